Background: an optimization exercise with open tools, aiming at small area. Do not read the settings as production practice. At most, simulation tests tie the RTL to the original design; equivalence was not proved. The runs stand in the order in which they began. Some may have run side by side, so a run need not build on the results above it, and the first need not be the original design. The series may have gaps, and a smaller design here may also do less where the tests do not look. For runs 2 and 13, only the layout was checked, not whether the RTL still works. The flow treats the clock pin as an ideal source, which a real chip does not have.

===== flow/run.sh =====
#!/bin/bash
# synth_recipe.tcl (not shown) runs the flow's synth.tcl, then flattens the netlist and writes it again
# the make line also repeats each setting of config.mk as NAME=value (left out here)
make -C /OpenROAD-flow-scripts/flow DESIGN_CONFIG=/design/flow/config.mk WORK_HOME=/design/flow/orfs CLKGATE_MAP_FILE= SYNTH_SCRIPT=/design/flow/synth_recipe.tcl finish

===== flow/constraint.sdc =====
create_clock -name core_clock -period 11.0 [get_ports {clk}]
set_input_delay 2.2000 -clock core_clock [delete_from_list [all_inputs] [get_ports {clk}]]
set_output_delay 2.2000 -clock core_clock [all_outputs]
set_load 0.01 [all_outputs]

===== flow/design.v =====
`timescale 1ns/1ps
`default_nettype none
module power #(
    parameter DATA_WIDTH = 32
)(
    input  wire                     clk,
    input  wire                     reset_n,
    input  wire                     s_valid,
    input  wire  [DATA_WIDTH-1:0]   s_data,
    output wire                     s_ready,
    input wire                      m_ready, 
    output wire                     m_valid,
    output wire  [63:0]   m_data
);
    wire [63:0] power_of_2;
    wire        hs;
    reg [2:0] r_valid;
    reg [63:0] r_power_of_2;
    wire [63:0] power_of_4;
    reg [63:0] r_power_of_4;
    wire [63:0] power_of_8;
    reg [63:0] r_power_of_8;
    assign hs = m_valid & m_ready;
    assign power_of_2 = s_data * s_data;
    assign s_ready = !m_valid | m_ready;  
    assign power_of_4 = r_power_of_2 * r_power_of_2;
    assign power_of_8 = r_power_of_4 * r_power_of_4;
    always@(posedge clk or negedge reset_n)begin
        if(!reset_n)begin
            r_valid[0] <= 1'b0; 
        end 
        else if(s_ready)begin
            r_valid[0] <= s_valid;
        end
    end
    always@(posedge clk or negedge reset_n)begin
        if(!reset_n)begin
            r_power_of_2 <= 'b0;
        end
        else if(s_ready)begin
            r_power_of_2 <= power_of_2;
        end
    end
    always@(posedge clk or negedge reset_n)begin
        if(!reset_n)begin
            r_valid[1] <= 1'b0;
        end
        else if(s_ready)begin
            r_valid[1] <= r_valid[0];
        end
    end
    always@(posedge clk or negedge reset_n)begin
        if(!reset_n)begin
            r_power_of_4 <= 'b0;
        end
        else if(s_ready)begin
            r_power_of_4 <= power_of_4;
        end
    end
    always@(posedge clk or negedge reset_n)begin
        if(!reset_n)begin
            r_valid[2] <= 1'b0;
        end
        else if(s_ready)begin
            r_valid[2] <= r_valid[1];
        end
    end
    always@(posedge clk or negedge reset_n)begin
        if(!reset_n)begin
            r_power_of_8 <= 'b0;
        end
        else if(s_ready)begin
            r_power_of_8 <= power_of_8;
        end
    end
    assign m_valid = r_valid[2];
    assign m_data = r_power_of_8;
endmodule
`default_nettype wire

===== flow/config.mk =====
export PLATFORM = sky130hd
export DESIGN_NAME = power
export DESIGN_NICKNAME = power
export VERILOG_FILES = /design/flow/design.v
export SDC_FILE = /design/flow/constraint.sdc
export NUM_CORES = 4
export LEC_CHECK = 0
export CAP_MARGIN = 20
export CORE_MARGIN = 2
export CORE_UTILIZATION = 40
export SLEW_MARGIN = 20

==> metrics.yaml, run 1 <==
drtIter0Drc: 4838
multi_input_area_sq_mm: 0.114
path_clk_slew_ns: 0.10
pre_cts_ws_ns: 0.250
critPathArrivalTime_ns: 10.67
synth.top_cell.area_share: 0.578
grt_pass1_vias: 104000
clock_skew_ns: 0.0390
io_pins: 102
crit-reg2reg-launch: "r_power_of_4[26]"
antenna_found_initial: 14
layout.cells.non_filler: 19200
synth_top_area_cell: "fa_1"
post_cts_resized: 0
place_inst: 19100
setup_ws_ns: 0.782
avgSynthCellArea_sq_um: 9.57
status: "timing/DRC/antenna clean"
synth_edf_count: 0
holdPathEnd: "r_valid[0]"
syn_to_final_growth_pct: 6.05
slowest_delay_ns: 0.94
finalWorstPathRequiredPeriod_ns: 10.22
synthFlopType: "dfrtp_1"
crit_family: "adder cells"
rows: 216
synth-seq-area-share: 0.0341
yosys_warnings: 1
required_ns: 11.45
htreeDepth: 4
cts-buffers-inserted: 25
grt_max_degree: 173
routedWlPerCell_um: 19.9
ys_types: 83
hp-start: "r_valid[0]"
worst_pin_slew_ns: 1.09
maxCapViolCount: 0
n_fill_cell: 34000
via_count: 90600
dieArea_sq_mm: 0.354
cpMostUsedCell: "fa_1"
synth_most_common_cell: "inv_1"
clock-sinks: 190
dr_wl_met3_um: 20400
grt_usage: 0.226
cts_tree: "yes"
slew_viol_final: 0
ys_top_cells_by_area: "fa_1, inv_1, ha_1"
drive_above_1_share: 0.0299
final-setup-viol-count: 0
hold_path_class: "flip-flop to flip-flop"
cts_setup_buffers: 0
drt_first_pass_iters: 6
drtAntennaViolNets: 0
fin_crit_sh: 0.929
syn-cell-area_sq_mm: 0.140
hold_viol: 0
max_freq_ghz: 0.0979
crit_slowest_cell: "dfrtp_1"
dr.max_layer_used: "met5"
setup_tns_ns: 0
r2r_end: "r_power_of_8[63]"
initial_core_util: 0.402
clk_latency_ns: 0.62
worst-path-buf-inv: 10
die_w_um: 595
min_path_cells: 2
overflow: 0
fin_nets: 19700
critPathKind: "flip-flop to flip-flop"
routabilityCongestion: 0.909
synth_common_cells: "inv_1, fa_1, nand2_1"
synth-seq-cells: 190
root_buffer: "clkbuf_16"
final_util: 0.427
reg2reg_slack_ns: 0.78
cts_hold_buf: 0
core_sq_mm: 0.347
viasPerCell: 4.73
start_kind: "flip-flop"
async_flop_share: 1.00
dp_hpwl_um: 331000
slew-limit-headroom: 0.273
rsz0062_at_grt: "false"
worstRegToRegCells: 34
end_kind: "flip-flop"
drc: 0
seqCellArea_sq_mm: 0.00480
syn_inst: 14600
die_y_um: 595
grt_pass1_wl_um: 611000
drt-met1-wl_um: 161000
portBuffers: 100
wl_um: 381000
wl_met2_um: 187000
clock_path_buffers: 3
path_max_fanout: 24
==> layer usage <==
metal  up-vias  track usage
met5         -            0
met4         4       0.0624
met3       439       0.0303
met2      2235        0.392
met1     47500        0.297
li1      40400            -
==> registers in the layout (all words and copies together) (netlist names) <==
name          flops
r_power_of_2     62
r_power_of_8     63
r_valid           3
r_power_of_4     62
==> kinds of logic after synthesis <==
logic type	after synthesis	synth area share
buffers and inverters	5502	0.148
adders and majority gates	5087	0.673
and+or+nand+nor	2907	0.100
AOI/OAI and AO/OA	643	0.0284
xor gates and xnor gates	254	0.0159
DFF	190	0.0341
muxes	5	0.000377
other	2	0.0000538
==> through the flow <==
| stage | hold WS [ns] | area (sq um) |
|---|---|---|
| floorplan | 0.430 | 140000 |
| global placement | 0.458 | 147000 |
| detailed placement | 0.464 | 147000 |
| CTS | 0.487 | 148000 |
| global route | 0.513 | 148000 |
| finish | 0.484 | 148000 |
==> cells in the final DEF (no fill, tap or decap), drive strengths merged, types with 26 or more instances in the layout <==
cell and n:
a21o 98, a21oi 262, and2 1057, buf 315, clkbuf 26, clkdlybuf4s50 99
conb 40, dfrtp 190, fa 4028, ha 1059, inv 4985, nand2 1350
nand3 30, nor2 315, nor2b 35, nor3 26, o21ai 145, xnor2 154
xor2 100
==> worst max-delay path by stage <==
stage                          start          endpoint  depth (start not counted)
global placement           s_data[8]  r_power_of_2[59]                         33
floorplan                 s_data[16]  r_power_of_2[62]                         32
CTS                  r_power_of_4[5]  r_power_of_8[63]                         31
detailed placement         s_data[3]  r_power_of_2[62]                         29
finish              r_power_of_4[26]  r_power_of_8[63]                         34
global route         r_power_of_4[5]  r_power_of_8[63]                         31
==> worst min-delay path, stage by stage (launching register included) <==
cell	delay, ns
dfrtp_1	0.36
nand2_1	0.05
nand2_1	0.05
==> cell type report <==
class	count	share of cell area
Clock inverter	7	0.00113
Timing Repair Buffer	414	0.0245
Inverter	4994	0.127
Clock buffer	26	0.00432
Antenna cell	5	0.0000845
Multi-Input combinational cell	8936	0.772
Tap cell	4578	0.0387
Sequential cell	190	0.0324
Power of run 1 is not shown: default switching activity piles up to over one toggle a cycle in this logic, so the estimate is an artifact.
==> run 2: too many edits to list; what changed since run 1 <==
flow/design.v: 79 -> 7531 lines; modules unchanged: 0
  power: edited, 76 -> 7518 lines, shown in part
  power_fa: new, 10 lines
==> module power as of run 2, first 47 of 7518 lines <==
module power #(
    parameter DATA_WIDTH = 32
)(
    input  wire                     clk,
    input  wire                     reset_n,
    input  wire                     s_valid,
    input  wire  [DATA_WIDTH-1:0]   s_data,
    output wire                     s_ready,
    input  wire                     m_ready,
    output wire                     m_valid,
    output wire  [63:0]             m_data
);
  wire p1 = ~(s_data[0] & s_data[1]);
  wire p2 = ~(s_data[0] & s_data[2]);
  wire p3 = ~(s_data[0] & s_data[3]);
  wire p4 = ~(s_data[0] & s_data[4]);
  wire p5 = ~(s_data[0] & s_data[5]);
  wire p6 = ~(s_data[0] & s_data[6]);
  wire p7 = ~(s_data[0] & s_data[7]);
  wire p8 = ~(s_data[0] & s_data[8]);
  wire p9 = ~(s_data[0] & s_data[9]);
  wire p10 = ~(s_data[0] & s_data[10]);
  wire p11 = ~(s_data[0] & s_data[11]);
  wire p12 = ~(s_data[0] & s_data[12]);
  wire p13 = ~(s_data[0] & s_data[13]);
  wire p14 = ~(s_data[0] & s_data[14]);
  wire p15 = ~(s_data[0] & s_data[15]);
  wire p16 = ~(s_data[0] & s_data[16]);
  wire p17 = ~(s_data[0] & s_data[17]);
  wire p18 = ~(s_data[0] & s_data[18]);
  wire p19 = ~(s_data[0] & s_data[19]);
  wire p20 = ~(s_data[0] & s_data[20]);
  wire p21 = ~(s_data[0] & s_data[21]);
  wire p22 = ~(s_data[0] & s_data[22]);
  wire p23 = ~(s_data[0] & s_data[23]);
  wire p24 = ~(s_data[0] & s_data[24]);
  wire p25 = ~(s_data[0] & s_data[25]);
  wire p26 = ~(s_data[0] & s_data[26]);
  wire p27 = ~(s_data[0] & s_data[27]);
  wire p28 = ~(s_data[0] & s_data[28]);
  wire p29 = ~(s_data[0] & s_data[29]);
  wire p30 = ~(s_data[0] & s_data[30]);
  wire p31 = ~(s_data[0] & s_data[31]);
  wire p32 = ~(s_data[1] & s_data[2]);
  wire p33 = ~(s_data[1] & s_data[3]);
  wire p34 = ~(s_data[1] & s_data[4]);
  wire p35 = ~(s_data[1] & s_data[5]);
==> module power_fa as of run 2 <==
module power_fa (
    input  wire a,
    input  wire b,
    input  wire c,
    output wire s,
    output wire co
);
    assign s  = a ^ b ^ c;
    assign co = (a & b) | (a & c) | (b & c);
endmodule
--- a/flow/config.mk
+++ b/flow/config.mk
@@ -10,2 +10,3 @@
 export CORE_UTILIZATION = 40
 export SLEW_MARGIN = 20
+export SYNTH_HIERARCHICAL = 1
==> run 2 against run 1 <==
Sequential share of layout area rose by 2.3 points. First-iteration DRC count fell by 24%. Via count decreased by 50%. Critical endpoint is now m_data[63]. Largest cell class unchanged.
==> metrics.yaml, run 2 <==
core_sq_mm: 0.156  # -55%
crit_slowest_cell: "edfxtp_1"
worstPathCellList: "buf_4 -> nand2_1 -> fa_1 -> fa_1 -> fa_1 -> fa_1 -> fa_1 -> fa_1 -> inv_1 -> ha_1 -> o21a_1 -> a211o_1 -> or2_2 -> a31oi_1 -> nor2b_1 -> a21oi_1 -> buf_4 -> o211ai_1 -> a31oi_1 -> buf_4 -> a21oi_1 -> xnor2_1 -> clkdlybuf4s50_1"
synth_most_common_cell: "nand2_1"
crit_family: "adder cells"
antenna_found_initial: 1  # -13
max_freq_ghz: 0.0972  # -0.64%
slew-limit-headroom: 0.261  # -0.0119
end_kind: "primary output"
drt_first_pass_iters: 6  # unchanged
clock_path_buffers: 2  # -1
slowest_delay_ns: 0.85  # -0.09 ns
grt_pass1_wl_um: 300000  # -51%
path_max_fanout: 24  # unchanged
drive_above_1_share: 0.0366  # +0.00670
grt_pass1_vias: 51700  # -50%
antenna_cells: 0  # -5
worst-path-buf-inv: 5  # -5
final_cell_mix: "nand2_1, fa_1, inv_1"
die_w_um: 401  # -33%
routedWlPerCell_um: 23.3  # +17%
drtIter0Drc: 3674  # -24%
async_flop_share: 0.0163  # -0.984
finalWorstPathRequiredPeriod_ns: 10.28  # +0.0660 ns
cpMostUsedCell: "fa_1"
grt_usage: 0.243  # +0.0167
reg.largest.list: "r_x2 (61), r_x4 (60)"
largest_register: "r_x2"
start_kind: "flip-flop"
syn-cell-area_sq_mm: 0.0630  # -55%
viasPerCell: 5.50  # +16%
placed_area_sq_mm: 0.0657  # -55%
syn_to_final_growth_pct: 5.18
die_y_um: 401  # -33%
cts_hold_buf: 0  # unchanged
io_pins: 102  # unchanged
cts-buffers-inserted: 17  # -32%
hold_viol: 0  # unchanged
critPathArrivalTime_ns: 8.08  # -2.59 ns
overflow: 0  # unchanged
wl_um: 190000  # -50%
dp_hpwl_um: 138000  # -58%
post_cts_resized: 0  # unchanged
final_common_cell: "nand2_1"
fin_area_sq_mm: 0.0663  # -55%
synth-seq-area-share: 0.0585  # +0.0244
ys_top_cells_by_area: "fa_1, nand2_1, edfxtp_1"
syn_inst: 6352  # -56%
routabilityCongestion: 0.888  # -2.3%
portBuffers: 97  # -3.0%
synth_edf_count: 121  # +121
initial_core_util: 0.403  # about the same
synth_top_area_cell: "fa_1"
required_ns: 8.80  # -2.65 ns
maxCapViolCount: 0  # unchanged
synth_common_cells: "nand2_1, fa_1, inv_1"
status: "timing/DRC/antenna clean"
cts_tree: "yes"
avgSynthCellArea_sq_um: 9.92  # +3.7%
setup_tns_ns: 0  # unchanged
worst_pin_slew_ns: 1.11  # +0.0179 ns
cts_setup_buffers: 0  # unchanged
hold_path_class: "flip-flop to flip-flop"
clock_skew_ns: 0.0320  # -0.00693 ns
clock-sinks: 123  # -35%
drc: 0  # unchanged
ys_types: 61  # -27%
htreeDepth: 4  # unchanged
path_clk_slew_ns: 0.07  # -0.03 ns
grt_max_degree: 115  # -34%
slew_viol_final: 0  # unchanged
dieArea_sq_mm: 0.161  # -55%
clk_latency_ns: 0.50  # -0.12 ns
rows: 145  # -33%
fin_nets: 8312  # -58%
largest_reg_flops: 61  # -3.2%
synth.top_cell.area_share: 0.595  # +0.0175
synthFlopType: "edfxtp_1"
rsz0062_at_grt: "false"
via_count: 45000  # -50%
yosys_warnings: 7  # +6
critPathKind: "flip-flop to primary output"
root_buffer: "clkbuf_16"
fin_crit_sh: 0.935  # +0.00600
final-setup-viol-count: 0  # unchanged
drtAntennaViolNets: 0  # unchanged
synth-seq-cells: 123  # -35%
## run 2: changes by cell type after synthesis, sizes merged, moves of 51 or more
cell / previous run / this run
ha: 1059 / 289
xor2: 100 / 49
o21ai: 145 / 28
a21o: 98 / 30
nand2: 1350 / 2031
fa: 4028 / 1873
dfrtp: 190 / 2
a21oi: 262 / 70
nor2: 315 / 82
inv: 4983 / 645
buf: 9 / 112
edfxtp: 0 / 121
clkbuf: 499 / 406
and2: 1057 / 224
## run 2: final timing paths
kind,to,from,slack [ns],depth (start not counted)
setup / recovery,m_data[63],r_x4[2],0.72,23
hold / removal,r_valid,r_vpipe,0.48,1
setup reg to reg,r_x4[59],r_x2[17],3.35,21
hold reg to reg,r_valid,r_vpipe,0.48,1
max in group asynchronous,r_vpipe,reset_n,9.01,1
min in group asynchronous,r_valid,reset_n,1.87,1
## run 2: modules after synthesis (local to each module, per instance)
module	copies in the design	cells inside
power_fa	1855	1
power	1	4497
## run 2: cell type report
cell class                      instances  area (sq um)
Fill cell                           14900         90100
Timing Repair Buffer                  258          2260
Clock inverter                         12           139
Clock buffer                           20           457
Tap cell                             2058          2570
Inverter                              645          2420
Multi-Input combinational cell       5069         54700
Sequential cell                       123          3680
## run 2: routing by layer
metal  GRT usage  share of wire  vias up
li1            -              -    18300
met1       0.305           0.38    23800
met2       0.421           0.50     2384
met3      0.0395          0.082      523
met4      0.0912          0.038        2
met5           0       0.000068        -
## run 2: metrics by stage
step           worst slack, ns  utilization  cells  hold WS, ns
2_1_floorplan             2.53            -   6355        0.430
3_3_place_gp              1.21        0.420   8153        0.440
3_5_place_dp              1.26        0.420   8153        0.459
4_1_cts                  0.717        0.424   8185        0.479
5_1_grt                  0.331        0.424   8185        0.511
6_report                 0.716        0.424   8185        0.476
## run 2: cell families (layout without fill, tap and decap cells)
kind of cell | Yosys count | count (layout) | share of synthesized area
muxes | 3 | 3 | 0.000497
AOI/OAI and AO/OA | 230 | 230 | 0.0253
xor gates and xnor gates | 226 | 226 | 0.0314
other | 1 | 4 | 0.0000595
buffers and inverters | 1163 | 935 | 0.0731
DFF | 123 | 123 | 0.0585
adders and majority gates | 2162 | 2162 | 0.653
and+or+nand+nor | 2444 | 2444 | 0.158
Power of run 2 is left out for the same reason.
--- run 3: outline of the changes from run 2 ---
flow/design.v: 7531 -> 9040 lines; modules unchanged: 0
  power: edited, 7518 -> 9037 lines, shown in part
  removed: power_fa
==> module power as of run 3, first 50 of 9037 lines <==
module power #(
    parameter DATA_WIDTH = 32
)(
    input  wire                     clk,
    input  wire                     reset_n,
    input  wire                     s_valid,
    input  wire  [DATA_WIDTH-1:0]   s_data,
    output wire                     s_ready,
    input  wire                     m_ready,
    output wire                     m_valid,
    output wire  [63:0]             m_data
);
  wire p1 = s_data[0] & s_data[1];
  wire p2 = s_data[0] & s_data[2];
  wire p3 = s_data[0] & s_data[3];
  wire p4 = s_data[0] & s_data[4];
  wire p5 = s_data[0] & s_data[5];
  wire p6 = s_data[0] & s_data[6];
  wire p7 = s_data[0] & s_data[7];
  wire p8 = s_data[0] & s_data[8];
  wire p9 = s_data[0] & s_data[9];
  wire p10 = s_data[0] & s_data[10];
  wire p11 = s_data[0] & s_data[11];
  wire p12 = s_data[0] & s_data[12];
  wire p13 = s_data[0] & s_data[13];
  wire p14 = s_data[0] & s_data[14];
  wire p15 = s_data[0] & s_data[15];
  wire p16 = s_data[0] & s_data[16];
  wire p17 = s_data[0] & s_data[17];
  wire p18 = s_data[0] & s_data[18];
  wire p19 = s_data[0] & s_data[19];
  wire p20 = s_data[0] & s_data[20];
  wire p21 = s_data[0] & s_data[21];
  wire p22 = s_data[0] & s_data[22];
  wire p23 = s_data[0] & s_data[23];
  wire p24 = s_data[0] & s_data[24];
  wire p25 = s_data[0] & s_data[25];
  wire p26 = s_data[0] & s_data[26];
  wire p27 = s_data[0] & s_data[27];
  wire p28 = s_data[0] & s_data[28];
  wire p29 = s_data[0] & s_data[29];
  wire p30 = s_data[0] & s_data[30];
  wire p31 = s_data[0] & s_data[31];
  wire p32 = s_data[1] & s_data[2];
  wire p33 = s_data[1] & s_data[3];
  wire p34 = s_data[1] & s_data[4];
  wire p35 = s_data[1] & s_data[5];
  wire p36 = s_data[1] & s_data[6];
  wire p37 = s_data[1] & s_data[7];
  wire p38 = s_data[1] & s_data[8];
--- a/flow/config.mk
+++ b/flow/config.mk
@@ -10,3 +10,2 @@
 export CORE_UTILIZATION = 40
 export SLEW_MARGIN = 20
-export SYNTH_HIERARCHICAL = 1
==> run 3 against run 2 <==
Synthesized cell count is 15% higher. Critical path type unchanged. Largest cell class unchanged. Non-clock buffer count is 37 higher. Still clean on timing, DRC and antenna. Design area is 15% higher. Utilization is 0.22 points higher. Wire length is 8.4% higher.
==> metrics.yaml, run 3 <==
status: "timing/DRC/antenna clean"
critPathKind: "flip-flop to primary output"
fin_nets: 9425  # +13%
grt_pass1_vias: 54700  # +5.8%
fin_crit_sh: 0.947  # +0.0123
synth.top_cell.area_share: 0.541  # -0.0543
ys_top_cells_by_area: "fa_1, and2_1, inv_1"
grt_pass1_wl_um: 326000  # +8.5%
grt_max_degree: 62  # -46%
clock-sinks: 123  # unchanged
largest_register: "r_x2"
dp_hpwl_um: 150000  # +8.5%
final_common_cell: "and2_1"
grt_usage: 0.236  # -0.00661
required_ns: 8.80  # about the same
worst_pin_slew_ns: 1.11  # -0.00282 ns
path_max_fanout: 2  # -92%
rsz0062_at_grt: "false"
clock_path_buffers: 2  # unchanged
die_y_um: 427  # +6.6%
path_clk_slew_ns: 0.07  # about the same
dieArea_sq_mm: 0.183  # +14%
initial_core_util: 0.402  # -0.000775
core_sq_mm: 0.178  # +14%
final_cell_mix: "and2_1, fa_1, inv_1"
maxCapViolCount: 0  # unchanged
end_kind: "primary output"
synth_edf_count: 121  # unchanged
viasPerCell: 4.99  # -9.3%
overflow: 0  # unchanged
start_kind: "flip-flop"
antenna_found_initial: 10  # +9
yosys_warnings: 1  # -6
slew-limit-headroom: 0.261  # -0.000432
critPathArrivalTime_ns: 8.22  # +0.14 ns
finalWorstPathRequiredPeriod_ns: 10.42  # +0.135 ns
largest_reg_flops: 61  # unchanged
root_buffer: "clkbuf_16"
syn_inst: 7323  # +15%
clk_latency_ns: 0.52  # +0.02 ns
cts-buffers-inserted: 17  # unchanged
final-setup-viol-count: 0  # unchanged
io_pins: 102  # unchanged
synth-seq-area-share: 0.0514  # -0.00707
hold_path_class: "flip-flop to flip-flop"
synth_common_cells: "and2_1, fa_1, inv_1"
crit_slowest_cell: "edfxtp_1"
slew_viol_final: 0  # unchanged
routabilityCongestion: 0.882  # -0.69%
max_freq_ghz: 0.0960  # -1.3%
clock_skew_ns: 0.0244  # -0.00764 ns
routedWlPerCell_um: 21.6  # -7.1%
ys_types: 46  # -25%
synthFlopType: "edfxtp_1"
cts_tree: "yes"
die_w_um: 427  # +6.6%
synth_top_area_cell: "fa_1"
synth-seq-cells: 123  # unchanged
drive_above_1_share: 0.0377  # +0.00115
cpMostUsedCell: "fa_2"
slowest_delay_ns: 0.40  # -0.45 ns
synth_most_common_cell: "and2_1"
wl_um: 206000  # +8.4%
rows: 155  # +6.9%
drc: 0  # unchanged
reg.largest.list: "r_x2 (61), r_x4 (60)"
hold_viol: 0  # unchanged
drtAntennaViolNets: 0  # unchanged
via_count: 47700  # +5.8%
syn_to_final_growth_pct: 5.93
async_flop_share: 0.0163  # unchanged
final_util: 0.426  # +0.00218
cts_hold_buf: 0  # unchanged
drt_first_pass_iters: 5  # -1
htreeDepth: 4  # unchanged
setup_tns_ns: 0  # unchanged
avgSynthCellArea_sq_um: 9.78  # -1.3%
syn-cell-area_sq_mm: 0.0716  # +14%
drtIter0Drc: 2945  # -20%
portBuffers: 97  # unchanged
holdWs_ns: 0.472  # -0.00366 ns
## run 3: repair_timing
| action | in CTS | in global routing |
|---|---|---|
| pin swaps | 5 | 7 |
| buffers inserted | 1 | 4 |
| endpoints found under the setup margin | 2 | 1 |
| resized for setup | 17 | 11 |
## run 3: area by class of cell
class	count	area, sq um
Antenna cell	7	17.5
Clock buffer	18	429
Clock inverter	14	138
Fill cell	17300	102000
Inverter	1802	6760
Multi-Input combinational cell	4935	59300
Sequential cell	123	3680
Tap cell	2355	2950
Timing Repair Buffer	295	2620
## run 3: final timing paths
path	startpoint	end	slack [ns]	cells past startpoint
setup / recovery	r_x4[4]	m_data[63]	0.58	33
hold / removal	r_vpipe	r_valid	0.47	1
setup reg to reg	r_x2[0]	r_x4[58]	1.96	25
hold reg to reg	r_vpipe	r_valid	0.47	1
max in group asynchronous	reset_n	r_vpipe	9.05	1
min in group asynchronous	reset_n	r_valid	1.84	1
## run 3: metal layers
metal,vias up,track usage,wire length [um]
li1,20200,-,-
met1,25500,0.307,84200
met2,1550,0.411,102000
met3,394,0.0264,12300
met4,8,0.0793,7480
met5,-,0,58
## run 3: cell families (layout without fill, tap and decap cells)
logic type,count (synthesis),in the layout,share of synthesized area
and+or+nand+nor,2345,2345,0.197
other,1,11,0.0000523
xor gates and xnor gates,182,182,0.0222
buffers and inverters,2268,2129,0.122
muxes,1,1,0.000157
DFF,123,123,0.0514
adders and majority gates,2215,2215,0.590
AOI/OAI and AO/OA,188,188,0.0172
## run 3: critical path: cells and delay by family, from the launching register on
family | cells | cell delay, ns
AOI/OAI and AO/OA | 8 | 1.23
adders and majority gates | 13 | 4.21
buffers and inverters | 5 | 0.69
xor gates and xnor gates | 5 | 0.93
and+or+nand+nor | 2 | 0.24
DFF | 1 | 0.40
## run 3: stage by stage
stage / instance area [sq um] / cells / setup WS (ns)
4_1_cts: 75800 / 9538 / 0.0102
5_1_grt: 75900 / 9543 / 0.245
3_5_place_dp: 75200 / 9506 / -0.374
2_1_floorplan: 71700 / 7326 / 1.20
3_3_place_gp: 75200 / 9506 / -0.305
6_report: 75900 / 9549 / 0.581
Power of run 3 is left out for the same reason.
## Run 4: large edit since run 3, in outline
flow/design.v: 9040 -> 7502 lines; modules unchanged: 0
  power: edited, 9037 -> 7483 lines, shown in part
  power_fa: new, 10 lines
  power_inv: new, 6 lines
==> module power as of run 4, first 44 of 7483 lines <==
module power #(
    parameter DATA_WIDTH = 32
)(
    input  wire                     clk,
    input  wire                     reset_n,
    input  wire                     s_valid,
    input  wire  [DATA_WIDTH-1:0]   s_data,
    output wire                     s_ready,
    input  wire                     m_ready,
    output wire                     m_valid,
    output wire  [63:0]             m_data
);
  wire [31:0] s_data_n;
  power_inv u_inv (.a(s_data), .y(s_data_n));
  wire p1 = ~(s_data_n[0] | s_data_n[1]);
  wire p2 = ~(s_data_n[0] | s_data_n[2]);
  wire p3 = ~(s_data_n[0] | s_data_n[3]);
  wire p4 = ~(s_data_n[0] | s_data_n[4]);
  wire p5 = ~(s_data_n[0] | s_data_n[5]);
  wire p6 = ~(s_data_n[0] | s_data_n[6]);
  wire p7 = ~(s_data_n[0] | s_data_n[7]);
  wire p8 = ~(s_data_n[0] | s_data_n[8]);
  wire p9 = ~(s_data_n[0] | s_data_n[9]);
  wire p10 = ~(s_data_n[0] | s_data_n[10]);
  wire p11 = ~(s_data_n[0] | s_data_n[11]);
  wire p12 = ~(s_data_n[0] | s_data_n[12]);
  wire p13 = ~(s_data_n[0] | s_data_n[13]);
  wire p14 = ~(s_data_n[0] | s_data_n[14]);
  wire p15 = ~(s_data_n[0] | s_data_n[15]);
  wire p16 = ~(s_data_n[0] | s_data_n[16]);
  wire p17 = ~(s_data_n[0] | s_data_n[17]);
  wire p18 = ~(s_data_n[0] | s_data_n[18]);
  wire p19 = ~(s_data_n[0] | s_data_n[19]);
  wire p20 = ~(s_data_n[0] | s_data_n[20]);
  wire p21 = ~(s_data_n[0] | s_data_n[21]);
  wire p22 = ~(s_data_n[0] | s_data_n[22]);
  wire p23 = ~(s_data_n[0] | s_data_n[23]);
  wire p24 = ~(s_data_n[0] | s_data_n[24]);
  wire p25 = ~(s_data_n[0] | s_data_n[25]);
  wire p26 = ~(s_data_n[0] | s_data_n[26]);
  wire p27 = ~(s_data_n[0] | s_data_n[27]);
  wire p28 = ~(s_data_n[0] | s_data_n[28]);
  wire p29 = ~(s_data_n[0] | s_data_n[29]);
  wire p30 = ~(s_data_n[0] | s_data_n[30]);
==> module power_fa as of run 4 <==
module power_fa (
    input  wire a,
    input  wire b,
    input  wire c,
    output wire s,
    output wire co
);
    assign s  = a ^ b ^ c;
    assign co = (a & b) | (a & c) | (b & c);
endmodule
==> module power_inv as of run 4 <==
module power_inv (
    input  wire [31:0] a,
    output wire [31:0] y
);
    assign y = ~a;
endmodule
--- a/flow/config.mk
+++ b/flow/config.mk
@@ -10,2 +10,3 @@
 export CORE_UTILIZATION = 40
 export SLEW_MARGIN = 20
+export SYNTH_HIERARCHICAL = 1
==> run 4 against run 3 <==
Critical endpoint is now m_data[48]. Count of clock-buffer cells in the layout fell by 1. Critical path type unchanged. Hold slack worse by 0.011 ns. Via count shrank 8.0%.
==> metrics.yaml, run 4 <==
setup_ws_ns: 0.758  # +0.177 ns
io_pins: 102  # unchanged
async_flop_share: 0.0163  # unchanged
antenna_cells: 0  # -7
cts_tree: "yes"
synth_top_area_cell: "fa_1"
synth-seq-area-share: 0.0606  # +0.00917
synth_most_common_cell: "nor2_1"
initial_core_util: 0.402  # about the same
path_clk_slew_ns: 0.08  # about the same
clock-sinks: 123  # unchanged
final_common_cell: "nor2_1"
ys_top_cells_by_area: "fa_1, nor2_1, edfxtp_1"
finalWorstPathRequiredPeriod_ns: 10.24  # -0.177 ns
routabilityCongestion: 0.941  # +6.7%
setup_tns_ns: 0  # unchanged
yosys_warnings: 7  # +6
via_count: 43900  # -8.0%
seqCellArea_sq_mm: 0.00368  # unchanged
synth_edf_count: 121  # unchanged
critPathArrivalTime_ns: 8.04  # -0.18 ns
die_y_um: 394  # -7.8%
clk_latency_ns: 0.51  # about the same
drc: 0  # unchanged
dr_wl_met3_um: 17000  # +39%
cts_hold_buf: 0  # unchanged
drt_first_pass_iters: 7  # +2
multi_input_area_sq_mm: 0.0542  # -8.5%
cts_setup_buffers: 0  # -1
viasPerCell: 5.70  # +14%
critPathKind: "flip-flop to primary output"
final-setup-viol-count: 0  # unchanged
syn_inst: 5890  # -20%
root_buffer: "clkbuf_16"
rsz0062_at_grt: "false"
synth-seq-cells: 123  # unchanged
slew-limit-headroom: 0.186  # -0.0751
fin_nets: 7853  # -17%
wl_met2_um: 92700  # -9.4%
end_kind: "primary output"
fin_crit_sh: 0.931  # -0.0161
reg.largest.list: "r_x2 (61), r_x4 (60)"
grt_max_degree: 66  # +6.5%
dr.max_layer_used: "met5"
core_sq_mm: 0.151  # -15%
dieArea_sq_mm: 0.155  # -15%
grt_pass1_wl_um: 297000  # -8.9%
pre_cts_ws_ns: 1.20  # +1.58 ns
start_kind: "flip-flop"
grt_pass1_vias: 50100  # -8.5%
ys_types: 71  # +54%
largest_register: "r_x2"
status: "timing/DRC/antenna clean"
maxCapViolCount: 0  # unchanged
drtAntennaViolNets: 0  # unchanged
routedWlPerCell_um: 24.7  # +14%
synth_common_cells: "nor2_1, fa_1, clkbuf_1"
die_w_um: 394  # -7.8%
drt-met1-wl_um: 71200  # -15%
hold_path_class: "flip-flop to flip-flop"
cts-buffers-inserted: 17  # unchanged
drtIter0Drc: 3969  # +35%
synth.top_cell.area_share: 0.617  # +0.0758
clock_path_buffers: 2  # unchanged
worst_pin_slew_ns: 1.22  # +0.116 ns
final_cell_mix: "nor2_1, fa_1, ha_1"
avgSynthCellArea_sq_um: 10.3  # +5.5%
antenna_found_initial: 1  # -9
post_cts_resized: 0  # -17
dp_hpwl_um: 136000  # -9.3%
syn-cell-area_sq_mm: 0.0608  # -15%
required_ns: 8.80  # about the same
max_freq_ghz: 0.0976  # +1.7%
hold_viol: 0  # unchanged
grt_usage: 0.250  # +0.0138
slew_viol_final: 0  # unchanged
overflow: 0  # unchanged
synthFlopType: "edfxtp_1"
portBuffers: 97  # unchanged
path_max_fanout: 42  # +40
drive_above_1_share: 0.0418  # +0.00411
wl_um: 190000  # -7.8%
largest_reg_flops: 61  # unchanged
clock_skew_ns: 0.0244  # -0.0000160 ns
n_fill_cell: 14500  # -16%
htreeDepth: 4  # unchanged
rows: 143  # -7.7%
syn_to_final_growth_pct: 5.34
run 4: cell count changes after synthesis, moves of 57 or more:
| cell | previous run | this run |
|---|---|---|
| nor2_1 | 25 | 2261 |
| and2_1 | 2057 | 5 |
| inv_1 | 1802 | 177 |
| fa_1 | 1936 | 1873 |
| buf_1 | 0 | 95 |
| xnor2_1 | 116 | 173 |
| nand2_1 | 190 | 36 |
run 4: metrics by stage:
stage	hold WS [ns]	utilization	cells	instance area (sq um)
finish	0.461	0.423	7698	64000
global route	0.506	0.423	7698	64000
CTS	0.467	0.423	7697	64000
detailed placement	0.453	0.419	7665	63500
global placement	0.442	0.419	7665	63500
floorplan	0.424	-	5893	60800
run 4: worst paths after layout:
kind,start,to,slack [ns],cells after the start
hold / removal,r_vpipe,r_valid,0.46,1
setup / recovery,r_x4[1],m_data[48],0.76,21
hold reg to reg,r_vpipe,r_valid,0.46,1
setup reg to reg,r_x2[6],r_x4[59],3.32,20
max in group asynchronous,reset_n,r_valid,9.01,1
min in group asynchronous,reset_n,r_vpipe,1.87,1
run 4: layout make-up:
class	instances	area share
Sequential cell	123	0.0575
Multi-Input combinational cell	5063	0.847
Inverter	177	0.0104
Tap cell	2030	0.0397
Clock inverter	15	0.00242
Clock buffer	17	0.00664
Timing Repair Buffer	273	0.0365
run 4: kinds of logic (layout without fill, tap and decap cells):
group                    count (synthesis)  after routing  share of synthesized area
AND/OR/NAND/NOR                       2414           2414                      0.154
adder cells (fa/ha/maj)               2162           2162                      0.676
buffers and inverters                  707            482                     0.0476
AO/OA/AOI/OAI                          246            246                     0.0278
XOR/XNOR                               235            235                     0.0339
flip-flops                             123            123                     0.0606
multiplexers                             2              2                   0.000350
other                                    1              4                  0.0000617
run 4: worst max-delay path, cell delays in order, from the launching register on:
cell,delay (ns)
edfxtp_1,0.71
buf_12,0.31
nor2_1,0.12
fa_1,0.48
fa_1,0.57
fa_1,0.44
fa_1,0.41
fa_1,0.52
fa_1,0.43
ha_1,0.38
nand4_1,0.12
or3_1,0.40
a2111oi_4,0.38
o21ai_1,0.15
o21ai_0,0.39
a21oi_1,0.22
nor2b_1,0.18
o21a_1,0.15
nor2_1,0.06
fa_1,0.37
xnor2_1,0.14
clkdlybuf4s50_1,0.56
run 4: modules after synthesis, one instance, submodules excluded:
module	flip-flops and latches	copies in the design	cell area (sq um)
power_inv	0	1	120
power_fa	0	1855	20.0
power	123	1	23500
run 4: layer usage:
| layer | up-vias | global-route usage |
|---|---|---|
| met2 | 2582 | 0.423 |
| met5 | - | 0 |
| met4 | 2 | 0.112 |
| met3 | 623 | 0.0472 |
| li1 | 17400 | - |
| met1 | 23300 | 0.312 |
Power of run 4 is left out for the same reason.
==> run 5, diff against run 4 <==
--- a/flow/config.mk
+++ b/flow/config.mk
@@ -8,5 +8,6 @@
 export CAP_MARGIN = 20
 export CORE_MARGIN = 2
-export CORE_UTILIZATION = 40
+export CORE_UTILIZATION = 65
+export PLACE_DENSITY = 0.75
 export SLEW_MARGIN = 20
 export SYNTH_HIERARCHICAL = 1
==> run 5 against run 4 <==
Synthesized cell count is the same. Count of clock-buffer cells in the layout unchanged. Via count up 2.0%. Die area fell by 38%. Hold slack hardly changed. Global-route usage is 14 points higher. Clock skew down 0.011 ns. Sequential share of layout area up 0.092 points. Design area down 1.6%. Flip-flop and latch count did not move. Final cell count decreased by 10%. Worst setup slack improved by 0.0098 ns. Largest cell class unchanged.
==> metrics.yaml, run 5 <==
status: "timing/DRC/antenna clean"
clock-sinks: 123  # unchanged
required_ns: 8.80  # about the same
post_cts_resized: 0  # unchanged
crit_slowest_cell: "edfxtp_1"
avgSynthCellArea_sq_um: 10.3  # unchanged
syn_inst: 5890  # unchanged
final_common_cell: "nor2_1"
path_clk_slew_ns: 0.07  # about the same
largest_register: "r_x2"
hold_viol: 0  # unchanged
cts_tree: "yes"
setup_ws_ns: 0.768  # +0.00975 ns
grt_usage: 0.395  # +0.145
path_max_fanout: 16  # -62%
ys_top_cells_by_area: "fa_1, nor2_1, edfxtp_1"
worst_pin_slew_ns: 1.24  # +0.0227 ns
viasPerCell: 6.46  # +13%
drt_first_pass_iters: 9  # +2
critPathKind: "flip-flop to primary output"
max_freq_ghz: 0.0977  # about the same
grt_pass1_wl_um: 284000  # -4.2%
wl_um: 178000  # -6.5%
die_w_um: 310  # -21%
routabilityCongestion: 0.992  # +5.5%
clk_latency_ns: 0.48  # -0.03 ns
portBuffers: 97  # unchanged
hold_path_class: "flip-flop to flip-flop"
antenna_cells: 0  # unchanged
fin_nets: 7850  # -0.038%
syn-cell-area_sq_mm: 0.0608  # unchanged
layout.cells.non_filler: 6919  # -10%
place_inst: 6887  # -10%
finalWorstPathRequiredPeriod_ns: 10.23  # -0.00975 ns
cpMostUsedCell: "fa_1"
reg.largest.list: "r_x2 (61), r_x4 (60)"
critPathArrivalTime_ns: 8.03  # about the same
drive_above_1_share: 0.0411  # -0.000684
fin_area_sq_mm: 0.0630  # -1.6%
placed_area_sq_mm: 0.0625  # -1.6%
dr.max_layer_used: "met5"
root_buffer: "clkbuf_16"
dr_wl_met3_um: 20600  # +21%
drc: 0  # unchanged
htreeDepth: 4  # unchanged
io_pins: 102  # unchanged
async_flop_share: 0.0163  # unchanged
synthFlopType: "edfxtp_1"
rows: 112  # -22%
initial_core_util: 0.653  # +0.252
slew-limit-headroom: 0.170  # -0.0151
dp_hpwl_um: 131000  # -3.9%
slew_viol_final: 0  # unchanged
synth_top_area_cell: "fa_1"
reg2reg_slack_ns: 2.93  # -0.39 ns
overflow: 0  # unchanged
yosys_warnings: 7  # unchanged
largest_reg_flops: 61  # unchanged
wl_met2_um: 85400  # -7.9%
ys_types: 71  # unchanged
die_y_um: 310  # -21%
setup_tns_ns: 0  # unchanged
syn_to_final_growth_pct: 3.69
synth.top_cell.area_share: 0.617  # unchanged
synth_most_common_cell: "nor2_1"
grt_max_degree: 64  # -3.0%
drtAntennaViolNets: 0  # unchanged
start_kind: "flip-flop"
final_cell_mix: "nor2_1, fa_1, ha_1"
synth-seq-cells: 123  # unchanged
worstPathCellList: "nor2_1 -> fa_1 -> fa_1 -> fa_1 -> fa_1 -> fa_1 -> fa_1 -> ha_1 -> nand4_1 -> or3_1 -> a2111oi_4 -> o21ai_1 -> o21ai_0 -> a21oi_1 -> nor2b_1 -> o21a_1 -> nor2_1 -> fa_1 -> xnor2_1 -> clkdlybuf4s50_1"
pre_cts_ws_ns: 1.29  # +0.0866 ns
grt_pass1_vias: 51200  # +2.3%
core_sq_mm: 0.0930  # -39%
routedWlPerCell_um: 25.7  # +4.0%
synth-seq-area-share: 0.0606  # unchanged
fin_crit_sh: 0.930  # about the same
drtIter0Drc: 4420  # +11%
cts_hold_buf: 0  # unchanged
end_kind: "primary output"
rsz0062_at_grt: "false"
drt-met1-wl_um: 59300  # -17%
dieArea_sq_mm: 0.0960  # -38%
synth_edf_count: 121  # unchanged
clock_path_buffers: 2  # unchanged
cts-buffers-inserted: 17  # unchanged
antenna_found_initial: 3  # +2
cts_setup_buffers: 0  # unchanged
via_count: 44700  # +2.0%
clock_skew_ns: 0.0131  # -0.0113 ns
final-setup-viol-count: 0  # unchanged
maxCapViolCount: 0  # unchanged
slowest_delay_ns: 1.09  # +0.38 ns
synth_common_cells: "nor2_1, fa_1, clkbuf_1"
## run 5: final cells by class
type                    instances  area, sq um
repair buffers                270         2310
flip-flops and latches        123         3680
inverters                     177          664
clock buffers                  17          425
multi-input cells            5063        54200
fillers                      7035        30000
clock inverters                15          150
well taps                    1254         1570
## run 5: logic make-up (layout without fill, tap and decap cells)
kind of cell	after synthesis	count (layout)	synth area share
compound gates	246	246	0.0278
xor+xnor	235	235	0.0339
fa+ha+maj	2162	2162	0.676
buf+inv	707	479	0.0476
flops	123	123	0.0606
mux	2	2	0.000350
other cells	1	4	0.0000617
simple gates	2414	2414	0.154
## run 5: critical path, delay by kind of cell (launching register included)
family          cells  cell delay (ns)
buf+inv             1             0.54
xor+xnor            1             0.14
fa+ha+maj           8             3.52
simple gates        5             0.94
flops               1             1.09
compound gates      5             1.31
## run 5: metrics by stage
step / utilization / hold slack [ns]
after floorplan: - / 0.424
after global placement: 0.671 / 0.441
after detailed placement: 0.671 / 0.449
after CTS: 0.678 / 0.464
after global routing: 0.678 / 0.491
final: 0.678 / 0.462
## run 5: metal layers
| layer | global-route usage | vias up |
|---|---|---|
| met5 | 0 | - |
| met4 | 0.235 | 4 |
| met3 | 0.0981 | 997 |
| met2 | 0.646 | 3355 |
| met1 | 0.479 | 23000 |
| li1 | - | 17400 |
## run 5: modules after synthesis (local to each module, per instance)
module,flip-flops and latches,times used
power,123,1
power_fa,0,1855
power_inv,0,1
## run 5: path summary, 6_finish.rpt
path | startpoint | end | depth (start not counted)
max in group asynchronous | reset_n | r_vpipe | 1
worst max-delay path | r_x4[8] | m_data[48] | 20
worst min register to register | r_vpipe | r_valid | 1
worst max register to register | r_x2[4] | r_x4[57] | 20
worst min-delay path | r_vpipe | r_valid | 1
min in group asynchronous | reset_n | r_valid | 1
Power of run 5 is left out for the same reason.
==> run 6, diff against run 5 <==
--- a/flow/config.mk
+++ b/flow/config.mk
@@ -6,8 +6,8 @@
 export NUM_CORES = 4
 export LEC_CHECK = 0
-export CAP_MARGIN = 20
+export CAP_MARGIN = 5
 export CORE_MARGIN = 2
 export CORE_UTILIZATION = 65
 export PLACE_DENSITY = 0.75
-export SLEW_MARGIN = 20
+export SLEW_MARGIN = 5
 export SYNTH_HIERARCHICAL = 1
==> run 6 against run 5 <==
Flip-flop and latch count did not move. Design area did not move. Die area stayed put. Register-to-register slack hardly changed. Count of clock-buffer cells in the layout did not move. Critical endpoint unchanged.
==> metrics.yaml, run 6 <==
status: "timing/DRC/antenna clean"
syn_to_final_growth_pct: 3.69  # unchanged
grt_max_degree: 64  # unchanged
syn-cell-area_sq_mm: 0.0608  # unchanged
path_max_fanout: 16  # unchanged
synth_top_area_cell: "fa_1"
cts-buffers-inserted: 17  # unchanged
critPathKind: "flip-flop to primary output"
core_sq_mm: 0.0930  # unchanged
antenna_found_initial: 3  # unchanged
drt_first_pass_iters: 9  # unchanged
hold_viol: 0  # unchanged
rsz0062_at_grt: "false"
syn_inst: 5890  # unchanged
synth_most_common_cell: "nor2_1"
drtIter0Drc: 4420  # unchanged
drc: 0  # unchanged
slowest_delay_ns: 1.09  # about the same
viasPerCell: 6.46  # unchanged
hold_path_class: "flip-flop to flip-flop"
crit_slowest_cell: "edfxtp_1"
synth-seq-area-share: 0.0606  # unchanged
worstPathCellList: "nor2_1 -> fa_1 -> fa_1 -> fa_1 -> fa_1 -> fa_1 -> fa_1 -> ha_1 -> nand4_1 -> or3_1 -> a2111oi_4 -> o21ai_1 -> o21ai_0 -> a21oi_1 -> nor2b_1 -> o21a_1 -> nor2_1 -> fa_1 -> xnor2_1 -> clkdlybuf4s50_1"
synthFlopType: "edfxtp_1"
io_pins: 102  # unchanged
fin_nets: 7850  # unchanged
antenna_cells: 0  # unchanged
worst_pin_slew_ns: 1.24  # unchanged
ys_types: 71  # unchanged
htreeDepth: 4  # unchanged
final-setup-viol-count: 0  # unchanged
synth_common_cells: "nor2_1, fa_1, clkbuf_1"
grt_usage: 0.395  # unchanged
synth.top_cell.area_share: 0.617  # unchanged
yosys_warnings: 7  # unchanged
largest_register: "r_x2"
die_w_um: 310  # unchanged
finalWorstPathRequiredPeriod_ns: 10.23  # unchanged
root_buffer: "clkbuf_16"
final_cell_mix: "nor2_1, fa_1, ha_1"
largest_reg_flops: 61  # unchanged
maxCapViolCount: 0  # unchanged
grt_pass1_vias: 51200  # unchanged
slew-limit-headroom: 0.170  # unchanged
routedWlPerCell_um: 25.7  # unchanged
drive_above_1_share: 0.0411  # unchanged
routabilityCongestion: 0.992  # unchanged
grt_pass1_wl_um: 284000  # unchanged
dp_hpwl_um: 131000  # unchanged
dieArea_sq_mm: 0.0960  # unchanged
portBuffers: 97  # unchanged
die_y_um: 310  # unchanged
avgSynthCellArea_sq_um: 10.3  # unchanged
final_util: 0.678  # unchanged
clock-sinks: 123  # unchanged
cpMostUsedCell: "fa_1"
ys_top_cells_by_area: "fa_1, nor2_1, edfxtp_1"
clock_path_buffers: 2  # unchanged
async_flop_share: 0.0163  # unchanged
fin_crit_sh: 0.930  # unchanged
critPathArrivalTime_ns: 8.03  # about the same
end_kind: "primary output"
overflow: 0  # unchanged
fin_area_sq_mm: 0.0630  # unchanged
cts_tree: "yes"
start_kind: "flip-flop"
synth-seq-cells: 123  # unchanged
post_cts_resized: 0  # unchanged
max_freq_ghz: 0.0977  # unchanged
placed_area_sq_mm: 0.0625  # unchanged
reg.largest.list: "r_x2 (61), r_x4 (60)"
n_fill_cell: 7035  # unchanged
clock_skew_ns: 0.0131  # unchanged
setup_tns_ns: 0  # unchanged
via_count: 44700  # unchanged
initial_core_util: 0.653  # unchanged
synth_edf_count: 121  # unchanged
holdWs_ns: 0.462  # unchanged
drtAntennaViolNets: 0  # unchanged
rows: 112  # unchanged
wl_um: 178000  # unchanged
cts_setup_buffers: 0  # unchanged
clk_latency_ns: 0.48  # about the same
slew_viol_final: 0  # unchanged
path_clk_slew_ns: 0.07  # about the same
cts_hold_buf: 0  # unchanged
required_ns: 8.80  # about the same
final_common_cell: "nor2_1"
==> run 6: cell counts in the layout (fill, tap and decap cells not counted) <==
No cell type changed its count.
==> run 6: kinds of logic (layout without fill, tap and decap cells) <==
logic type | Yosys count | in the layout | synth area share
compound gates | 246 | 246 | 0.0278
other cells | 1 | 4 | 0.0000617
fa+ha+maj | 2162 | 2162 | 0.676
mux | 2 | 2 | 0.000350
simple gates | 2414 | 2414 | 0.154
xor+xnor | 235 | 235 | 0.0339
buf+inv | 707 | 479 | 0.0476
flops | 123 | 123 | 0.0606
==> run 6: per-layer routing <==
| metal | vias to the layer above | share of wire | track usage |
|---|---|---|---|
| met3 | 997 | 0.12 | 0.0981 |
| met5 | - | 0.00017 | 0 |
| met2 | 3355 | 0.48 | 0.646 |
| li1 | 17400 | - | - |
| met1 | 23000 | 0.33 | 0.479 |
| met4 | 4 | 0.071 | 0.235 |
==> run 6: final cells by class <==
class	instances	area, sq um	area share
clock buffer	17	425	0.00675
clock inverter	15	150	0.00238
inverter	177	664	0.0105
multi-input combinational	5063	54200	0.860
sequential	123	3680	0.0584
tap	1254	1570	0.0249
timing repair buffer	270	2310	0.0366
==> run 6: metrics by stage <==
stage	instances	worst slack, ns
4_1_cts	6919	0.761
6_report	6919	0.768
5_1_grt	6919	0.353
3_3_place_gp	6887	1.33
3_5_place_dp	6887	1.29
2_1_floorplan	5893	2.48
==> run 6: Yosys stat by module, one instance, submodules excluded <==
module     flip-flops and latches  times used  area [sq um]
power                         123           1         23500
power_inv                       0           1           120
power_fa                        0        1855          20.0
==> run 6: final timing paths <==
kind / to / cells after the start / slack, ns / from
min: r_valid / 1 / 0.46 / r_vpipe
max in group asynchronous: r_vpipe / 1 / 8.99 / reset_n
min in group asynchronous: r_valid / 1 / 1.89 / reset_n
max reg2reg: r_x4[57] / 20 / 2.93 / r_x2[4]
min reg2reg: r_valid / 1 / 0.46 / r_vpipe
max: m_data[48] / 20 / 0.77 / r_x4[8]
==> run 6: critical path, delay by kind of cell, from the launching register on <==
kind,cells,cell delay [ns]
and+or+nand+nor,5,0.94
DFF,1,1.09
xor gates and xnor gates,1,0.14
buffers and inverters,1,0.54
AOI/OAI and AO/OA,5,1.31
adders and majority gates,8,3.52
Power of run 6 is left out for the same reason.
--- run 7: outline of the changes from run 6 ---
flow/design.v: 7502 -> 7266 lines; modules unchanged: 2
  power: edited, 7483 -> 7247 lines, shown in part
==> module power, changes in run 7, first 41 of 12060 lines <==
@@ -508,102 +508,102 @@
   wire p494 = ~(s_data_n[29] | s_data_n[30]);
   wire p495 = ~(s_data_n[29] | s_data_n[31]);
-  wire s496 = ~s_data_n[2] ^ p3;
-  wire c497 = ~s_data_n[2] & p3;
-  wire s498 = p4 ^ p33;
-  wire c499 = p4 & p33;
-  wire s500 = ~s_data_n[3] ^ p5;
-  wire c501 = ~s_data_n[3] & p5;
+  wire s496, c497;
+  power_fa u_s496 (.a(s_data[2]), .b(p3), .c(p32), .s(s496), .co(c497));
+  wire s498, c499;
+  power_fa u_s498 (.a(p4), .b(p33), .c(c497), .s(s498), .co(c499));
+  wire s500, c501;
+  power_fa u_s500 (.a(s_data[3]), .b(p5), .c(p34), .s(s500), .co(c501));
   wire s502, c503;
-  power_fa u_s502 (.a(p34), .b(p62), .c(c499), .s(s502), .co(c503));
-  wire s504 = p6 ^ p35;
-  wire c505 = p6 & p35;
+  power_fa u_s502 (.a(p62), .b(s500), .c(c499), .s(s502), .co(c503));
+  wire s504, c505;
+  power_fa u_s504 (.a(p6), .b(p35), .c(p63), .s(s504), .co(c505));
   wire s506, c507;
-  power_fa u_s506 (.a(p63), .b(c501), .c(s504), .s(s506), .co(c507));
-  wire s508 = ~s_data_n[4] ^ p7;
-  wire c509 = ~s_data_n[4] & p7;
+  power_fa u_s506 (.a(c501), .b(s504), .c(c503), .s(s506), .co(c507));
+  wire s508, c509;
+  power_fa u_s508 (.a(s_data[4]), .b(p7), .c(p36), .s(s508), .co(c509));
   wire s510, c511;
-  power_fa u_s510 (.a(p36), .b(p64), .c(p91), .s(s510), .co(c511));
+  power_fa u_s510 (.a(p64), .b(p91), .c(c505), .s(s510), .co(c511));
   wire s512, c513;
-  power_fa u_s512 (.a(c505), .b(s508), .c(s510), .s(s512), .co(c513));
-  wire s514 = p8 ^ p37;
-  wire c515 = p8 & p37;
+  power_fa u_s512 (.a(s508), .b(s510), .c(c507), .s(s512), .co(c513));
+  wire s514, c515;
+  power_fa u_s514 (.a(p8), .b(p37), .c(p65), .s(s514), .co(c515));
   wire s516, c517;
-  power_fa u_s516 (.a(p65), .b(p92), .c(c509), .s(s516), .co(c517));
--- a/flow/config.mk
+++ b/flow/config.mk
@@ -6,8 +6,7 @@
 export NUM_CORES = 4
 export LEC_CHECK = 0
-export CAP_MARGIN = 5
+export CAP_MARGIN = 20
 export CORE_MARGIN = 2
-export CORE_UTILIZATION = 65
-export PLACE_DENSITY = 0.75
-export SLEW_MARGIN = 5
+export CORE_UTILIZATION = 40
+export SLEW_MARGIN = 20
 export SYNTH_HIERARCHICAL = 1
==> run 7 against run 6 <==
Worst setup slack worse by 0.32 ns. Hold slack worse by 0.0031 ns. Highest routed layer unchanged. Design area is 0.81% lower.
==> metrics.yaml, run 7 <==
worstPathCellList: "buf_4 -> nor2_1 -> fa_1 -> fa_1 -> fa_1 -> fa_1 -> fa_1 -> fa_1 -> ha_1 -> a31o_2 -> a21oi_1 -> o21ai_0 -> a21o_1 -> a31oi_1 -> o41ai_2 -> buf_4 -> a21oi_1 -> a21oi_1 -> buf_4 -> a21oi_1 -> xnor2_1 -> clkdlybuf4s50_1"
final_cell_mix: "nor2_1, fa_1, buf_4"
drc: 0  # unchanged
final_common_cell: "nor2_1"
htreeDepth: 4  # unchanged
grt_pass1_wl_um: 290000  # +2.0%
setup_tns_ns: 0  # unchanged
antenna_found_initial: 2  # -1
cpMostUsedCell: "fa_1"
maxCapViolCount: 0  # unchanged
syn_inst: 5675  # -3.7%
holdPathEnd: "r_valid"
post_cts_resized: 0  # unchanged
critPathKind: "flip-flop to primary output"
final_util: 0.424  # -0.253
clock-sinks: 123  # unchanged
hold_viol: 0  # unchanged
synth_common_cells: "nor2_1, fa_1, clkbuf_1"
crit_family: "adder cells"
die_y_um: 389  # +25%
finalWorstPathRequiredPeriod_ns: 10.55  # +0.320 ns
slew_viol_final: 0  # unchanged
clk_latency_ns: 0.48  # about the same
routedWlPerCell_um: 25.1  # -2.4%
cts_hold_buf: 0  # unchanged
worst_pin_slew_ns: 0.997  # -0.247 ns
path_clk_slew_ns: 0.06  # about the same
portBuffers: 97  # unchanged
drive_above_1_share: 0.0483  # +0.00717
slew-limit-headroom: 0.335  # +0.165
synth_top_area_cell: "fa_1"
io_pins: 102  # unchanged
overflow: 0  # unchanged
avgSynthCellArea_sq_um: 10.4  # +1.0%
hp-start: "r_vpipe"
required_ns: 8.80  # about the same
cts_tree: "yes"
via_count: 42200  # -5.7%
grt_usage: 0.253  # -0.142
drtAntennaViolNets: 0  # unchanged
reg2reg_slack_ns: 2.80  # -0.13 ns
end_kind: "primary output"
fin_crit_sh: 0.959  # +0.0291
cp_num_cells: 22  # +10%
initial_core_util: 0.402  # -0.252
drt_first_pass_iters: 5  # -4
cts-buffers-inserted: 17  # unchanged
viasPerCell: 5.69  # -12%
worstRegToRegCells: 21  # +5.0%
start_kind: "flip-flop"
clock_skew_ns: 0.0195  # +0.00639 ns
ys_types: 61  # -14%
drtIter0Drc: 3755  # -15%
crit_slowest_cell: "edfxtp_1"
max_freq_ghz: 0.0948  # -3.0%
routabilityCongestion: 0.925  # -6.8%
syn_to_final_growth_pct: 5.65
crit_start: "r_x4[6]"
slowest_delay_ns: 0.86  # -0.23 ns
rows: 141  # +26%
hold_path_class: "flip-flop to flip-flop"
root_buffer: "clkbuf_16"
grt_pass1_vias: 48500  # -5.3%
synth-seq-area-share: 0.0622  # +0.00165
synth_most_common_cell: "nor2_1"
core_sq_mm: 0.147  # +58%
status: "timing/DRC/antenna clean"
synth-seq-cells: 123  # unchanged
setup_ws_ns: 0.448  # -0.320 ns
path_max_fanout: 26  # +10
fin_nets: 7586  # -3.4%
ys_top_cells_by_area: "fa_1, nor2_1, edfxtp_1"
antenna_cells: 0  # unchanged
critPathArrivalTime_ns: 8.35  # +0.32 ns
largest_reg_flops: 61  # unchanged
async_flop_share: 0.0163  # unchanged
synth_edf_count: 121  # unchanged
dieArea_sq_mm: 0.151  # +57%
r2r_end: "r_x4[58]"
die_w_um: 389  # +25%
worst-path-buf-inv: 4  # +3
synthFlopType: "edfxtp_1"
syn-cell-area_sq_mm: 0.0592  # -2.7%
synth.top_cell.area_share: 0.642  # +0.0256
final-setup-viol-count: 0  # unchanged
wl_um: 186000  # +4.6%
yosys_warnings: 7  # unchanged
min_path_cells: 1  # unchanged
pre_cts_ws_ns: 0.797  # -0.494 ns
holdWs_ns: 0.459  # -0.00307 ns
crit-reg2reg-launch: "r_x2[0]"
reg.largest.list: "r_x2 (61), r_x4 (60)"
clock_path_buffers: 2  # unchanged
largest_register: "r_x2"
grt_max_degree: 61  # -4.7%
dp_hpwl_um: 136000  # +4.3%
rsz0062_at_grt: "false"
-- run 7: cell types whose count changed after synthesis, moves of 7 or more --
| cell | before | now |
|---|---|---|
| nor2_1 | 2261 | 2245 |
| o21ai_0 | 41 | 21 |
| a21oi_1 | 72 | 56 |
| ha_1 | 289 | 177 |
| a21o_1 | 43 | 24 |
| a31oi_1 | 4 | 11 |
| a211oi_1 | 8 | 1 |
| inv_1 | 177 | 156 |
| fa_1 | 1873 | 1899 |
-- run 7: cells by family (layout without fill, tap and decap cells) --
logic type	Yosys count	after routing	synth area share
buffers and inverters	685	494	0.0474
and+or+nand+nor	2376	2376	0.154
xor gates and xnor gates	235	235	0.0348
DFF	123	123	0.0622
other	1	4	0.0000634
adders and majority gates	2076	2076	0.680
AOI/OAI and AO/OA	178	178	0.0214
muxes	1	1	0.000190
-- run 7: layout make-up --
class	instances	area, sq um
fill	13900	84800
multi-input combinational	4870	52700
sequential	123	3680
timing repair buffer	306	2580
tap	1930	2410
inverter	156	586
clock buffer	18	429
clock inverter	14	123
-- run 7: per-stage QoR --
step,cells,area (sq um)
final,7417,62500
after floorplan,5678,59200
after detailed placement,7384,62000
after global routing,7417,62500
after global placement,7384,62000
after CTS,7416,62500
-- run 7: metal layers --
| layer | global-route usage | vias to the layer above | share of wire | routed length (um) |
|---|---|---|---|---|
| li1 | - | 16600 | - | - |
| met1 | 0.320 | 22400 | 0.37 | 69300 |
| met2 | 0.432 | 2577 | 0.50 | 92200 |
| met3 | 0.0436 | 561 | 0.089 | 16600 |
| met4 | 0.101 | 4 | 0.042 | 7820 |
| met5 | 0 | - | 0.00013 | 24 |
-- run 7: what timing repair did --
| item | 4_1_cts | 5_1_grt |
|---|---|---|
| setup endpoints to repair | 0 | 1 |
| setup buffers | 0 | 1 |
| hold endpoints to repair | 0 | 0 |
-- run 7: worst reg2reg max path, delay by kind of cell (launching register included) --
kind	cells	cell delay (ns)
xor+xnor	1	0.54
flops	1	0.67
simple gates	3	0.47
compound gates	7	2.49
fa+ha+maj	9	3.29
buf+inv	1	0.44
-- run 7: worst max path at each step --
stage                 endpoint  slack (ns)
finish              m_data[63]        0.45
global route        m_data[63]        0.01
CTS                 m_data[63]        0.25
detailed placement  m_data[63]        0.80
global placement    m_data[63]        0.87
floorplan           m_data[53]        2.46
-- run 7: per-module statistics from Yosys, one instance, submodules excluded --
module     copies in the design  area [sq um]  cells inside  flip-flops and latches
power_inv                     1           120            32                       0
power_fa                   1890          20.0             1                       0
power                         1         21200          3753                     123
Power of run 7 is left out for the same reason.
==> run 8, diff against run 7 <==
==> flow/flow/run.sh (new file) <==
#!/bin/bash
# The standard layout, with one change: the port buffers that global
# placement inserts are buf_1 cells (buffer_ports picks clkdlybuf4s50_1 on
# its own).  Everything else, synthesis included, is standard.sh's.
set -euo pipefail
bash standard.sh 'BUFFER_PORTS_ARGS=-buffer_cell sky130_fd_sc_hd__buf_1' finish > standard_flow.log 2>&1
==> flow/standard.sh (new file) <==
#!/bin/bash
# synth_recipe.tcl (not shown) runs the flow's synth.tcl, then flattens the netlist and writes it again
# the make line also repeats each setting of config.mk as NAME=value (left out here)
make -C /OpenROAD-flow-scripts/flow DESIGN_CONFIG=/design/flow/config.mk WORK_HOME=/design/flow/orfs CLKGATE_MAP_FILE= SYNTH_SCRIPT=/design/flow/synth_recipe.tcl "${@:-finish}"
removed: flow/run.sh
==> run 8 against run 7 <==
Global-route usage shrank 0.058 points. Count of clock-buffer cells in the layout shrank 1. Still clean on timing, DRC and antenna. Die area is the same. Hold slack gained 0.0059 ns. Synthesized cell count is the same. Final cell count shrank 0.40%. Utilization shrank 0.56 points. Largest cell class unchanged.
==> metrics.yaml, run 8 <==
ys_types: 61  # unchanged
n_fill_cell: 14000  # +0.83%
cts_tree: "yes"
path_max_fanout: 16  # -38%
wl_um: 186000  # about the same
end_kind: "primary output"
clock-sinks: 123  # unchanged
rows: 141  # unchanged
syn-cell-area_sq_mm: 0.0592  # unchanged
drive_above_1_share: 0.0434  # -0.00487
initial_core_util: 0.402  # unchanged
hold_viol: 0  # unchanged
overflow: 0  # unchanged
routedWlPerCell_um: 25.2  # +0.44%
drtIter0Drc: 3571  # -4.9%
clock_path_buffers: 2  # unchanged
fin_crit_sh: 0.954  # -0.00525
synth_edf_count: 121  # unchanged
routabilityCongestion: 0.939  # +1.5%
slew-limit-headroom: 0.303  # -0.0323
largest_reg_flops: 61  # unchanged
fin_nets: 7556  # -0.40%
synth-seq-cells: 123  # unchanged
worstRegToRegCells: 22  # +4.8%
clock_skew_ns: 0.0158  # -0.00366 ns
status: "timing/DRC/antenna clean"
slew_viol_final: 0  # unchanged
synth.top_cell.area_share: 0.642  # unchanged
grt_usage: 0.252  # -0.000584
reg2reg_slack_ns: 2.68  # -0.12 ns
drc: 0  # unchanged
synth_top_area_cell: "fa_1"
dp_hpwl_um: 135000  # -0.97%
setup_tns_ns: 0  # unchanged
die_y_um: 389  # unchanged
synth-seq-area-share: 0.0622  # unchanged
critPathKind: "flip-flop to primary output"
final-setup-viol-count: 0  # unchanged
core_sq_mm: 0.147  # unchanged
portBuffers: 97  # unchanged
via_count: 42100  # -0.064%
start_kind: "flip-flop"
largest_register: "r_x2"
antenna_cells: 0  # unchanged
finalWorstPathRequiredPeriod_ns: 10.49  # -0.0577 ns
clk_latency_ns: 0.49  # about the same
syn_to_final_growth_pct: 4.26
root_buffer: "clkbuf_16"
cts_hold_buf: 0  # unchanged
crit_end: "m_data[63]"
reg.largest.list: "r_x2 (61), r_x4 (60)"
worst_pin_slew_ns: 1.05  # +0.0484 ns
async_flop_share: 0.0163  # unchanged
max_freq_ghz: 0.0953  # +0.55%
path_clk_slew_ns: 0.06  # about the same
hold_path_class: "flip-flop to flip-flop"
antenna_found_initial: 0  # -2
avgSynthCellArea_sq_um: 10.4  # unchanged
syn_inst: 5675  # unchanged
grt_pass1_wl_um: 289000  # -0.22%
maxCapViolCount: 0  # unchanged
rsz0062_at_grt: "false"
grt_max_degree: 61  # unchanged
die_w_um: 389  # unchanged
critPathArrivalTime_ns: 8.29  # -0.06 ns
grt_pass1_vias: 48400  # -0.29%
dieArea_sq_mm: 0.151  # unchanged
required_ns: 8.80  # about the same
final_cell_mix: "nor2_1, fa_1, ha_1, buf_4, xnor2_1"
htreeDepth: 4  # unchanged
viasPerCell: 5.71  # +0.34%
final_common_cell: "nor2_1"
yosys_warnings: 7  # unchanged
synthFlopType: "edfxtp_1"
crit-reg2reg-launch: "r_x2[0]"
synth_most_common_cell: "nor2_1"
synth_common_cells: "nor2_1, fa_1, clkbuf_1"
cts-buffers-inserted: 17  # unchanged
io_pins: 102  # unchanged
crit_start: "r_x4[2]"
drtAntennaViolNets: 0  # unchanged
r2r_end: "r_x4[58]"
drt_first_pass_iters: 6  # +1
ys_top_cells_by_area: "fa_1, nor2_1, edfxtp_1"
## run 8: cell types whose count changed in the layout (fill, tap and decap cells not counted), moves of 2 or more
cell,change
inv_8,+5
inv_6,+2
buf_4,-28
clkinvlp_4,-3
clkdlybuf4s50_1,-97
buf_1,+97
clkinv_2,-4
## run 8: cell families (layout without fill, tap and decap cells)
family,after synthesis,after routing,share of synthesized area
AOI/OAI and AO/OA,178,178,0.0214
xor gates and xnor gates,235,235,0.0348
adders and majority gates,2076,2076,0.680
buffers and inverters,685,464,0.0474
DFF,123,123,0.0622
muxes,1,1,0.000190
other,1,4,0.0000634
and+or+nand+nor,2376,2376,0.154
## run 8: per-stage QoR
step	hold WS [ns]	worst slack [ns]	instances	util	instance area, sq um
detailed placement	0.448	0.545	7348	0.415	61100
global route	0.504	0.158	7387	0.419	61700
finish	0.464	0.505	7387	0.419	61700
CTS	0.463	0.0151	7380	0.419	61700
global placement	0.439	0.695	7348	0.415	61100
floorplan	0.424	2.46	5678	-	59200
## run 8: final cells by class
type	count	area, sq um	area share
multi-input cells	4870	52700	0.854
flip-flops and latches	123	3680	0.0597
clock inverters	15	149	0.00241
well taps	1930	2410	0.0391
clock buffers	17	425	0.00689
inverters	156	586	0.00949
repair buffers	276	1730	0.0281
## run 8: routing by layer
metal	part of all wire	up-vias	global-route usage
met5	0	-	0
met4	0.042	0	0.102
met3	0.095	522	0.0476
met2	0.49	2659	0.428
met1	0.37	22400	0.318
li1	-	16500	-
## run 8: Yosys stat by module, one instance, submodules excluded
module	cell area, sq um	times used	cells
power	21200	1	3753
power_inv	120	1	32
power_fa	20.0	1890	1
## run 8: repair_timing
| action | 4_1_cts | 5_1_grt |
|---|---|---|
| setup buffers | 0 | 7 |
| resized for setup | 0 | 1 |
| endpoints found under the hold margin | 0 | 0 |
| setup endpoints to repair | 0 | 2 |
## run 8: worst max-delay path: stages (launching register included)
cell and delay [ns]:
edfxtp_1 0.70, buf_4 0.36, nor2_1 0.11, fa_1 0.43
fa_1 0.58, fa_1 0.45, fa_1 0.47, fa_1 0.44
fa_1 0.42, fa_1 0.39, ha_1 0.35, nand4_1 0.17
nor3_1 0.27, o2111a_1 0.27, o21a_1 0.20, a31oi_1 0.33
o41ai_2 0.43, buf_4 0.20, a21oi_1 0.10, a21oi_2 0.40
a21oi_1 0.17, xnor2_1 0.37, buf_1 0.20
## run 8: worst min path at each step
stage          startpoint      end  slack, ns  cells after the start
2_1_floorplan     r_x2[0]  r_x4[0]       0.42                      0
3_3_place_gp      r_vpipe  r_valid       0.44                      1
3_5_place_dp      r_vpipe  r_valid       0.45                      1
4_1_cts           r_vpipe  r_valid       0.46                      1
5_1_grt           r_vpipe  r_valid       0.50                      1
6_report          r_vpipe  r_valid       0.46                      1
Power of run 8 is left out for the same reason.
==> run 9, diff against run 8 <==
==> flow/flow/run.sh (replaced) <==
#!/bin/bash
# The standard layout (standard.sh, its synthesis unchanged), with two
# changes after synthesis:
#  - the port buffers that global placement inserts are buf_1 cells
#    (buffer_ports picks clkdlybuf4s50_1 on its own);
#  - the resizer may not use buffers larger than buf_2 (flow/dontuse.tcl,
#    sourced at the start of each layout step).
set -euo pipefail
bash standard.sh synth > standard_synth.log 2>&1
H="$PWD/flow/dontuse.tcl"
bash standard.sh 'BUFFER_PORTS_ARGS=-buffer_cell sky130_fd_sc_hd__buf_1' \
  PRE_FLOORPLAN_TCL="$H" PRE_GLOBAL_PLACE_TCL="$H" PRE_RESIZE_TCL="$H" \
  PRE_DETAIL_PLACE_TCL="$H" PRE_CTS_TCL="$H" PRE_GLOBAL_ROUTE_TCL="$H" \
  PRE_REPAIR_TIMING_POST_PLACE_TCL="$H" PRE_DETAIL_ROUTE_TCL="$H" \
  finish > standard_flow.log 2>&1
==> flow/flow/dontuse.tcl (new file) <==
# Keep the resizer to small buffers: it otherwise splits the fanout of the
# registers with buf_4 cells, where buf_1/buf_2 do.
set_dont_use {sky130_fd_sc_hd__buf_4 sky130_fd_sc_hd__buf_6 sky130_fd_sc_hd__buf_8 sky130_fd_sc_hd__buf_12 sky130_fd_sc_hd__buf_16}
--- a/flow/config.mk
+++ b/flow/config.mk
@@ -9,4 +9,5 @@
 export CORE_MARGIN = 2
 export CORE_UTILIZATION = 40
+export CTS_BUF_LIST = sky130_fd_sc_hd__clkbuf_8
 export SLEW_MARGIN = 20
 export SYNTH_HIERARCHICAL = 1
==> run 9 against run 8 <==
Still clean. Critical path depth unchanged. Die area unchanged. Maximum frequency shrank 1.4%. Design area increased by 0.97%. Register-to-register slack better by 0.42 ns. Final cell count grew 0.22%. Hold slack gained 0.00084 ns. Flip-flop and latch count unchanged. Critical path type unchanged. Critical endpoint unchanged.
==> metrics.yaml, run 9 <==
die_y_um: 389  # unchanged
worst_pin_slew_ns: 1.23  # +0.183 ns
wl_um: 186000  # -0.18%
syn_to_final_growth_pct: 5.27
worstRegToRegCells: 19  # -14%
crit_slowest_cell: "edfxtp_1"
finalWorstPathRequiredPeriod_ns: 10.65  # +0.154 ns
dieArea_sq_mm: 0.151  # unchanged
synth_most_common_cell: "nor2_1"
syn-cell-area_sq_mm: 0.0592  # unchanged
grt_usage: 0.253  # +0.00106
initial_core_util: 0.402  # unchanged
grt_pass1_wl_um: 291000  # +0.73%
met3_usage: 0.0478  # +0.000213
avgSynthCellArea_sq_um: 10.4  # unchanged
r2r_end: "r_x4[58]"
fin_crit_sh: 0.968  # +0.0140
critPathKind: "flip-flop to primary output"
via_count: 42200  # +0.16%
hold_path_class: "flip-flop to flip-flop"
async_flop_share: 0.0163  # unchanged
overflow: 0  # unchanged
path_max_fanout: 26  # +10
synth_top_area_cell: "fa_1"
synth-seq-area-share: 0.0622  # unchanged
path_clk_slew_ns: 0.09  # +0.03 ns
ys_types: 61  # unchanged
post_cts_resized: 0  # unchanged
min_path_cells: 1  # unchanged
drtIter0Drc: 4197  # +18%
status: "timing/DRC/antenna clean"
routedWlPerCell_um: 25.1  # -0.40%
largest_register: "r_x2"
critPathArrivalTime_ns: 8.45  # +0.16 ns
cts_hold_buf: 0  # unchanged
reg.largest.list: "r_x2 (61), r_x4 (60)"
dp_hpwl_um: 139000  # +3.1%
io_pins: 102  # unchanged
largest_reg_flops: 61  # unchanged
final_util: 0.423  # +0.00405
core_sq_mm: 0.147  # unchanged
grt_pass1_vias: 48700  # +0.61%
drt_first_pass_iters: 5  # -1
max_freq_ghz: 0.0939  # -1.4%
reg2reg_slack_ns: 3.10  # +0.42 ns
start_kind: "flip-flop"
drc: 0  # unchanged
use_met2: 0.429  # +0.00101
slew-limit-headroom: 0.180  # -0.122
clk_latency_ns: 0.55  # +0.06 ns
n_fill_cell: 14000  # -0.0071%
cpMostUsedCell: "fa_1"
worstPathCellList: "nor2_1 -> fa_1 -> fa_1 -> fa_1 -> fa_1 -> fa_1 -> fa_1 -> fa_1 -> ha_1 -> nand4_1 -> nor4b_1 -> dlygate4sd1_1 -> o2111a_1 -> o21a_1 -> a31oi_1 -> o41ai_2 -> a21oi_1 -> a21oi_1 -> dlygate4sd1_1 -> a21oi_1 -> xnor2_1 -> buf_1"
fin_nets: 7571  # +0.20%
antenna_found_initial: 3  # +3
portBuffers: 97  # unchanged
cts_setup_buffers: 0  # unchanged
slew_viol_final: 0  # unchanged
synth_edf_count: 121  # unchanged
holdPathEnd: "r_valid"
die_w_um: 389  # unchanged
drtAntennaViolNets: 0  # unchanged
final-setup-viol-count: 0  # unchanged
clock_skew_ns: 0.0237  # +0.00782 ns
setup_tns_ns: 0  # unchanged
routabilityCongestion: 0.925  # -1.5%
rsz0062_at_grt: "false"
grt_max_degree: 67  # +9.8%
clock-sinks: 123  # unchanged
hold_viol: 0  # unchanged
top_usage_layer: "met2"
synthFlopType: "edfxtp_1"
final_common_cell: "nor2_1"
final_cell_mix: "nor2_1, fa_1, ha_1"
cts-buffers-inserted: 17  # unchanged
synth-seq-cells: 123  # unchanged
synth.top_cell.area_share: 0.642  # unchanged
synth_common_cells: "nor2_1, fa_1, clkbuf_1"
maxCapViolCount: 0  # unchanged
ys_top_cells_by_area: "fa_1, nor2_1, edfxtp_1"
met1_usage: 0.322  # +0.00374
required_ns: 8.80  # about the same
slowest_delay_ns: 1.10  # +0.40 ns
end_kind: "primary output"
syn_inst: 5675  # unchanged
cts_tree: "yes"
rows: 141  # unchanged
hp-start: "r_vpipe"
crit-reg2reg-launch: "r_x2[0]"
viasPerCell: 5.70  # about the same
drive_above_1_share: 0.0289  # -0.0146
yosys_warnings: 7  # unchanged
## run 9: cell counts after synthesis
Identical to the previous run, type by type.
## run 9: per-layer routing
| metal | wire [um] | share of wire | vias to the layer above |
|---|---|---|---|
| met2 | 91500 | 0.49 | 2575 |
| met3 | 17200 | 0.093 | 532 |
| met5 | 0 | 0 | - |
| met4 | 7600 | 0.041 | 0 |
| met1 | 69400 | 0.37 | 22500 |
| li1 | - | - | 16600 |
## run 9: logic make-up (layout without fill, tap and decap cells)
logic type | Yosys count | count (layout) | share of synthesized area
buf+inv | 685 | 479 | 0.0474
other cells | 1 | 5 | 0.0000634
compound gates | 178 | 178 | 0.0214
fa+ha+maj | 2076 | 2076 | 0.680
simple gates | 2376 | 2376 | 0.154
xor+xnor | 235 | 235 | 0.0348
flops | 123 | 123 | 0.0622
mux | 1 | 1 | 0.000190
## run 9: how the worst max path moves through the flow
stage             from         end  slack (ns)  cells past startpoint
6_report       r_x4[1]  m_data[63]        0.35                     22
5_1_grt        r_x4[1]  m_data[53]        0.07                     23
2_1_floorplan  r_x4[0]  m_data[53]        2.46                     24
3_5_place_dp   r_x4[0]  m_data[63]        0.89                     22
4_1_cts        r_x4[0]  m_data[63]        0.25                     22
3_3_place_gp   r_x4[0]  m_data[53]        0.92                     23
## run 9: metrics by stage
stage	instance area [sq um]	cells	setup WS (ns)	hold WS [ns]
global route	62300	7403	0.0731	0.508
global placement	61800	7364	0.922	0.438
floorplan	59200	5678	2.46	0.424
detailed placement	61900	7368	0.893	0.447
CTS	62300	7400	0.252	0.469
finish	62300	7403	0.351	0.465
## run 9: per-module statistics from Yosys, one instance, submodules excluded
| module | copies in the design | flip-flops and latches | cell area, sq um |
|---|---|---|---|
| power | 1 | 123 | 21200 |
| power_fa | 1890 | 0 | 20.0 |
| power_inv | 1 | 0 | 120 |
## run 9: worst max-delay path, delay by kind of cell (launching register included)
family / cells / cell delay [ns]
adder cells (fa/ha/maj): 8 / 3.31
buffers and inverters: 3 / 0.88
XOR/XNOR: 1 / 0.17
AO/OA/AOI/OAI: 7 / 1.62
AND/OR/NAND/NOR: 3 / 0.80
flip-flops: 1 / 1.10
## run 9: cell type report
type	instances	area, sq um	share of cell area
flip-flops and latches	123	3680	0.0591
clock buffers	17	234	0.00376
repair buffers	291	2520	0.0405
inverters	156	586	0.00940
diodes	1	2.50	0.0000402
multi-input cells	4870	52700	0.846
well taps	1930	2410	0.0388
clock inverters	15	149	0.00239
Power of run 9 is left out for the same reason.
==> run 10, diff against run 9 <==
==> flow/flow/run.sh (replaced) <==
#!/bin/bash
# The standard layout, with one change: the port buffers that global
# placement inserts are buf_1 cells (buffer_ports picks clkdlybuf4s50_1 on
# its own).  Everything else, synthesis included, is standard.sh's.
set -euo pipefail
bash standard.sh 'BUFFER_PORTS_ARGS=-buffer_cell sky130_fd_sc_hd__buf_1' finish > standard_flow.log 2>&1
--- a/flow/config.mk
+++ b/flow/config.mk
@@ -10,4 +10,6 @@
 export CORE_UTILIZATION = 40
 export CTS_BUF_LIST = sky130_fd_sc_hd__clkbuf_8
+export CTS_CLUSTER_DIAMETER = 150
+export CTS_CLUSTER_SIZE = 40
 export SLEW_MARGIN = 20
 export SYNTH_HIERARCHICAL = 1
removed: flow/flow/dontuse.tcl
==> run 10 against run 9 <==
Synthesized cell count unchanged. Sequential share of layout area rose by 0.079 points. Die area stayed put. Utilization is 0.56 points lower. Maximum frequency up 0.83%. Global-route usage down 0.11 points.
==> metrics.yaml, run 10 <==
status: "timing/DRC/antenna clean"
dp_hpwl_um: 135000  # -3.0%
routabilityCongestion: 0.939  # +1.5%
synth_top_area_cell: "fa_1"
wl_um: 186000  # -0.11%
avgSynthCellArea_sq_um: 10.4  # unchanged
drt_first_pass_iters: 6  # +1
drtIter0Drc: 3568  # -15%
slew_viol_final: 0  # unchanged
drtAntennaViolNets: 0  # unchanged
synth-seq-area-share: 0.0622  # unchanged
fin_crit_sh: 0.960  # -0.00801
largest_reg_flops: 61  # unchanged
antenna_found_initial: 2  # -1
worst-path-buf-inv: 3  # unchanged
final_common_cell: "nor2_1"
n_fill_cell: 14000  # +0.23%
crit_slowest_cell: "edfxtp_1"
worstPathCellList: "buf_4 -> nor2_1 -> fa_1 -> fa_1 -> fa_1 -> fa_1 -> fa_1 -> fa_1 -> fa_1 -> ha_1 -> nand4_1 -> nor3_1 -> o2111a_1 -> o21a_1 -> a31oi_1 -> o41ai_2 -> buf_4 -> a21oi_1 -> a21oi_2 -> a21oi_1 -> xnor2_1 -> buf_1"
slowest_delay_ns: 0.70  # -0.40 ns
async_flop_share: 0.0163  # unchanged
final-setup-viol-count: 0  # unchanged
cts_hold_buf: 0  # unchanged
fin_nets: 7551  # -0.26%
dieArea_sq_mm: 0.151  # unchanged
critPathArrivalTime_ns: 8.36  # -0.09 ns
synth.top_cell.area_share: 0.642  # unchanged
ys_top_cells_by_area: "fa_1, nor2_1, edfxtp_1"
core_sq_mm: 0.147  # unchanged
hold_path_class: "flip-flop to flip-flop"
overflow: 0  # unchanged
drc: 0  # unchanged
rsz0062_at_grt: "false"
routedWlPerCell_um: 25.1  # +0.16%
grt_pass1_vias: 48400  # -0.55%
initial_core_util: 0.402  # unchanged
yosys_warnings: 7  # unchanged
syn_to_final_growth_pct: 3.88
grt_max_degree: 61  # -9.0%
viasPerCell: 5.69  # -0.22%
ys_types: 61  # unchanged
die_y_um: 389  # unchanged
min_path_cells: 1  # unchanged
finalWorstPathRequiredPeriod_ns: 10.56  # -0.0881 ns
hold_viol: 0  # unchanged
path_max_fanout: 16  # -38%
cts-buffers-inserted: 17  # unchanged
path_clk_slew_ns: 0.08  # about the same
syn_inst: 5675  # unchanged
cp_num_cells: 22  # unchanged
die_w_um: 389  # unchanged
htreeDepth: 4
clock_skew_ns: 0.0257  # +0.00200 ns
synth_common_cells: "nor2_1, fa_1, clkbuf_1"
max_freq_ghz: 0.0947  # +0.83%
clock_path_buffers: 2
worstRegToRegCells: 22  # +3
start_kind: "flip-flop"
cpMostUsedCell: "fa_1"
final_cell_mix: "nor2_1, fa_1, ha_1"
grt_usage: 0.252  # -0.00108
cts_tree: "yes"
portBuffers: 97  # unchanged
grt_pass1_wl_um: 289000  # -0.73%
synth-seq-cells: 123  # unchanged
root_buffer: "clkbuf_8"
crit_family: "adder cells"
clk_latency_ns: 0.55  # about the same
multi_input_area_sq_mm: 0.0527  # about the same
synth_edf_count: 121  # unchanged
largest_register: "r_x2"
slew-limit-headroom: 0.312  # +0.132
io_pins: 102  # unchanged
clock-sinks: 123  # unchanged
drive_above_1_share: 0.0426  # +0.0137
synthFlopType: "edfxtp_1"
synth_most_common_cell: "nor2_1"
critPathKind: "flip-flop to primary output"
end_kind: "primary output"
reg.largest.list: "r_x2 (61), r_x4 (60)"
rows: 141  # unchanged
required_ns: 8.80  # about the same
worst_pin_slew_ns: 1.03  # -0.198 ns
maxCapViolCount: 0  # unchanged
seqCellArea_sq_mm: 0.00368  # unchanged
syn-cell-area_sq_mm: 0.0592  # unchanged
setup_tns_ns: 0  # unchanged
via_count: 42000  # -0.49%
## run 10: cell counts after synthesis
Identical to the previous run, type by type.
## run 10: final timing paths
check / from / to / slack [ns]
max: r_x4[2] / m_data[63] / 0.44
min: r_vpipe / r_valid / 0.47
max reg2reg: r_x2[0] / r_x4[58] / 2.64
min reg2reg: r_vpipe / r_valid / 0.47
max in group asynchronous: reset_n / r_vpipe / 9.44
min in group asynchronous: reset_n / r_valid / 1.44
## run 10: per-module statistics from Yosys (local to each module, per instance)
| module | flops+latches | area (sq um) | copies in the design |
|---|---|---|---|
| power_inv | 0 | 120 | 1 |
| power_fa | 0 | 20.0 | 1890 |
| power | 123 | 21200 | 1 |
## run 10: routing by layer
| layer | up-vias | GRT usage | part of all wire |
|---|---|---|---|
| met5 | - | 0 | 0.000070 |
| met4 | 2 | 0.101 | 0.042 |
| met3 | 519 | 0.0481 | 0.093 |
| met2 | 2573 | 0.428 | 0.49 |
| met1 | 22400 | 0.319 | 0.37 |
| li1 | 16500 | - | - |
## run 10: logic make-up after synthesis
family / synth area share
compound gates: 0.0214
xor+xnor: 0.0348
fa+ha+maj: 0.680
buf+inv: 0.0474
flops: 0.0622
mux: 0.000190
other cells: 0.0000634
simple gates: 0.154
## run 10: stage by stage
step	hold slack, ns	utilization	instance area (sq um)	cells	setup WS (ns)
after floorplan	0.424	-	59200	5678	2.46
after global placement	0.439	0.415	61100	7348	0.695
after detailed placement	0.448	0.415	61100	7348	0.545
after CTS	0.469	0.417	61500	7382	0.0859
after global routing	0.510	0.417	61500	7383	0.0730
final	0.470	0.417	61500	7383	0.439
## run 10: cell type report
cell class | count | share of cell area
clock inverter | 15 | 0.00242
tap | 1930 | 0.0393
clock buffer | 17 | 0.00381
multi-input combinational | 4870 | 0.857
antenna | 1 | 0.0000407
inverter | 156 | 0.00952
timing repair buffer | 271 | 0.0276
sequential | 123 | 0.0599
## run 10: repair_timing
item,CTS,global route
gates resized for setup,0,1
setup endpoints to repair,1,1
endpoints found under the hold margin,0,0
setup buffers,2,0
cloned,0,0
Power of run 10 is left out for the same reason.
==> run 11, diff against run 10 <==
--- a/flow/config.mk
+++ b/flow/config.mk
@@ -10,6 +10,4 @@
 export CORE_UTILIZATION = 40
 export CTS_BUF_LIST = sky130_fd_sc_hd__clkbuf_8
-export CTS_CLUSTER_DIAMETER = 150
-export CTS_CLUSTER_SIZE = 40
 export SLEW_MARGIN = 20
 export SYNTH_HIERARCHICAL = 1
==> run 11 against run 10 <==
First-iteration DRC count stayed put. Global-route usage stayed put. Utilization stayed put. Final cell count stayed put. Critical path type unchanged. Critical endpoint unchanged.
==> metrics.yaml, run 11 <==
status: "timing/DRC/antenna clean"
max_freq_ghz: 0.0947  # unchanged
fin_nets: 7551  # unchanged
path_max_fanout: 16  # unchanged
synth-seq-area-share: 0.0622  # unchanged
grt_usage: 0.252  # unchanged
fin_area_sq_mm: 0.0615  # unchanged
async_flop_share: 0.0163  # unchanged
crit_start: "r_x4[2]"
grt_pass1_vias: 48400  # unchanged
grt_max_degree: 61  # unchanged
drtIter0Drc: 3568  # unchanged
hold_viol: 0  # unchanged
clock-sinks: 123  # unchanged
fin_crit_sh: 0.960  # unchanged
rows: 141  # unchanged
hold_path_class: "flip-flop to flip-flop"
synth_top_area_cell: "fa_1"
drtAntennaViolNets: 0  # unchanged
viasPerCell: 5.69  # unchanged
setup_tns_ns: 0  # unchanged
reg2reg_slack_ns: 2.64  # about the same
placed_area_sq_mm: 0.0611  # unchanged
slew_viol_final: 0  # unchanged
synth_edf_count: 121  # unchanged
final_util: 0.417  # unchanged
synth.top_cell.area_share: 0.642  # unchanged
portBuffers: 97  # unchanged
synth_most_common_cell: "nor2_1"
worstPathCellList: "buf_4 -> nor2_1 -> fa_1 -> fa_1 -> fa_1 -> fa_1 -> fa_1 -> fa_1 -> fa_1 -> ha_1 -> nand4_1 -> nor3_1 -> o2111a_1 -> o21a_1 -> a31oi_1 -> o41ai_2 -> buf_4 -> a21oi_1 -> a21oi_2 -> a21oi_1 -> xnor2_1 -> buf_1"
finalWorstPathRequiredPeriod_ns: 10.56  # unchanged
initial_core_util: 0.402  # unchanged
antenna_found_initial: 2  # unchanged
clk_latency_ns: 0.55  # about the same
drt_first_pass_iters: 6  # unchanged
core_sq_mm: 0.147  # unchanged
slew-limit-headroom: 0.312  # unchanged
rsz0062_at_grt: "false"
crit_slowest_cell: "edfxtp_1"
hp-start: "r_vpipe"
cts-buffers-inserted: 17  # unchanged
htreeDepth: 4  # unchanged
grt_pass1_wl_um: 289000  # unchanged
io_pins: 102  # unchanged
largest_reg_flops: 61  # unchanged
ys_types: 61  # unchanged
cts_hold_buf: 0  # unchanged
clock_path_buffers: 2  # unchanged
final_cell_mix: "nor2_1, fa_1, ha_1"
die_w_um: 389  # unchanged
syn_inst: 5675  # unchanged
ys_top_cells_by_area: "fa_1, nor2_1, edfxtp_1"
via_count: 42000  # unchanged
worst_pin_slew_ns: 1.03  # unchanged
synthFlopType: "edfxtp_1"
syn_to_final_growth_pct: 3.88  # unchanged
crit_end: "m_data[63]"
r2r_end: "r_x4[58]"
crit-reg2reg-launch: "r_x2[0]"
required_ns: 8.80  # about the same
drc: 0  # unchanged
dieArea_sq_mm: 0.151  # unchanged
drive_above_1_share: 0.0426  # unchanged
reg.largest.list: "r_x2 (61), r_x4 (60)"
wl_um: 186000  # unchanged
die_y_um: 389  # unchanged
overflow: 0  # unchanged
path_clk_slew_ns: 0.08  # about the same
critPathArrivalTime_ns: 8.36  # about the same
critPathKind: "flip-flop to primary output"
maxCapViolCount: 0  # unchanged
dp_hpwl_um: 135000  # unchanged
cts_tree: "yes"
synth-seq-cells: 123  # unchanged
final_common_cell: "nor2_1"
synth_common_cells: "nor2_1, fa_1, clkbuf_1"
routedWlPerCell_um: 25.1  # unchanged
avgSynthCellArea_sq_um: 10.4  # unchanged
cpMostUsedCell: "fa_1"
end_kind: "primary output"
syn-cell-area_sq_mm: 0.0592  # unchanged
slowest_delay_ns: 0.70  # about the same
start_kind: "flip-flop"
worstRegToRegCells: 22  # unchanged
routabilityCongestion: 0.939  # unchanged
clock_skew_ns: 0.0257  # unchanged
holdWs_ns: 0.470  # unchanged
root_buffer: "clkbuf_8"
final-setup-viol-count: 0  # unchanged
largest_register: "r_x2"
yosys_warnings: 7  # unchanged
run 11: cell counts in the layout (fill, tap and decap cells not counted):
No cell type changed its count.
run 11: area by class of cell:
cell class,count,area (sq um)
fillers,14000,85800
flip-flops and latches,123,3680
multi-input cells,4870,52700
clock inverters,15,149
well taps,1930,2410
clock buffers,17,234
inverters,156,586
diodes,1,2.50
repair buffers,271,1700
run 11: cells by family (layout without fill, tap and decap cells):
group / after synthesis / after routing / share of synthesized area
AND/OR/NAND/NOR: 2376 / 2376 / 0.154
adder cells (fa/ha/maj): 2076 / 2076 / 0.680
buffers and inverters: 685 / 459 / 0.0474
XOR/XNOR: 235 / 235 / 0.0348
AO/OA/AOI/OAI: 178 / 178 / 0.0214
flip-flops: 123 / 123 / 0.0622
other: 1 / 5 / 0.0000634
multiplexers: 1 / 1 / 0.000190
run 11: per-stage QoR:
| stage | setup slack [ns] | cells |
|---|---|---|
| global route | 0.0730 | 7383 |
| global placement | 0.695 | 7348 |
| CTS | 0.0859 | 7382 |
| detailed placement | 0.545 | 7348 |
| finish | 0.439 | 7383 |
| floorplan | 2.46 | 5678 |
run 11: repair_timing:
item	CTS	global route
buffers inserted	2	0
hold endpoints to repair	0	0
resized for setup	0	1
setup endpoints to repair	1	1
run 11: worst min-delay path by stage:
stage	endpoint	slack [ns]	depth (start not counted)
floorplan	r_x4[0]	0.42	0
global placement	r_valid	0.44	1
detailed placement	r_valid	0.45	1
CTS	r_valid	0.47	1
global route	r_valid	0.51	1
finish	r_valid	0.47	1
run 11: per-module statistics from Yosys (local to each module, per instance):
module,cells inside,times used,area (sq um)
power,3753,1,21200
power_fa,1,1890,20.0
power_inv,32,1,120
run 11: layer usage:
metal	global-route usage	part of all wire	vias up
met5	0	0.000070	-
met4	0.101	0.042	2
met3	0.0481	0.093	519
met2	0.428	0.49	2573
met1	0.319	0.37	22400
li1	-	-	16500
run 11: critical path, delay by kind of cell (launching register included):
family | cells | cell delay (ns)
xor gates and xnor gates | 1 | 0.37
and+or+nand+nor | 3 | 0.55
AOI/OAI and AO/OA | 7 | 1.88
DFF | 1 | 0.70
buffers and inverters | 3 | 0.76
adders and majority gates | 8 | 3.56
Power of run 11 is left out for the same reason.
==> run 12, diff against run 11 <==
==> flow/flow/run.sh (replaced) <==
#!/bin/bash
# The standard layout (standard.sh, its synthesis unchanged), with two
# changes after synthesis:
#  - the port buffers that global placement inserts are buf_1 cells
#    (buffer_ports picks clkdlybuf4s50_1 on its own);
#  - clock tree synthesis inserts no dummy loads (its arguments are ORFS's
#    own, with the buffer list of config.mk, plus -dont_use_dummy_load).
set -euo pipefail
bash standard.sh 'BUFFER_PORTS_ARGS=-buffer_cell sky130_fd_sc_hd__buf_1' \
  'CTS_ARGS=-sink_clustering_enable -repair_clock_nets -buf_list sky130_fd_sc_hd__clkbuf_8 -dont_use_dummy_load' \
  finish > standard_flow.log 2>&1
==> run 12 against run 11 <==
Final cell count shrank 0.19%. Worst setup slack better by 0.034 ns. Hold slack worse by 0.011 ns. Wire length is 0.16% higher. Clock skew is 0.015 ns higher. Critical path type unchanged.
==> metrics.yaml, run 12 <==
status: "timing/DRC/antenna clean"
required_ns: 8.80  # about the same
root_buffer: "clkbuf_8"
htreeDepth: 4  # unchanged
final_cell_mix: "nor2_1, fa_1, ha_1"
yosys.area_share.adder: 0.680  # unchanged
clock-sinks: 123  # unchanged
avgSynthCellArea_sq_um: 10.4  # unchanged
synth-seq-cells: 123  # unchanged
synth_xor_area_frac: 0.0348  # unchanged
routedWlPerCell_um: 25.2  # +0.35%
initial_core_util: 0.402  # unchanged
drtIter0Drc: 3604  # +1.0%
setup_ws_ns: 0.474  # +0.0341 ns
synth_top_area_cell: "fa_1"
via_count: 42000  # +0.079%
clock_skew_ns: 0.0409  # +0.0153 ns
hold_viol: 0  # unchanged
ys_top_cells_by_area: "fa_1, nor2_1, edfxtp_1"
syn-cell-area_sq_mm: 0.0592  # unchanged
die_y_um: 389  # unchanged
largest_register: "r_x2"
synth_common_cells: "nor2_1, fa_1, clkbuf_1"
synth_edf_count: 121  # unchanged
synth-compound-area-share: 0.0214  # unchanged
finalWorstPathRequiredPeriod_ns: 10.53  # -0.0341 ns
antenna_found_initial: 2  # unchanged
maxCapViolCount: 0  # unchanged
syn_inst: 5675  # unchanged
drtAntennaViolNets: 0  # unchanged
wl_um: 186000  # +0.16%
rsz0062_at_grt: "false"
die_w_um: 389  # unchanged
cts-buffers-inserted: 17  # unchanged
synthMuxAreaShare: 0.000190  # unchanged
slew_viol_final: 0  # unchanged
syn_to_final_growth_pct: 3.63
grt_max_degree: 61  # unchanged
reg.largest.list: "r_x2 (61), r_x4 (60)"
worst_pin_slew_ns: 1.04  # +0.00969 ns
synthFlopType: "edfxtp_1"
yosys_warnings: 7  # unchanged
final_common_cell: "nor2_1"
layout.cells.non_filler: 7369  # -0.19%
cts_tree: "yes"
clk_latency_ns: 0.54  # about the same
fin_crit_sh: 0.957  # -0.00310
slew-limit-headroom: 0.306  # -0.00646
async_flop_share: 0.0163  # unchanged
dp_hpwl_um: 135000  # unchanged
synth_top_family_by_area: "adder cells"
max_freq_ghz: 0.0950  # +0.32%
grt_pass1_wl_um: 289000  # about the same
core_sq_mm: 0.147  # unchanged
portBuffers: 97  # unchanged
path_max_fanout: 15  # -1
cts_hold_buf: 0  # unchanged
drc: 0  # unchanged
setup_tns_ns: 0  # unchanged
place_inst: 7348  # unchanged
synth-seq-area-share: 0.0622  # unchanged
final-setup-viol-count: 0  # unchanged
synth.top_cell.area_share: 0.642  # unchanged
hold_path_class: "flip-flop to flip-flop"
end_kind: "primary output"
drt_first_pass_iters: 8  # +2
routabilityCongestion: 0.939  # unchanged
critPathArrivalTime_ns: 8.33  # -0.03 ns
ys_types: 61  # unchanged
clock_path_buffers: 2  # unchanged
pre_cts_ws_ns: 0.545  # unchanged
fin_nets: 7551  # unchanged
yosys.area_share.simple: 0.154  # unchanged
start_kind: "flip-flop"
dieArea_sq_mm: 0.151  # unchanged
reg2reg_slack_ns: 2.55  # -0.09 ns
grt_usage: 0.252  # about the same
grt_pass1_vias: 48400  # -0.054%
viasPerCell: 5.70  # +0.27%
drive_above_1_share: 0.0399  # -0.00264
holdWs_ns: 0.459  # -0.0107 ns
largest_reg_flops: 61  # unchanged
io_pins: 102  # unchanged
synth_most_common_cell: "nor2_1"
rows: 141  # unchanged
path_clk_slew_ns: 0.09  # about the same
critPathKind: "flip-flop to primary output"
overflow: 0  # unchanged
-- run 12: cells by family (layout without fill, tap and decap cells) --
| logic type | Yosys count | after routing |
|---|---|---|
| AO/OA/AOI/OAI | 178 | 178 |
| XOR/XNOR | 235 | 235 |
| adder cells (fa/ha/maj) | 2076 | 2076 |
| buffers and inverters | 685 | 444 |
| flip-flops | 123 | 123 |
| multiplexers | 1 | 1 |
| other | 1 | 6 |
| AND/OR/NAND/NOR | 2376 | 2376 |
-- run 12: critical path: stages, from the launching register on --
cell and delay [ns]:
edfxtp_1 0.74, buf_4 0.33, nor2_1 0.09, fa_1 0.47
fa_1 0.47, fa_1 0.53, fa_1 0.45, fa_1 0.44
fa_1 0.42, fa_1 0.39, ha_1 0.35, nand4_1 0.17
nor3_1 0.25, o2111a_1 0.26, o21a_1 0.19, a31oi_1 0.32
o41ai_2 0.43, buf_4 0.20, a21oi_1 0.10, a21oi_2 0.42
a21oi_1 0.18, xnor2_1 0.36, buf_1 0.20
-- run 12: area by class of cell --
type / count / area [sq um]
Multi-Input combinational cell: 4870 / 52700
Inverter: 156 / 586
Antenna cell: 2 / 5.00
Sequential cell: 123 / 3680
Clock buffer: 17 / 234
Tap cell: 1930 / 2410
Fill cell: 14000 / 86000
Timing Repair Buffer: 271 / 1700
-- run 12: final timing paths --
kind	startpoint	end	cells past startpoint
max in group asynchronous	reset_n	r_valid	1
worst max register to register	r_x2[0]	r_x4[59]	19
worst min-delay path	r_vpipe	r_valid	1
min in group asynchronous	reset_n	r_valid	1
worst min register to register	r_vpipe	r_valid	1
worst max-delay path	r_x4[7]	m_data[63]	22
-- run 12: per-module statistics from Yosys (local to each module, per instance) --
module | area (sq um) | copies in the design | cells
power | 21200 | 1 | 3753
power_inv | 120 | 1 | 32
power_fa | 20.0 | 1890 | 1
-- run 12: what timing repair did --
action | 4_1_cts | 5_1_grt
resized for setup | 0 | 1
pin swaps | 0 | 0
buffers inserted | 2 | 0
endpoints found under the setup margin | 1 | 1
-- run 12: through the flow --
step / area [sq um] / utilization
global route: 61300 / 0.416
CTS: 61300 / 0.416
global placement: 61100 / 0.415
floorplan: 59200 / -
detailed placement: 61100 / 0.415
finish: 61300 / 0.416
-- run 12: routing by layer --
| metal | up-vias | routed length, um | track usage |
|---|---|---|---|
| li1 | 16500 | - | - |
| met1 | 22400 | 69200 | 0.319 |
| met2 | 2583 | 91500 | 0.427 |
| met3 | 513 | 17200 | 0.0476 |
| met4 | 0 | 7830 | 0.102 |
| met5 | - | 0 | 0 |
Power of run 12 is left out for the same reason.
--- run 13: outline of the changes from run 12 ---
flow/design.v: 7266 -> 7216 lines; modules unchanged: 2
  power: edited, 7247 -> 7197 lines, shown in part
==> module power, changes in run 13, first 38 of 10485 lines <==
@@ -548,14 +548,14 @@
   wire s534, c535;
   power_fa u_s534 (.a(s530), .b(s532), .c(c527), .s(s534), .co(c535));
-  wire s536 = s_data[6] ^ p11;
-  wire c537 = s_data[6] & p11;
+  wire s536, c537;
+  power_fa u_s536 (.a(s_data[6]), .b(p11), .c(p40), .s(s536), .co(c537));
   wire s538, c539;
-  power_fa u_s538 (.a(p40), .b(p68), .c(p95), .s(s538), .co(c539));
+  power_fa u_s538 (.a(p68), .b(p95), .c(p121), .s(s538), .co(c539));
   wire s540, c541;
-  power_fa u_s540 (.a(p121), .b(p146), .c(s536), .s(s540), .co(c541));
+  power_fa u_s540 (.a(p146), .b(c529), .c(s536), .s(s540), .co(c541));
   wire s542, c543;
-  power_fa u_s542 (.a(c529), .b(s538), .c(s540), .s(s542), .co(c543));
+  power_fa u_s542 (.a(s538), .b(c531), .c(s540), .s(s542), .co(c543));
   wire s544, c545;
-  power_fa u_s544 (.a(c531), .b(s542), .c(c533), .s(s544), .co(c545));
+  power_fa u_s544 (.a(c533), .b(s542), .c(c535), .s(s544), .co(c545));
   wire s546, c547;
   power_fa u_s546 (.a(p12), .b(p41), .c(p69), .s(s546), .co(c547));
@@ -592,32 +592,32 @@
   wire s578, c579;
   power_fa u_s578 (.a(c565), .b(s576), .c(c567), .s(s578), .co(c579));
-  wire s580, c581;
-  power_fa u_s580 (.a(s_data[8]), .b(p15), .c(p44), .s(s580), .co(c581));
+  wire s580 = s_data[8] ^ p15;
+  wire c581 = s_data[8] & p15;
   wire s582, c583;
-  power_fa u_s582 (.a(p72), .b(p99), .c(p125), .s(s582), .co(c583));
+  power_fa u_s582 (.a(p44), .b(p72), .c(p99), .s(s582), .co(c583));
   wire s584, c585;
-  power_fa u_s584 (.a(p150), .b(p174), .c(p197), .s(s584), .co(c585));
+  power_fa u_s584 (.a(p125), .b(p150), .c(p174), .s(s584), .co(c585));
   wire s586, c587;
-  power_fa u_s586 (.a(c569), .b(c571), .c(s580), .s(s586), .co(c587));
+  power_fa u_s586 (.a(p197), .b(s580), .c(c569), .s(s586), .co(c587));
   wire s588, c589;
==> run 13 against run 12 <==
Still clean on timing, DRC and antenna. Final cell count barely moved. Sequential share of layout area barely moved. Maximum frequency fell by 0.81%. Worst setup slack got worse by 0.086 ns. Critical path depth rose by 2. Hold slack improved by 0.0052 ns. Critical endpoint is now m_data[62].
==> metrics.yaml, run 13 <==
synth-seq-cells: 123  # unchanged
cts_tree: "yes"
dr.max_layer_used: "met4"
die_y_um: 388  # -0.16%
r2r_end: "r_x4[56]"
synthFlopType: "edfxtp_1"
clock_skew_ns: 0.0303  # -0.0106 ns
worst-path-buf-inv: 4  # +1
final_cell_mix: "nor2_1, fa_1, buf_4"
wl_um: 186000  # +0.32%
status: "timing/DRC/antenna clean"
finalWorstPathRequiredPeriod_ns: 10.61  # +0.0863 ns
synthMuxAreaShare: 0.000191  # +0.000000630
setup_tns_ns: 0  # unchanged
syn_inst: 5644  # -0.55%
synth-compound-area-share: 0.0184  # -0.00307
core_sq_mm: 0.146  # -0.83%
holdWs_ns: 0.464  # +0.00515 ns
drt-met1-wl_um: 69300  # +0.11%
worstPathCellList: "buf_4 -> nor2_1 -> fa_1 -> fa_1 -> fa_1 -> fa_1 -> fa_1 -> fa_1 -> fa_1 -> ha_1 -> nand2_1 -> nor3_1 -> o211ai_1 -> a211oi_2 -> o211a_1 -> a31oi_1 -> o31ai_2 -> nand4_1 -> nand4b_1 -> buf_4 -> buf_4 -> nand2_1 -> xnor2_1 -> buf_1"
critPathArrivalTime_ns: 8.41  # +0.08 ns
slew-limit-headroom: 0.267  # -0.0385
final_common_cell: "nor2_1"
synth_top_area_cell: "fa_1"
largest_reg_flops: 61  # unchanged
fin_crit_sh: 0.965  # +0.00785
die_w_um: 388  # -0.16%
grt_max_degree: 61  # unchanged
start_kind: "flip-flop"
grt_pass1_vias: 48200  # -0.41%
drive_above_1_share: 0.0496  # +0.00967
holdPathEnd: "r_valid"
syn-cell-area_sq_mm: 0.0590  # -0.33%
routedWlPerCell_um: 25.3  # +0.37%
clock-sinks: 123  # unchanged
worst_pin_slew_ns: 1.10  # +0.0578 ns
min_path_cells: 1  # unchanged
hp-start: "r_vpipe"
async_flop_share: 0.0163  # unchanged
dieArea_sq_mm: 0.151  # -0.33%
cpMostUsedCell: "fa_1"
routabilityCongestion: 0.948  # +0.92%
reg2reg_slack_ns: 3.19  # +0.64 ns
yosys.area_share.adder: 0.682  # +0.00221
clk_latency_ns: 0.54  # about the same
required_ns: 8.80  # about the same
cts-buffers-inserted: 17  # unchanged
max_freq_ghz: 0.0942  # -0.81%
hold_path_class: "flip-flop to flip-flop"
yosys.area_share.simple: 0.157  # +0.00252
critPathKind: "flip-flop to primary output"
synth.top_cell.area_share: 0.649  # +0.00654
dp_hpwl_um: 138000  # +2.1%
slowest_delay_ns: 0.71  # -0.03 ns
synth_common_cells: "nor2_1, fa_1, clkbuf_1"
crit-reg2reg-launch: "r_x2[12]"
path_max_fanout: 35  # +20
ys_types: 63  # +3.3%
cp_num_cells: 24  # +9.1%
overflow: 0  # unchanged
fin_nets: 7552  # +0.013%
synth_most_common_cell: "nor2_1"
crit_slowest_cell: "edfxtp_1"
rsz0062_at_grt: "false"
n_fill_cell: 14000  # +0.021%
worstRegToRegCells: 20  # +1
initial_core_util: 0.404  # +0.00202
crit_start: "r_x4[10]"
multi_input_area_sq_mm: 0.0525  # -0.36%
ys_top_cells_by_area: "fa_1, nor2_1, edfxtp_1"
final-setup-viol-count: 0  # unchanged
yosys_warnings: 7  # unchanged
drtAntennaViolNets: 0  # unchanged
io_pins: 102  # unchanged
htreeDepth: 4  # unchanged
maxCapViolCount: 0  # unchanged
grt_usage: 0.254  # +0.00210
clock_path_buffers: 2  # unchanged
synth-seq-area-share: 0.0624  # +0.000206
path_clk_slew_ns: 0.08  # about the same
drt_first_pass_iters: 6  # -2
root_buffer: "clkbuf_8"
largest_register: "r_x2"
end_kind: "primary output"
synth_edf_count: 121  # unchanged
synth_xor_area_frac: 0.0328  # -0.00196
synth_top_family_by_area: "adder cells"
grt_pass1_wl_um: 290000  # +0.27%
hold_viol: 0  # unchanged
wl_met2_um: 92500  # +1.0%
via_count: 41600  # -0.97%
dr_wl_met3_um: 15800  # -8.3%
slew_viol_final: 0  # unchanged
viasPerCell: 5.65  # -0.92%
reg.largest.list: "r_x2 (61), r_x4 (60)"
layout.cells.non_filler: 7365  # -0.054%
seqCellArea_sq_mm: 0.00368  # unchanged
syn_to_final_growth_pct: 4.15
antenna_found_initial: 3  # +1
portBuffers: 97  # unchanged
avgSynthCellArea_sq_um: 10.5  # +0.22%
rows: 140  # -0.71%
crit_family: "adder cells"
place_inst: 7342  # -0.082%
drc: 0  # unchanged
drtIter0Drc: 3769  # +4.6%
[run 13: changes by cell type in the layout (fill, tap and decap cells not counted), sizes merged, moves of 5 or more]
cell    before   now
a31oi       11     6
a21oi       56    40
nor2b       12     6
o21bai      15     8
o21ai       23    29
fa        1899  1912
or3          2     7
buf        271   311
a211oi       1     6
nand2       41    50
xnor2      174   157
ha         177   156
[run 13: per-module statistics from Yosys (local to each module, per instance)]
module     area [sq um]  flip-flops and latches  cells  copies in the design
power_fa           20.0                       0      1                  1903
power             20800                     123   3709                     1
power_inv           120                       0     32                     1
[run 13: area by class of cell]
class                      instances  share of cell area
clock buffer                      17             0.00381
timing repair buffer             311              0.0327
tap                             1917              0.0390
sequential                       123              0.0600
antenna                            2           0.0000815
inverter                         155             0.00947
multi-input combinational       4840               0.855
[run 13: stage by stage]
stage               setup WS (ns)   util  cell area (sq um)
floorplan                    1.12      -              59000
global placement            0.372  0.418              61100
detailed placement          0.373  0.418              61100
CTS                         0.135  0.420              61400
global route               0.0388  0.421              61400
finish                      0.387  0.421              61400
[run 13: timing repair]
action,CTS,global route
gates resized for setup,1,1
setup buffers,2,1
setup endpoints to repair,2,3
pin swaps,1,0
endpoints found under the hold margin,0,0
hold buffers,0,0
[run 13: worst max-delay path by stage]
stage                 endpoint  slack (ns)
finish              m_data[62]        0.39
global route        m_data[63]        0.04
CTS                 m_data[63]        0.13
detailed placement    r_x2[60]        0.37
global placement      r_x2[60]        0.37
floorplan             r_x2[60]        1.12
[run 13: metal layers]
metal  up-vias  track usage
li1      16400            -
met5         -            0
met2      2403        0.435
met3       565       0.0435
met4         0        0.115
met1     22200        0.316
[run 13: kinds of logic (layout without fill, tap and decap cells)]
family                   Yosys count  after routing
AND/OR/NAND/NOR                 2394           2394
adder cells (fa/ha/maj)         2068           2068
buffers and inverters            684            483
XOR/XNOR                         221            221
AO/OA/AOI/OAI                    152            152
flip-flops                       123            123
other                              1              6
multiplexers                       1              1
Power of run 13 is left out for the same reason.
==> run 14, diff against run 13 <==
==> flow/design.v: back to that of run 7 <==
--- a/flow/flow/run.sh
+++ b/flow/flow/run.sh
@@ -8,4 +8,4 @@
 set -euo pipefail
 bash standard.sh 'BUFFER_PORTS_ARGS=-buffer_cell sky130_fd_sc_hd__buf_1' \
-  'CTS_ARGS=-sink_clustering_enable -repair_clock_nets -buf_list sky130_fd_sc_hd__clkbuf_8 -dont_use_dummy_load' \
+  'CTS_ARGS=-sink_clustering_enable -repair_clock_nets -buf_list sky130_fd_sc_hd__clkbuf_8 -sink_clustering_size 30 -sink_clustering_max_diameter 100 -dont_use_dummy_load' \
   finish > standard_flow.log 2>&1
==> run 14 against run 13 <==
Die area up 0.33%. Worst setup slack improved by 0.086 ns. Synthesized area is 0.33% higher. Wire length decreased by 0.32%. Via count is 0.98% higher. Non-clock buffer count down 40. Sequential share of layout area about the same. Maximum frequency rose by 0.82%. Register-to-register slack worse by 0.64 ns. Critical path type unchanged. Largest cell class unchanged.
==> metrics.yaml, run 14 <==
status: "timing/DRC/antenna clean"
drive_above_1_share: 0.0399  # -0.00967
grt_pass1_vias: 48400  # +0.41%
async_flop_share: 0.0163  # unchanged
slowest_delay_ns: 0.74  # +0.03 ns
largest_register: "r_x2"
worstRegToRegCells: 19  # -5.0%
placed_area_sq_mm: 0.0611  # -0.10%
hp-start: "r_vpipe"
ys_types: 61  # -3.2%
place_inst: 7348  # +0.082%
critPathKind: "flip-flop to primary output"
die_w_um: 389  # +0.16%
avgSynthCellArea_sq_um: 10.4  # -0.22%
dieArea_sq_mm: 0.151  # +0.33%
drtAntennaViolNets: 0  # unchanged
hold_viol: 0  # unchanged
rows: 141  # +0.71%
hold_path_class: "flip-flop to flip-flop"
drtIter0Drc: 3604  # -4.4%
synth_top_area_cell: "fa_1"
syn_inst: 5675  # +0.55%
drt_first_pass_iters: 8  # +2
required_ns: 8.80  # about the same
crit_slowest_cell: "edfxtp_1"
grt_max_degree: 61  # unchanged
syn-cell-area_sq_mm: 0.0592  # +0.33%
crit_family: "adder cells"
initial_core_util: 0.402  # -0.00202
synthFlopType: "edfxtp_1"
fin_crit_sh: 0.957  # -0.00785
slew-limit-headroom: 0.306  # +0.0385
drc: 0  # unchanged
die_y_um: 389  # +0.16%
max_freq_ghz: 0.0950  # +0.82%
critPathArrivalTime_ns: 8.33  # -0.08 ns
synth-seq-area-share: 0.0622  # -0.000206
finalWorstPathRequiredPeriod_ns: 10.53  # -0.0863 ns
final_common_cell: "nor2_1"
holdPathEnd: "r_valid"
worst-path-buf-inv: 3  # -1
clock_path_buffers: 2  # unchanged
end_kind: "primary output"
fin_area_sq_mm: 0.0613  # -0.16%
largest_reg_flops: 61  # unchanged
fin_nets: 7551  # -0.013%
r2r_end: "r_x4[59]"
cts-buffers-inserted: 17  # unchanged
antenna_found_initial: 2  # -1
grt_pass1_wl_um: 289000  # -0.27%
layout.cells.non_filler: 7369  # +0.054%
cpMostUsedCell: "fa_1"
maxCapViolCount: 0  # unchanged
min_path_cells: 1  # unchanged
final_cell_mix: "nor2_1, fa_1, ha_1"
worst_pin_slew_ns: 1.04  # -0.0578 ns
grt_usage: 0.252  # -0.00210
yosys_warnings: 7  # unchanged
cts_hold_buf: 0  # unchanged
path_max_fanout: 15  # -57%
start_kind: "flip-flop"
crit-reg2reg-launch: "r_x2[0]"
clk_latency_ns: 0.54  # about the same
portBuffers: 97  # unchanged
clock_skew_ns: 0.0409  # +0.0106 ns
synth_common_cells: "nor2_1, fa_1, clkbuf_1"
overflow: 0  # unchanged
final-setup-viol-count: 0  # unchanged
n_fill_cell: 14000  # -0.021%
clock-sinks: 123  # unchanged
synth_most_common_cell: "nor2_1"
synth_edf_count: 121  # unchanged
cts_tree: "yes"
htreeDepth: 4  # unchanged
synth-seq-cells: 123  # unchanged
viasPerCell: 5.70  # +0.93%
reg.largest.list: "r_x2 (61), r_x4 (60)"
dp_hpwl_um: 135000  # -2.0%
reg2reg_slack_ns: 2.55  # -0.64 ns
routedWlPerCell_um: 25.2  # -0.37%
setup_tns_ns: 0  # unchanged
syn_to_final_growth_pct: 3.63
synth.top_cell.area_share: 0.642  # -0.00654
worstPathCellList: "buf_4 -> nor2_1 -> fa_1 -> fa_1 -> fa_1 -> fa_1 -> fa_1 -> fa_1 -> fa_1 -> ha_1 -> nand4_1 -> nor3_1 -> o2111a_1 -> o21a_1 -> a31oi_1 -> o41ai_2 -> buf_4 -> a21oi_1 -> a21oi_2 -> a21oi_1 -> xnor2_1 -> buf_1"
wl_um: 186000  # -0.32%
path_clk_slew_ns: 0.09  # about the same
rsz0062_at_grt: "false"
io_pins: 102  # unchanged
via_count: 42000  # +0.98%
routabilityCongestion: 0.939  # -0.91%
core_sq_mm: 0.147  # +0.84%
slew_viol_final: 0  # unchanged
root_buffer: "clkbuf_8"
ys_top_cells_by_area: "fa_1, nor2_1, edfxtp_1"
## run 14: how the worst max path moves through the flow
stage / slack [ns] / cells past startpoint / start / to
after floorplan: 2.46 / 24 / r_x4[0] / m_data[53]
after global placement: 0.70 / 22 / r_x4[3] / m_data[63]
after detailed placement: 0.54 / 22 / r_x4[3] / m_data[63]
after CTS: 0.09 / 22 / r_x4[7] / m_data[63]
after global routing: 0.07 / 22 / r_x4[1] / m_data[63]
final: 0.47 / 22 / r_x4[7] / m_data[63]
## run 14: per-module statistics from Yosys (local to each module, per instance)
module / area (sq um) / copies in the design / cells inside
power_fa: 20.0 / 1890 / 1
power_inv: 120 / 1 / 32
power: 21200 / 1 / 3753
## run 14: cells by family (layout without fill, tap and decap cells)
family	after synthesis	count (layout)	share of synthesized area
other cells	1	6	0.0000634
compound gates	178	178	0.0214
xor+xnor	235	235	0.0348
simple gates	2376	2376	0.154
buf+inv	685	444	0.0474
mux	1	1	0.000190
fa+ha+maj	2076	2076	0.680
flops	123	123	0.0622
## run 14: final cells by class
class                   instances  area, sq um  share of cell area
flip-flops and latches        123         3680              0.0601
repair buffers                271         1700              0.0276
diodes                          2         5.00           0.0000816
multi-input cells            4870        52700               0.859
inverters                     156          586             0.00955
clock buffers                  17          234             0.00381
well taps                    1930         2410              0.0394
## run 14: timing repair
item / CTS / global route
pin swaps: 0 / 0
setup endpoints to repair: 1 / 1
setup buffers: 2 / 0
resized for setup: 0 / 1
gates cloned: 0 / 0
hold endpoints to repair: 0 / 0
## run 14: layer usage
metal,wire [um],track usage,vias to the layer above,share of wire
li1,-,-,16500,-
met1,69200,0.319,22400,0.37
met2,91500,0.427,2583,0.49
met3,17200,0.0476,513,0.093
met4,7830,0.102,0,0.042
met5,0,0,-,0
## run 14: worst reg2reg max path: cells and delay by family, from the launching register on
kind	cells	cell delay, ns
adder cells (fa/ha/maj)	7	3.19
AO/OA/AOI/OAI	7	2.25
flip-flops	1	1.02
buffers and inverters	1	0.56
XOR/XNOR	1	0.56
AND/OR/NAND/NOR	3	0.55
## run 14: per-stage QoR
| step | hold WS [ns] | utilization | setup WS [ns] |
|---|---|---|---|
| floorplan | 0.424 | - | 2.46 |
| global placement | 0.439 | 0.415 | 0.695 |
| detailed placement | 0.448 | 0.415 | 0.545 |
| CTS | 0.463 | 0.416 | 0.0851 |
| global route | 0.504 | 0.416 | 0.0750 |
| finish | 0.459 | 0.416 | 0.474 |
Power of run 14 is left out for the same reason.
==> run 15, diff against run 14 <==
==> flow/flow/run.sh (replaced) <==
#!/bin/bash
# The standard layout (standard.sh, its synthesis unchanged), with these
# changes after synthesis:
#  - the port buffers that global placement inserts are buf_1 cells
#    (buffer_ports picks clkdlybuf4s50_1 on its own);
#  - clock tree synthesis inserts no dummy loads (its arguments are ORFS's
#    own, with the buffer list of config.mk, plus -dont_use_dummy_load);
set -euo pipefail
bash standard.sh 'BUFFER_PORTS_ARGS=-buffer_cell sky130_fd_sc_hd__buf_1' \
  'CTS_ARGS=-sink_clustering_enable -repair_clock_nets -buf_list sky130_fd_sc_hd__clkbuf_8 -dont_use_dummy_load' \
  PRE_GLOBAL_PLACE_TCL="$PWD/flow/unbuffer.tcl" \
  finish > standard_flow.log 2>&1
==> flow/flow/unbuffer.tcl (new file) <==
# Global placement runs without timing-driven mode here, which would skip
# ORFS's removal of the buffers that synthesis (abc) inserted: remove them.
remove_buffers
--- a/flow/config.mk
+++ b/flow/config.mk
@@ -10,4 +10,5 @@
 export CORE_UTILIZATION = 40
 export CTS_BUF_LIST = sky130_fd_sc_hd__clkbuf_8
+export GPL_TIMING_DRIVEN = 0
 export SLEW_MARGIN = 20
 export SYNTH_HIERARCHICAL = 1
==> run 15 against run 14 <==
Critical path depth fell by 1. Wire length decreased by 0.88%. Maximum frequency is 1.4% lower. Final cell count increased by 0.62%. Utilization rose by 1.7 points. Critical path type unchanged. Critical endpoint unchanged. Highest routed layer unchanged.
==> metrics.yaml, run 15 <==
worstPathCellList: "buf_8 -> nor2_1 -> fa_1 -> fa_1 -> fa_1 -> fa_1 -> fa_1 -> fa_1 -> fa_1 -> ha_1 -> nand4_1 -> nor4_1 -> a211o_1 -> o21a_1 -> a31oi_1 -> o41ai_4 -> a21oi_1 -> a21oi_1 -> a21oi_1 -> xnor2_1 -> buf_1"
slew_viol_final: 0  # unchanged
rsz0062_at_grt: "false"
ys_types: 61  # unchanged
grt_pass1_vias: 49000  # +1.2%
overflow: 0  # unchanged
grt_max_degree: 60  # -1.6%
synth-seq-cells: 123  # unchanged
synth_common_cells: "nor2_1, fa_1, clkbuf_1"
avgSynthCellArea_sq_um: 10.4  # unchanged
largest_reg_flops: 61  # unchanged
worstRegToRegCells: 23  # +4
syn_to_final_growth_pct: 7.82
max_freq_ghz: 0.0937  # -1.4%
syn_inst: 5675  # unchanged
drtIter0Drc: 3129  # -13%
crit-reg2reg-launch: "r_x2[0]"
fin_nets: 7597  # +0.61%
synth-seq-area-share: 0.0622  # unchanged
clock_skew_ns: 0.0484  # +0.00753 ns
antenna_found_initial: 2  # unchanged
cts_tree: "yes"
layout.cells.non_filler: 7415  # +0.62%
place_inst: 7389  # +0.56%
yosys_warnings: 7  # unchanged
crit_slowest_cell: "edfxtp_1"
final_cell_mix: "nor2_1, fa_1, ha_1"
drt_first_pass_iters: 5  # -3
routabilityCongestion: 0.858  # -8.6%
synth_most_common_cell: "nor2_1"
crit_family: "adder cells"
end_kind: "primary output"
async_flop_share: 0.0163  # unchanged
min_path_cells: 1  # unchanged
required_ns: 8.80  # about the same
slew-limit-headroom: 0.167  # -0.139
grt_usage: 0.251  # -0.000965
worst-path-buf-inv: 2  # -1
ys_top_cells_by_area: "fa_1, nor2_1, edfxtp_1"
grt_pass1_wl_um: 289000  # about the same
status: "timing/DRC/antenna clean"
reg.largest.list: "r_x2 (61), r_x4 (60)"
start_kind: "flip-flop"
setup_tns_ns: 0  # unchanged
final_common_cell: "nor2_1"
hp-start: "r_vpipe"
clock_path_buffers: 2  # unchanged
cts-buffers-inserted: 17  # unchanged
htreeDepth: 4  # unchanged
viasPerCell: 5.71  # about the same
holdWs_ns: 0.474  # +0.0154 ns
reg2reg_slack_ns: 3.35  # +0.80 ns
drtAntennaViolNets: 0  # unchanged
via_count: 42300  # +0.65%
synth_top_area_cell: "fa_1"
dp_hpwl_um: 143000  # +6.1%
hold_viol: 0  # unchanged
final-setup-viol-count: 0  # unchanged
clk_latency_ns: 0.57  # +0.03 ns
worst_pin_slew_ns: 1.25  # +0.208 ns
synthFlopType: "edfxtp_1"
clock-sinks: 123  # unchanged
fin_crit_sh: 0.971  # +0.0136
initial_core_util: 0.402  # unchanged
largest_register: "r_x2"
io_pins: 102  # unchanged
drc: 0  # unchanged
r2r_end: "r_x4[58]"
die_w_um: 389  # unchanged
critPathArrivalTime_ns: 8.48  # +0.15 ns
critPathKind: "flip-flop to primary output"
routedWlPerCell_um: 24.8  # -1.5%
path_max_fanout: 15  # unchanged
synth_edf_count: 121  # unchanged
cts_hold_buf: 0  # unchanged
path_clk_slew_ns: 0.06  # -0.03 ns
holdPathEnd: "r_valid"
dieArea_sq_mm: 0.151  # unchanged
synth.top_cell.area_share: 0.642  # unchanged
die_y_um: 389  # unchanged
root_buffer: "clkbuf_8"
portBuffers: 97  # unchanged
hold_path_class: "flip-flop to flip-flop"
finalWorstPathRequiredPeriod_ns: 10.68  # +0.150 ns
rows: 141  # unchanged
maxCapViolCount: 0  # unchanged
drive_above_1_share: 0.0538  # +0.0139
cpMostUsedCell: "fa_1"
slowest_delay_ns: 0.92  # +0.18 ns
syn-cell-area_sq_mm: 0.0592  # unchanged
core_sq_mm: 0.147  # unchanged
wl_um: 184000  # -0.88%
-- run 15: cell count changes in the layout (fill, tap and decap cells not counted), moves of 4 or more --
cell,change
buf_4,-167
buf_16,+43
inv_2,+32
inv_1,-32
buf_8,+167
buf_6,+4
-- run 15: how the worst max path moves through the flow --
stage	startpoint	to	slack, ns	depth (start not counted)
after floorplan	r_x4[0]	m_data[53]	2.46	24
after global placement	r_x4[2]	m_data[61]	-0.87	19
after detailed placement	r_x4[0]	m_data[61]	0.57	22
after CTS	r_x4[11]	m_data[63]	0.07	23
after global routing	r_x4[1]	m_data[63]	0.02	22
final	r_x4[19]	m_data[63]	0.32	21
-- run 15: logic make-up (layout without fill, tap and decap cells) --
logic type,Yosys count,after routing,share of synthesized area
compound gates,178,178,0.0214
xor+xnor,235,235,0.0348
fa+ha+maj,2076,2076,0.680
buf+inv,685,490,0.0474
flops,123,123,0.0622
mux,1,1,0.000190
other cells,1,6,0.0000634
simple gates,2376,2376,0.154
-- run 15: what timing repair did --
| item | in CTS | in global routing |
|---|---|---|
| gates resized for setup | 1 | 1 |
| setup buffers | 5 | 0 |
| setup endpoints to repair | 2 | 2 |
-- run 15: Yosys stat by module, one instance, submodules excluded --
module     cells  cell area [sq um]  flops+latches
power       3753              21200            123
power_inv     32                120              0
power_fa       1               20.0              0
-- run 15: layout make-up --
class,instances,area (sq um)
Sequential cell,123,3680
Tap cell,1930,2410
Antenna cell,2,5.00
Multi-Input combinational cell,4870,52700
Fill cell,13600,83500
Clock buffer,17,234
Inverter,156,586
Timing Repair Buffer,317,4160
-- run 15: routing by layer --
| metal | part of all wire | vias to the layer above | GRT usage |
|---|---|---|---|
| met2 | 0.50 | 2610 | 0.428 |
| met1 | 0.37 | 22500 | 0.314 |
| li1 | - | 16600 | - |
| met4 | 0.046 | 0 | 0.110 |
| met5 | 0 | - | 0 |
| met3 | 0.090 | 626 | 0.0440 |
-- run 15: through the flow --
| step | worst slack [ns] | util | instance area [sq um] |
|---|---|---|---|
| 3_3_place_gp | -0.873 | 0.406 | 59800 |
| 3_5_place_dp | 0.572 | 0.431 | 63500 |
| 2_1_floorplan | 2.46 | - | 59200 |
| 4_1_cts | 0.0698 | 0.433 | 63700 |
| 5_1_grt | 0.0218 | 0.433 | 63800 |
| 6_report | 0.324 | 0.433 | 63800 |
-- run 15: worst reg2reg max path, stage by stage (launching register included) --
cell,delay (ns)
edfxtp_1,0.74
buf_16,0.25
buf_8,0.19
nor2_1,0.08
ha_1,0.18
ha_1,0.19
fa_1,0.36
ha_1,0.22
fa_1,0.39
fa_1,0.40
fa_1,0.39
fa_1,0.39
fa_1,0.39
fa_1,0.46
a211o_1,0.33
a2111oi_2,0.44
nor3b_1,0.18
o21ai_2,0.27
nand2_1,0.20
a221oi_4,0.43
o41ai_4,0.22
a311oi_1,0.39
o21bai_1,0.12
xnor2_1,0.17
Power of run 15 is left out for the same reason.

## static timing again, ports no longer ideal
No port has a modelled driver above. Below, the same layouts with a new extraction and two added sets of constraints. Step 1 assumes that a clkbuf_16 drives the clock port and a buf_2 every other input. Step 2 times the ports against the registers' clock, not the clock port: input delays grow and output delays shrink by t, the midpoint of the rising clock arrivals with the driver on. a / b / c = ideal ports / drivers / drivers and shift; a / b = the first two.
run	t, ns	slack for setup (ns)	hold WS [ns]	worst setup path at the end	worst data-port slew with drivers (ns)
run 1	0.670	0.782 / 0.782 / 0.254	0.484 / 0.484 / 0.484	input to register	0.10
run 2	0.558	0.716 / 0.640 / 1.198	0.476 / 0.476 / 0.476	register to output	0.05
run 3	0.583	0.581 / 0.509 / 0.871	0.472 / 0.472 / 0.472	input to register	0.08
run 4	0.572	0.758 / 0.681 / 1.253	0.461 / 0.461 / 0.461	register to output	0.04
run 5	0.544	0.768 / 0.692 / 1.236	0.462 / 0.462 / 0.462	register to output	0.04
run 6	0.544	0.768 / 0.692 / 1.236	0.462 / 0.462 / 0.462	register to output	0.04
run 7	0.548	0.448 / 0.370 / 0.918	0.459 / 0.459 / 0.459	register to output	0.04
run 8	0.559	0.505 / 0.427 / 0.987	0.464 / 0.464 / 0.464	register to output	0.04
run 9	0.619	0.351 / 0.276 / 0.894	0.465 / 0.465 / 0.465	register to output	0.04
run 10	0.611	0.439 / 0.366 / 0.977	0.470 / 0.470 / 0.470	register to output	0.04
run 11	0.611	0.439 / 0.366 / 0.977	0.470 / 0.470 / 0.470	register to output	0.04
run 12	0.597	0.474 / 0.400 / 0.996	0.459 / 0.459 / 0.459	register to output	0.04
run 13	0.595	0.387 / 0.315 / 0.416	0.464 / 0.464 / 0.464	input to register	0.04
run 14	0.597	0.474 / 0.400 / 0.996	0.459 / 0.459 / 0.459	register to output	0.04
run 15	0.612	0.324 / 0.259 / 0.871	0.474 / 0.474 / 0.474	register to output	0.05
After both steps every run listed still meets setup and hold. The setup slack of run 1, which loses most, moves by 0.000 ns with the drivers and by -0.528 ns with both steps.
